This design comes from an exercise in tuning for small area and a short achievable clock period on the open sky130 flow, not from production work. RTL that was checked went through simulation tests only; none was proved equivalent to the original. Runs are listed by start time; runs that overlapped did not see each other's results, and the first one shown may already differ from the original design. Not every run is shown, and edits may drop behaviour that the tests do not exercise. The RTL of runs 1 and 2 was laid out without a check of its function. Power is estimated from default activity; no workload was simulated.

`config.mk`:
```
export PLATFORM = sky130hd
export DESIGN_NAME = mips_core
export DESIGN_NICKNAME = mips_core
export VERILOG_FILES = /design/flow/design.v
export SDC_FILE = /design/flow/constraint.sdc
export NUM_CORES = 4
export LEC_CHECK = 0
export CAP_MARGIN = 20
export CORE_MARGIN = 2
export CORE_UTILIZATION = 30
export PLACE_DENSITY = 0.45
export SLEW_MARGIN = 20
```
`constraint.sdc`:
```
create_clock -name core_clock -period 8.0 [get_ports {clk}]
set_input_delay 1.6000 -clock core_clock [delete_from_list [all_inputs] [get_ports {clk}]]
set_output_delay 1.6000 -clock core_clock [all_outputs]
set_load 0.01 [all_outputs]
```
`design.v`:
```
module mux (a,b,out,select); 
  parameter n=32;
  input[n-1:0] a,b;
  output reg[n-1:0] out;
  input select;
	always@(a, b, select) out = (select==0) ? a : b;
endmodule
module ALU(
	input signed[31:0] val1, val2,
	input [3:0] exe_cmd,
	output reg [31:0] alu_res
);
	always@(*) begin
		case(exe_cmd)
			0: alu_res <= val1 + val2;
			2: alu_res <= val1 - val2;
			4: alu_res <= val1 & val2;
			5: alu_res <= val1 | val2;
			6: alu_res <= ~(val1 | val2);		 
			7: alu_res <= val1 ^ val2;			 
			8: alu_res <= val1 << val2;
			9: alu_res<=val1 >>> val2;
			10: alu_res <= val1 >> val2;
			default: alu_res <= 32'd0;
		endcase
	end
endmodule
module CU(input [5:0] opcode,
        output reg [3:0] execute_command,
        output  mem_read,
        output  mem_write,
        output  wb_enable,
        output is_immediate,
        output [1:0] branch_type
);
    wire is_i_type;
	assign is_i_type = (opcode == 32 || 
	                       opcode == 33 || 
	                         opcode == 36 || 
	                           opcode == 37 || 
	                             opcode == 40 || 
	                               opcode == 41 || 
	                                 opcode == 42 ) ? 1 : 0;
    assign is_immediate = is_i_type;
	assign branch_type = ((opcode == 40) ? 3 : (opcode == 41) ? 2 : (opcode == 42) ? 1 : 0);
	assign mem_read = ((opcode == 36) ? 1 : 0);    
	assign mem_write = ((opcode == 37) ? 1 : 0);   
	assign wb_enable = ((opcode == 32 || opcode == 33 || (!is_i_type == 1 && opcode!=0) || opcode==36) ? 1 : 0);
	always@(opcode) begin
        case(opcode) 
            1: execute_command = 0;
            3: execute_command = 2;
            5: execute_command = 4;
            6: execute_command = 5;
            7: execute_command = 6;
            8: execute_command = 7;
            9: execute_command = 8;     
            10: execute_command = 8;
            11: execute_command = 9;
            12: execute_command = 10;
            32: execute_command = 0;
            33: execute_command = 2;
            36: execute_command = 0;
            37: execute_command = 0;
            40: execute_command=0;
            41: execute_command=0;
            42: execute_command=0;
			0:execute_command=0;
			default:execute_command=0;
        endcase
    end
endmodule
module Condition_check(
    input [31:0] val1, src2_val,
    input [1:0] branch_type,
    output branch_taken
);
    assign branch_taken = ( (branch_type == 3 && val1 == 0) || 
                            (branch_type == 2 && val1 != src2_val) || 
                             branch_type == 1
                          ) ? 1 : 0; 
endmodule
module hazardDetector(input[4:0] src1,src2,exeDst,memDst,
	input isRegWriterAndImmediate,MEMwb_en,EXEwb_en,output hazard,input fwEn,IDRegMemReadEn);
    wire oneSource, twoSource;
  assign hazard =(fwEn==1)?(IDRegMemReadEn && (src1==exeDst || (src2==exeDst && !isRegWriterAndImmediate))):( oneSource | twoSource);
   assign oneSource = (isRegWriterAndImmediate && ((MEMwb_en && src1 == memDst) || (EXEwb_en && src1 == exeDst))) ? 1 : 0;
    assign twoSource = (!isRegWriterAndImmediate && ((MEMwb_en && (src1 == memDst || src2 == memDst)) || (EXEwb_en && (src1 == exeDst || src2 == exeDst)))) ? 1 : 0;
endmodule
module ForwardingUnit(input forwardEn,exeWbEn,memWbEn,input[4:0] exeRegDst,memRegDst,stAndBneSrc,src1,src2,
	output[1:0] val1Forward,val2Forward,src2_valForward);
	assign val1Forward=forwardEn?((exeRegDst==src1 && exeWbEn && exeRegDst!=0)?1:(memRegDst==src1 && memWbEn && memRegDst!=0)?2:0):0;
	assign val2Forward=forwardEn?((exeRegDst==src2 && exeWbEn && exeRegDst!=0)?1:(memRegDst==src2 && memWbEn && memRegDst!=0)?2:0):0;
	assign src2_valForward=forwardEn?((stAndBneSrc==exeRegDst && exeWbEn && exeRegDst!=0)?1:(stAndBneSrc==memRegDst && memWbEn && memRegDst!=0)?2:0):0;
endmodule
module Register_file(
	input clk,rst,wr_en,
	input[31:0] valueToWrite,
	input[4:0] readSrc1,readSrc2,writeDest,
	output[31:0] readVal1,readVal2
	);
	reg [31:0] rf[31:0];
	integer i;
	always@(posedge rst,negedge clk) begin
		if (rst) begin
			for(i = 0; i < 32; i = i + 1) begin
				rf[i] = i;
			end
		end
		else begin
			if(wr_en && writeDest != 0) rf[writeDest]<=valueToWrite;
		end
	end
	assign readVal1=rf[readSrc1];
	assign readVal2=rf[readSrc2];
endmodule
module IF_Stage(
	input clk,
	input rst, 
	input Br_taken,
	input [31:0] Br_addr,
	output [31:0] PCp4, instruction,
	input freeze,
	output [31:0] imem_addr,
	input [31:0] imem_rdata
);
	reg [31:0] pc;
	wire [31:0] next_offset, next_pc, Instruction;
	assign next_pc=(Br_taken==0)?(PCp4):(Br_addr);
	assign imem_addr = pc;
	assign Instruction = imem_rdata;
	always@(posedge clk,posedge rst) begin
		if (rst) pc <= 0;
		else begin
			pc <= (Br_taken) ? Br_addr : (freeze) ? pc : next_pc;
		end
	end
	assign PCp4 = pc+32'd4;
	assign instruction = Instruction;
endmodule
module IF_Stage_reg(
	input clk,
	input rst,
	input flush,
	input[31:0] PC_in, Instruction_in,
	output reg [31:0] PC, Instruction,
	input freeze
);
	always@(posedge clk,posedge rst)begin
		if(rst)
			{PC,Instruction}=64'd0;
		else if(flush)
			{PC,Instruction}=64'd0;
		else begin
			{Instruction, PC} <= (freeze) ? {Instruction, PC} : {Instruction_in, PC_in};
		end
	end
endmodule
module ID_Stage(
	input clk, rst,
	input [31:0] Instruction, reg1, reg2,	 
	output [4:0] src1, src2,hazardSrc2, dst,			 
	output [31:0] Reg2, Val2, Val1,
	output [1:0] finalBr_type,
	output [3:0] exe_cmd,
	output finalMem_r_en, finalMem_w_en, finalWb_en,
	input freeze,
	output isRegWriterAndImmediate
);
	wire [31:0] imm_sign_extended;
	wire i_type;
	wire[1:0]Br_type;
	wire wb_en,mem_w_en,mem_r_en;
	CU control_unit(
		.opcode(Instruction[31:26]),
		.execute_command(exe_cmd),
		.mem_read(mem_r_en),
		.mem_write(mem_w_en),
		.wb_enable(wb_en),
		.is_immediate(i_type),
		.branch_type(Br_type)
	);
	mux #(5) bubbleORnormalInsreuction_Selector ({mem_r_en,mem_w_en,wb_en,Br_type},5'b0,
	                   {finalMem_r_en,finalMem_w_en,finalWb_en,finalBr_type},freeze);
	assign isRegWriterAndImmediate= (i_type && Instruction[31:26] != 37 && Instruction[31:26] != 41) ? 1 : 0;
	assign src1 = Instruction[25:21]; 
	assign src2 = Instruction[20:16];
	assign hazardSrc2=(!i_type)?Instruction[20:16]:5'b00000;
	assign dst = (!i_type) ? Instruction[15:11] : (i_type) ? Instruction[20:16] : 0;
	assign Val1 = reg1;
	assign imm_sign_extended = (Instruction[15]) ? {16'b1111111111111111, Instruction[15:0]} : {16'b0, Instruction[15:0]};
	assign Val2 = (i_type) ? (Br_type!=0?imm_sign_extended<<2:imm_sign_extended) : reg2;
	assign Reg2 = reg2;
endmodule
module ID_Stage_reg(
	input clk, rst,flush,
	input [4:0] dst_in,
	input [31:0] reg2_in, val2_in, val1_in, PC_in,
	input [1:0] Br_type_in,
	input [3:0] exe_cmd_in,
	input mem_r_en_in, mem_w_en_in, wb_en_in,
	input[4:0] src1_in,src2_in,
	output reg [4:0] dst,
	output reg [31:0] reg2, val2, val1, PC_out,
	output reg [1:0] Br_type,
	output reg [3:0] exe_cmd,
	output reg mem_r_en, mem_w_en, wb_en,
	output reg[4:0] src1,src2
);
	always@(posedge clk,posedge rst)begin
		if(rst )
			{dst,reg2,val2,val1,PC_out,Br_type,exe_cmd,mem_r_en,mem_w_en,wb_en,src1,src2}=0;
		else if( flush)
			{dst,reg2,val2,val1,PC_out,Br_type,exe_cmd,mem_r_en,mem_w_en,wb_en,src1,src2}=0;
		else begin
			dst<=dst_in;
			reg2<=reg2_in;
			val2<=val2_in;
			val1<=val1_in;
			PC_out<=PC_in;
			Br_type<=Br_type_in;
			exe_cmd<=exe_cmd_in;
			mem_r_en<=mem_r_en_in;
			mem_w_en<=mem_w_en_in;
			wb_en<=wb_en_in;
			src1<=src1_in;
			src2<=src2_in;
		end
	end
endmodule
module EXE_Stage (
	input clk,
	input [3:0] exe_cmd,
	input [31:0] val1, val2, val_src2, PC,
	input [1:0] Br_type,
	output [31:0] alu_result, Br_addr,
	output Br_taken,
	output [31:0] st_val,
	input[31:0] exeStVal,memStVal,
	input[1:0] val1Forward,val2Forward,src2_valForward
);
	wire[31:0] finalVal2=(val2Forward==1)?exeStVal:(val2Forward==2)?memStVal:val2;
	wire[31:0] finalVal1=(val1Forward==1)?exeStVal:(val1Forward==2)?memStVal:val1;
	ALU arithmetic_and_logic_unit(
		.val1((Br_type!=0)?PC:finalVal1),
		.val2(finalVal2),
		.exe_cmd(exe_cmd),
		.alu_res(alu_result)
	);
	wire[31:0] finalVal_src2=(src2_valForward==1)?exeStVal:(src2_valForward==2)?memStVal:val_src2;
	Condition_check  conditionCheck(
		.val1(finalVal1),
		.src2_val(finalVal_src2),
		.branch_type(Br_type),
		.branch_taken(Br_taken)
	);
	assign st_val = finalVal_src2;
	assign Br_addr =    alu_result;
endmodule
module EXE_Stage_reg (
	input clk, rst,
	input wb_en_in, mem_r_en_in, mem_w_en_in,
	input[4:0] dst_in,
	input [31:0] PC_in, alu_result_in, st_val_in,
	output reg wb_en, mem_r_en, mem_w_en,
	output reg [31:0] PC, alu_result, st_val,
	output reg [4:0] dst
);
	always@(posedge clk,posedge rst)begin
		if(rst)
			{wb_en,mem_r_en,mem_w_en,PC,alu_result,st_val,dst}=104'd0;
		else begin
			wb_en<=wb_en_in;
			mem_r_en<=mem_r_en_in;
			mem_w_en<=mem_w_en_in;
			PC<=PC_in;
			alu_result<=alu_result_in;
			st_val<=st_val_in;
			dst<=dst_in;
		end
	end
endmodule
module MEM_Stage (
	input clk, rst,mem_r_en_in, mem_w_en_in,
	input [31:0] alu_result_in, st_val,
	output [31:0] mem_read_value,
	output [31:0] dmem_addr, dmem_wdata,
	output dmem_we, dmem_re,
	input [31:0] dmem_rdata
);
assign dmem_addr=alu_result_in;
assign dmem_wdata=st_val;
assign dmem_we=mem_w_en_in;
assign dmem_re=mem_r_en_in;
assign mem_read_value=dmem_rdata;
endmodule
module MEM_Stage_reg (
	input clk, rst, wb_en_in, mem_r_en_in,
	input [31:0] alu_result_in, mem_read_value_in,
	input [4:0] dst_in,
	output reg wb_en, mem_r_en,
	output reg [31:0] alu_result, mem_read_value,
	output reg [4:0] dst
);
	always@(posedge clk,posedge rst)begin
		if(rst)
			{wb_en,mem_r_en,alu_result,mem_read_value,dst}=71'd0;
		else begin
			wb_en<=wb_en_in;
			mem_r_en<=mem_r_en_in;
			alu_result<=alu_result_in;
			mem_read_value<=mem_read_value_in;
			dst<=dst_in;
		end
	end
endmodule
module WB_Stage (
	input clk, wb_en_in, mem_r_en,
	input [31:0] alu_result, mem_r_value,
	input [4:0] dst_in,
	output wb_en, 
	output [31:0] write_value,
	output [4:0] dst
);
mux #(32) wb_result (alu_result,mem_r_value,write_value,mem_r_en);
assign wb_en=wb_en_in;
assign dst=dst_in;
endmodule
module mips_core(
	input clk,
	input rst,
	input fwd_en,
	output [31:0] imem_addr,
	input  [31:0] imem_rdata,
	output [31:0] dmem_addr,
	output [31:0] dmem_wdata,
	output dmem_we,
	output dmem_re,
	input  [31:0] dmem_rdata,
	output wb_en,
	output [4:0] wb_dst,
	output [31:0] wb_data
);
wire myClock = clk;
		wire[31:0] PC_if_ifReg,inst_if_ifReg;
	 wire Br_taken_EXE_IFandIFReg;
	 wire[31:0] Br_addr_EXE_IF;
	 wire hazard_HD_IFandIFRegAndID; 
	IF_Stage if_stage (.clk(myClock),
								.rst(rst),
								.Br_taken(Br_taken_EXE_IFandIFReg),
								.Br_addr(Br_addr_EXE_IF),
								.PCp4(PC_if_ifReg),
								.instruction(inst_if_ifReg),
								.freeze(hazard_HD_IFandIFRegAndID),
								.imem_addr(imem_addr),
								.imem_rdata(imem_rdata)
	);
	wire[31:0] PC_IFReg_IDReg,inst_IFReg_ID;
	   wire flush_EXE_IFRegandIDReg;
	   assign flush_EXE_IFRegandIDReg=Br_taken_EXE_IFandIFReg;
	IF_Stage_reg IF_ID_stage_reg(.clk(myClock),
										.rst(rst),
										.flush(flush_EXE_IFRegandIDReg),
										.PC_in(PC_if_ifReg),
										.Instruction_in(inst_if_ifReg),
										.Instruction(inst_IFReg_ID),
										.PC(PC_IFReg_IDReg),
										.freeze(hazard_HD_IFandIFRegAndID)
										);
  wire [4:0] src1_ID_RF, src2_ID_RF, dst_ID_IDReg;
	wire [31:0] Reg2_ID_IDReg, Val2_ID_IDReg, Val1_ID_IDReg; 
	wire [1:0] Br_type_ID_IDReg;
	wire [3:0] exe_cmd_ID_IDReg;
	wire mem_r_en_ID_IDReg, mem_w_en_ID_IDReg, wb_en_ID_IDReg;
	wire isRegWriterAndImmediate_ID_HD;
	wire[4:0] hazardSrc2_ID_IDReg;
  wire[31:0] Reg1_RF_ID,Reg2_RF_ID;
	ID_Stage id_stage (.clk(myClock),
								.rst(rst),
								.Instruction(inst_IFReg_ID),
								.reg1(Reg1_RF_ID), 
								.reg2(Reg2_RF_ID),
	              .src1(src1_ID_RF),
	              .src2(src2_ID_RF),
				  .hazardSrc2(hazardSrc2_ID_IDReg),
	              .dst(dst_ID_IDReg),
                .Reg2(Reg2_ID_IDReg),
                .Val2(Val2_ID_IDReg),
                .Val1(Val1_ID_IDReg),
                .finalBr_type(Br_type_ID_IDReg),
                .exe_cmd(exe_cmd_ID_IDReg),
	              .finalMem_r_en(mem_r_en_ID_IDReg),
	              .finalMem_w_en(mem_w_en_ID_IDReg),
	              .finalWb_en(wb_en_ID_IDReg),
	              .freeze(hazard_HD_IFandIFRegAndID),
	              .isRegWriterAndImmediate(isRegWriterAndImmediate_ID_HD)
);
  wire wb_en_WB_RF;
  wire[31:0] valueToWrite_WB_RF;
  wire[4:0] writeDest_WB_RF;
Register_file r_f(.clk(myClock),
							.rst(rst),
							.wr_en(wb_en_WB_RF),
							.valueToWrite(valueToWrite_WB_RF),
							.readSrc1(src1_ID_RF),
							.readSrc2(src2_ID_RF),
							.writeDest(writeDest_WB_RF),
							.readVal1(Reg1_RF_ID),
							.readVal2(Reg2_RF_ID)
							);
	wire[4:0] dst_IDReg_EXEReg;
	wire[31:0] reg2_IDReg_EXEandEXEReg, val2_IDReg_EXE, val1_IDReg_EXE, PC_IDReg_EXEandEXEReg;
	wire[1:0] Br_type_IDReg_EXE;
	wire[3:0] exe_cmd_IDReg_EXE;
	wire mem_r_en_IDReg_EXEReg, mem_w_en_IDReg_EXEReg, wb_en_IDReg_EXEReg;
	wire[4:0] src1_IDReg_FU,src2_IDReg_FU;
  wire[4:0] src1_ID_RFandIDReg=src1_ID_RF;
ID_Stage_reg  ID_EXE_stage_reg(
   .clk(myClock),
   .rst(rst),
   .flush(flush_EXE_IFRegandIDReg),
	 .dst_in(dst_ID_IDReg),
	 .reg2_in(Reg2_ID_IDReg), 
	 .val2_in(Val2_ID_IDReg), 
	 .val1_in(Val1_ID_IDReg), 
	 .PC_in(PC_IFReg_IDReg),
	 .Br_type_in(Br_type_ID_IDReg),
	 .exe_cmd_in(exe_cmd_ID_IDReg),
	 .mem_r_en_in(mem_r_en_ID_IDReg), 
	 .mem_w_en_in(mem_w_en_ID_IDReg),
	 .wb_en_in(wb_en_ID_IDReg),
	 .src1_in(src1_ID_RFandIDReg),
	 .src2_in(hazardSrc2_ID_IDReg),
	 .dst(dst_IDReg_EXEReg),
	 .reg2(reg2_IDReg_EXEandEXEReg),
	 .val2(val2_IDReg_EXE),
	 .val1(val1_IDReg_EXE),
	 .PC_out(PC_IDReg_EXEandEXEReg),
	 .Br_type(Br_type_IDReg_EXE),
	 .exe_cmd(exe_cmd_IDReg_EXE),
	 .mem_r_en(mem_r_en_IDReg_EXEReg), 
	 .mem_w_en(mem_w_en_IDReg_EXEReg),
	 .wb_en(wb_en_IDReg_EXEReg),
	 .src1(src1_IDReg_FU),
	 .src2(src2_IDReg_FU)
);
  wire[31:0] alu_result_EXE_EXEReg;
  wire[31:0] st_val_EXE_EXEReg;
	wire[1:0] val1Forward_FU_EXE,val2Forward_FU_EXE,src2ValForward_FU_EXE;
	wire[31:0] alu_result_EXEReg_MEMandMEMReg; 
	wire[31:0] alu_result_EXEReg_MEMandMEMRegAndEXE=alu_result_EXEReg_MEMandMEMReg;
	wire[31:0] valueToWrite_WB_RFandEXE=valueToWrite_WB_RF;
EXE_Stage exe(
	.clk(myClock),
	.exe_cmd(exe_cmd_IDReg_EXE),
	.val1(val1_IDReg_EXE),
	.val2(val2_IDReg_EXE), 
	.val_src2(reg2_IDReg_EXEandEXEReg), 
	.PC(PC_IDReg_EXEandEXEReg),
	.Br_type(Br_type_IDReg_EXE),
	.alu_result(alu_result_EXE_EXEReg),
	.Br_addr(Br_addr_EXE_IF),
	.Br_taken(Br_taken_EXE_IFandIFReg),
	.st_val(st_val_EXE_EXEReg),
	.exeStVal(alu_result_EXEReg_MEMandMEMRegAndEXE),
	.memStVal(valueToWrite_WB_RFandEXE),
	.val1Forward(val1Forward_FU_EXE),
	.val2Forward(val2Forward_FU_EXE),
	.src2_valForward(src2ValForward_FU_EXE)
);
  wire[31:0] PC_EXEReg_WBReg,reg2_EXEReg_MEM;
  wire wb_en_EXEReg_MEMReg, mem_r_en_EXEReg_MEMandMEMReg, mem_w_en_EXEReg_MEM;
  wire[4:0] dst_EXEReg_MEMReg;
EXE_Stage_reg exe_reg(
	.clk(myClock),
	.rst(rst),
	.wb_en_in(wb_en_IDReg_EXEReg), 
	.mem_r_en_in(mem_r_en_IDReg_EXEReg), 
	.mem_w_en_in(mem_w_en_IDReg_EXEReg),
	.dst_in(dst_IDReg_EXEReg),
	.PC_in(PC_IDReg_EXEandEXEReg), 
	.alu_result_in(alu_result_EXE_EXEReg), 
	.st_val_in(st_val_EXE_EXEReg), 
	.wb_en(wb_en_EXEReg_MEMReg), 
	.mem_r_en(mem_r_en_EXEReg_MEMandMEMReg),
	.mem_w_en(mem_w_en_EXEReg_MEM),
	.PC(PC_EXEReg_WBReg), 
	.alu_result(alu_result_EXEReg_MEMandMEMReg), 
	.st_val(reg2_EXEReg_MEM),
	.dst(dst_EXEReg_MEMReg)
);
  wire[31:0] memReadVal_MEM_MEMReg;
MEM_Stage mem(
	.clk(myClock), 
	.rst(rst),
	.mem_r_en_in(mem_r_en_EXEReg_MEMandMEMReg), 
	.mem_w_en_in(mem_w_en_EXEReg_MEM),
	.alu_result_in(alu_result_EXEReg_MEMandMEMReg), 
	.st_val(reg2_EXEReg_MEM),
	.mem_read_value(memReadVal_MEM_MEMReg),
	.dmem_addr(dmem_addr),
	.dmem_wdata(dmem_wdata),
	.dmem_we(dmem_we),
	.dmem_re(dmem_re),
	.dmem_rdata(dmem_rdata)
);	
  wire wb_en_MEMReg_WB,mem_r_en_MEMReg_WB;
  wire[31:0] alu_result_MEMReg_WB,memReadValue_MEMReg_WB;
  wire[4:0] dst_MEMReg_WB; 
MEM_Stage_reg mem_reg(
	.clk(myClock), 
	.rst(rst), 
	.wb_en_in(wb_en_EXEReg_MEMReg), 
	.mem_r_en_in(mem_r_en_EXEReg_MEMandMEMReg),
	.alu_result_in(alu_result_EXEReg_MEMandMEMReg), 
	.mem_read_value_in(memReadVal_MEM_MEMReg),
	.dst_in(dst_EXEReg_MEMReg),
	.wb_en(wb_en_MEMReg_WB), 
	.mem_r_en(mem_r_en_MEMReg_WB),
	.alu_result(alu_result_MEMReg_WB), 
	.mem_read_value(memReadValue_MEMReg_WB),
	.dst(dst_MEMReg_WB)
);
  wire wb_en_IDReg_EXERegAndHD=wb_en_IDReg_EXEReg;
  wire wb_en_EXEReg_MEMRegAndHD=wb_en_EXEReg_MEMReg;
  wire[4:0] dst_IDReg_EXERegAndHD=dst_IDReg_EXEReg;
  wire[4:0] dst_EXEReg_MEMRegAndHD=dst_EXEReg_MEMReg;
  wire[4:0] src1_ID_RFandHD=src1_ID_RF;
  wire[4:0] src2_ID_RFandHD=src2_ID_RF;
  wire forwardingEn=fwd_en;
  wire mem_r_en_IDReg_EXERegAndHD=mem_r_en_IDReg_EXEReg;
  hazardDetector HD(.src1(src1_ID_RFandHD),
                    .src2(src2_ID_RFandHD),
                    .exeDst(dst_IDReg_EXERegAndHD),
                    .memDst(dst_EXEReg_MEMRegAndHD),
                    .isRegWriterAndImmediate(isRegWriterAndImmediate_ID_HD),
                    .MEMwb_en(wb_en_EXEReg_MEMRegAndHD),
                    .EXEwb_en(wb_en_IDReg_EXERegAndHD),
                    .hazard(hazard_HD_IFandIFRegAndID),
					.fwEn(forwardingEn),
					.IDRegMemReadEn(mem_r_en_IDReg_EXERegAndHD)
  );  
WB_Stage wb(
	.clk(myClock), 
	.wb_en_in(wb_en_MEMReg_WB), 
	.mem_r_en(mem_r_en_MEMReg_WB),
	.alu_result(alu_result_MEMReg_WB),
	.mem_r_value(memReadValue_MEMReg_WB),
	.dst_in(dst_MEMReg_WB),
	.wb_en(wb_en_WB_RF), 
	.write_value(valueToWrite_WB_RF),
	.dst(writeDest_WB_RF)
);
	wire wb_en_MEMReg_WBandFU=wb_en_MEMReg_WB;
	wire[4:0] dst_MEMReg_WBandFU=dst_MEMReg_WB;
	wire wb_en_EXEReg_MEMRegAndFU=wb_en_EXEReg_MEMReg;
	wire[4:0] dst_EXEReg_MEMRegAndFU=dst_EXEReg_MEMReg;
	wire[4:0] StAndBneSrc2_IDReg_FU=dst_IDReg_EXEReg;
	ForwardingUnit fu(
		.forwardEn(forwardingEn),
		.exeWbEn(wb_en_EXEReg_MEMRegAndFU),
		.memWbEn(wb_en_MEMReg_WBandFU),
		.exeRegDst(dst_EXEReg_MEMRegAndFU),
		.memRegDst(dst_MEMReg_WBandFU),
		.stAndBneSrc(StAndBneSrc2_IDReg_FU),
		.src1(src1_IDReg_FU),
		.src2(src2_IDReg_FU),
		.val1Forward(val1Forward_FU_EXE),
		.val2Forward(val2Forward_FU_EXE),
		.src2_valForward(src2ValForward_FU_EXE)
	);
assign wb_en = wb_en_WB_RF;
assign wb_dst = writeDest_WB_RF;
assign wb_data = valueToWrite_WB_RF;
endmodule
```
`run.sh`:
```
#!/bin/bash
# synth_recipe.tcl (not shown) runs the flow's synth.tcl, then flattens the netlist and writes it again
# the make line also repeats each setting of config.mk as NAME=value (left out here)
make -C /OpenROAD-flow-scripts/flow DESIGN_CONFIG=/design/flow/config.mk WORK_HOME=/design/flow/orfs CLKGATE_MAP_FILE= SYNTH_SCRIPT=/design/flow/synth_recipe.tcl finish
```
==> results of run 1 <==
-- sequential cells by signal, indices dropped and copies added (netlist names), 2 cells and up --
signal	flops
IF_ID_stage_reg.PC	32
ID_EXE_stage_reg.exe_cmd	4
ID_EXE_stage_reg.dst	5
ID_EXE_stage_reg.val2	32
IF_ID_stage_reg.Instruction	32
ID_EXE_stage_reg.val1	32
exe_reg.dst	5
ID_EXE_stage_reg.PC_out	32
ID_EXE_stage_reg.Br_type	2
exe_reg.st_val	32
exe_reg.alu_result	32
ID_EXE_stage_reg.src1	5
mem_reg.dst	5
mem_reg.alu_result	32
if_stage.pc	32
ID_EXE_stage_reg.src2	5
mem_reg.mem_read_value	32
ID_EXE_stage_reg.reg2	32
r_f.rf	1024
-- power by group --
| group | internal (uW) | switching [uW] |
|---|---|---|
| logic | 9430 | 18400 |
| registers | 10800 | 3860 |
| clock network | 4870 | 3550 |
-- kinds of logic after synthesis --
logic type / synth area share
compound gates: 0.252
buf+inv: 0.0476
flops: 0.474
xor+xnor: 0.0226
mux: 0.0525
fa+ha+maj: 0.0173
simple gates: 0.134
-- metal layers --
layer	GRT usage	up-vias
li1	-	30100
met1	0.453	37300
met2	0.540	5864
met3	0.102	1736
met4	0.240	34
met5	0.00206	-
-- worst max path at each step --
stage	from	to	slack, ns	depth (start not counted)
3_5_place_dp	fwd_en	if_stage.pc[27]	0.14	24
5_1_grt	fwd_en	if_stage.pc[27]	0.66	25
4_1_cts	mem_reg.dst[2]	r_f.rf[29][9]	0.98	5
6_report	fwd_en	if_stage.pc[27]	0.87	24
3_3_place_gp	fwd_en	if_stage.pc[27]	-0.05	23
2_1_floorplan	rst	r_f.rf[0][0]	-16.62	1
-- layout by cell type, fill, tap and decap left out, types with 102 or more instances in the layout --
cell type	count
a21oi_1	827
inv_1	232
clkdlybuf4s50_1	202
nand2_1	602
dfrtn_1	944
a22oi_1	336
mux2i_1	186
buf_4	494
dfrtp_1	388
a22o_1	321
nand4_1	161
o21ai_0	472
a221oi_1	373
nor2_1	922
xnor2_1	156
ha_1	102
nand3_1	121
clkbuf_16	172
-- per-stage QoR --
stage | utilization | total power, uW | instances | TNS [ns]
detailed placement | 0.340 | 41300 | 11400 | 0
global route | 0.365 | 52500 | 11700 | 0
floorplan | - | 26900 | 8021 | -
CTS | 0.365 | 49800 | 11700 | 0
finish | 0.366 | 50900 | 11800 | 0
global placement | 0.340 | 41200 | 11400 | -0.0591
-- cell usage after synthesis, types with 12 or more instances --
cell / count
a211oi_1: 86
a21o_1: 25
a21oi_1: 827
a221oi_1: 375
a22o_1: 321
a22oi_1: 336
a31oi_1: 41
a32oi_1: 12
and2_1: 54
and3_1: 22
buf_1: 46
buf_2: 51
clkbuf_1: 655
dfrtn_1: 944
dfrtp_1: 391
dfstp_2: 80
ha_1: 102
inv_1: 155
mux2_2: 43
mux2i_1: 219
mux4_2: 55
nand2_1: 613
nand2b_1: 21
nand3_1: 122
nand4_1: 161
nor2_1: 1002
nor2b_1: 83
nor3_1: 100
nor4_1: 19
o211ai_1: 40
o21ai_0: 472
o221ai_1: 17
o22ai_1: 21
o31ai_1: 30
o32a_1: 49
o32ai_1: 41
or3_1: 23
xnor2_1: 156
xor2_1: 37
-- final cells by class --
cell class	count	area [um^2]	share of cell area
diodes	20	50.0	0.000551
clock inverters	150	1270	0.0140
repair buffers	766	7120	0.0784
clock buffers	244	4940	0.0544
well taps	3330	4170	0.0459
flip-flops and latches	1415	35500	0.391
multi-input cells	5687	37200	0.409
inverters	155	586	0.00645
==> impl_metrics.ini, run 1 <==
[floorplanning]
die_h_um = 504
start_util = 0.302
row_count = 183
die_area_um2 = 254000
ios = 203
die_x_um = 504
coreArea_um2 = 248000

[timing]
max_slew_margin = 0.110
fmax_mhz = 140
finalHoldViolCount = 0
finalCritPeriodShare = 0.891
period_needed_ns = 7.13
finalClockSkew_ns = 0.116
fin_ws_ns = 0.874
whs_ns = 0.341
setup_violations = 0
rsz0062_at_grt = false
slew_viol_final = 0
worstMarginPinSlew_ns = 1.33

[place]
gp_congestion = 1.03
pre_cts_slack_ns = 0.140
dpl_cell_area_um2 = 84600
io_buffers = 202
hpwl_mm = 309

[worst_setup_path]
crit_required_ns = 8.74
worstRegToRegCells = 5
path_cells = clkdlybuf4s50_1, o211ai_2, buf_4, or4_1, buf_4, nor2_1, buf_4, a221oi_1, buf_4, a21boi_0, inv_1, ha_1, buf_4, inv_1, or3_1, o22ai_1, buf_4, nand4_1, a21oi_1, a41oi_1, xor2_1, o22ai_1, or4_1, mux2_2
crit_top_cell = buf_4
reg2reg_slack_ns = 0.98
crit_path_max_incr_delay_ns = 0.83
cpMaxStageDelayCell = or4_1
crit_buf_inv = 9
crit_family = buffers and inverters
critical_path.max_fanout = 17
timing.rr.end = r_f.rf[29][9]
arrival_ns = 7.86
end_kind = flop
r2r_start = mem_reg.dst[2]
cp-start-kind = primary input
crit_type = primary input to flop

[logic_synthesis]
synthesis.area_um2 = 74900
synth_cells = 8021
seq_area_frac_synth = 0.474
synth-main-ff-cell = dfrtn_1
synth_edf_count = 0
synth_area_leaders = dfrtn_1 (32%), dfrtp_1 (13%), a21oi_1 (5.5%), nor2_1 (5.0%), a221oi_1 (4.4%)
synth_top_area_share = 0.315
ys_warn_count = 11
synth.distinct_cells = 93
async_reset_ff_frac = 1.00
avgSynthCellArea_um2 = 9.34
synth_top_area_cell = dfrtn_1
synth-seq-cells = 1415

[worst_hold_path]
min_from = ID_EXE_stage_reg.mem_w_en
hp-class = flop to flop
whs_path_depth = 0
holdPathEnd = exe_reg.mem_w_en

[clocking]
cts_buffers = 169
ctsHoldBuffers = 0
cts-root-buf = clkbuf_16
ctsHtreeMaxLevel = 4
clockBufferDepth = 3
cts-resized-gates = 0
cts_tree = yes
path_clk_slew_ns = 0.06
clk_latency_ns = 0.87
cts_num_sinks = 1415
post_cts_buffers = 0

[finish]
fill_cells = 25000
area_delta_synth_final_pct = 21.2
post-route-cell-area_um2 = 90800
layout-drive-gt1-share = 0.145
nets = 8444

[route]
route.met3.wl_mm = 52.1
dr.pass1.iters = 8
avgViaCountPerCell = 6.37
drc_errors = 0
highest_layer = met5
drtAntennaViolNets = 0
drt_wl_total_mm = 473
wl_per_cell_um = 40.2
vias = 75000
wl_met2_mm = 203
wl_met1_mm = 180
dr.first_iter.drc_count = 12300

[power_and_ir_drop]
leakagePower_uw = 0.0382
powerDensity_nw_per_um2 = 560
vdd_drop_max_mv = 0.300

[global_routing]
overflow = 0
grt_pass1_vias = 71200
grt_max_degree = 94
antenna_found_initial = 60
grt_pass1_wl_mm = 637
grt.total_usage = 0.361

[run_status]
outcome = finished clean

[flow_run]
cap_violations = 0
==> run 2, diff against run 1 <==
==> design.v (replaced) <==
module mips_core(
	input clk,
	input rst,
	input fwd_en,
	output [31:0] imem_addr,
	input  [31:0] imem_rdata,
	output [31:0] dmem_addr,
	output [31:0] dmem_wdata,
	output dmem_we,
	output dmem_re,
	input  [31:0] dmem_rdata,
	output wb_en,
	output [4:0] wb_dst,
	output [31:0] wb_data
);
	reg  [31:2] pc;
	reg  [31:16] ir_hi;           
	reg  [15:0]  ir_lo;           
	reg         ex_wb, ex_mr, ex_mw, ex_bez, ex_bne, ex_jmp;
	reg         ex_usepc, ex_itype;
	reg  [3:0]  ex_cmd;
	reg  [18:0] ex_imm;
	reg  [4:0]  ex_dst;
	reg  [31:0] ex_a, ex_b;
	reg         ex_f1e, ex_f1m, ex_f2e, ex_f2m;
	reg         m_wb, m_mr, m_mw;
	reg  [31:0] m_res, m_st;
	reg  [4:0]  m_dst;
	reg         w_en;
	reg  [4:0]  w_dst;
	reg  [31:0] w_val;
	reg  [31:1] rf_vld;
	wire [31:0] rf_q [1:31];
	wire [5:0] op = ir_hi[31:26];
	wire [4:0] rs = ir_hi[25:21];
	wire [4:0] rt = ir_hi[20:16];
	wire [4:0] rd = ir_lo[15:11];
	wire [15:0] imm = ir_lo;
	wire d_bez   = (op == 6'd40);
	wire d_bne   = (op == 6'd41);
	wire d_jmp   = (op == 6'd42);
	wire d_br    = d_bez | d_bne | d_jmp;
	wire d_ld    = (op == 6'd36);
	wire d_st    = (op == 6'd37);
	wire d_itype = (op == 6'd32) | (op == 6'd33) | d_ld | d_st | d_br;
	wire d_wb    = (op == 6'd32) | (op == 6'd33) | d_ld | (!d_itype && op != 6'd0);
	wire d_rwi   = d_itype & !d_st & !d_bne;    
	wire [4:0] d_dst = d_itype ? rt : rd;
	reg [3:0] d_cmd;
	always @(*) begin
		case (op)
			6'd3, 6'd33: d_cmd = 4'd2;    
			6'd5:        d_cmd = 4'd4;    
			6'd6:        d_cmd = 4'd5;    
			6'd7:        d_cmd = 4'd6;    
			6'd8:        d_cmd = 4'd7;    
			6'd9, 6'd10: d_cmd = 4'd8;    
			6'd11:       d_cmd = 4'd9;    
			6'd12:       d_cmd = 4'd10;   
			default:     d_cmd = 4'd0;    
		endcase
	end
	wire [16:0] imm_sx  = {imm[15], imm};
	wire [16:0] imm_m1  = imm_sx - 17'd1;
	wire [18:0] d_imm   = d_br ? {imm_m1, 2'b00} : {{3{imm[15]}}, imm};
	wire rs_e = (rs == ex_dst), rt_e = (rt == ex_dst);
	wire rs_m = (rs == m_dst),  rt_m = (rt == m_dst);
	wire hz_fwd = ex_mr & (rs_e | (rt_e & !d_rwi));
	wire hz_nofwd = d_rwi ? ((m_wb & rs_m) | (ex_wb & rs_e))
	                      : ((m_wb & (rs_m | rt_m)) | (ex_wb & (rs_e | rt_e)));
	wire freeze = fwd_en ? hz_fwd : hz_nofwd;
	wire exd_nz = |ex_dst, md_nz = |m_dst;
	wire f1e = fwd_en & ex_wb & exd_nz & rs_e;
	wire f1m = fwd_en & m_wb & md_nz & rs_m;
	wire f2e = fwd_en & ex_wb & exd_nz & rt_e;
	wire f2m = fwd_en & m_wb & md_nz & rt_m;
	reg  [31:0] ra, rb;
	reg         ha, hb;
	integer k;
	always @(*) begin
		ra = 32'd0; rb = 32'd0; ha = 1'b0; hb = 1'b0;
		for (k = 1; k < 32; k = k + 1) begin
			ra = ra | ({32{rs == k && rf_vld[k]}} & rf_q[k]);
			rb = rb | ({32{rt == k && rf_vld[k]}} & rf_q[k]);
			ha = ha | (rs == k && rf_vld[k]);
			hb = hb | (rt == k && rf_vld[k]);
		end
		ra[4:0] = ra[4:0] | (rs & {5{!ha}});
		rb[4:0] = rb[4:0] | (rt & {5{!hb}});
	end
	wire [31:0] fa = ex_f1e ? m_res : ex_f1m ? w_val : ex_a;
	wire [31:0] fb = ex_f2e ? m_res : ex_f2m ? w_val : ex_b;
	wire [31:0] x  = ex_usepc ? {pc, 2'b00} : fa;
	wire [31:0] y  = ex_itype ? {{13{ex_imm[18]}}, ex_imm} : fb;
	wire        sub = (ex_cmd == 4'd2);
	wire [31:0] sum = x + (y ^ {32{sub}}) + {31'd0, sub};
	wire        sh_left  = (ex_cmd == 4'd8);
	wire        sh_fill  = (ex_cmd == 4'd9) & x[31];
	wire        sh_big   = |y[31:5];
	reg  [31:0] x_rev, r_rev;
	wire [31:0] sh_in = sh_left ? x_rev : x;
	wire [32:0] sh_ext = $signed({sh_fill, sh_in}) >>> y[4:0];
	wire [31:0] sh_r = sh_ext[31:0];
	always @(*) begin
		for (k = 0; k < 32; k = k + 1) begin
			x_rev[k] = x[31-k];
			r_rev[k] = sh_r[31-k];
		end
	end
	wire [31:0] sh_out = sh_big ? {32{sh_fill}} : (sh_left ? r_rev : sh_r);
	reg [31:0] res;
	always @(*) begin
		case (ex_cmd)
			4'd4:    res = x & y;
			4'd5:    res = x | y;
			4'd6:    res = ~(x | y);
			4'd7:    res = x ^ y;
			4'd8, 4'd9, 4'd10: res = sh_out;
			default: res = sum;
		endcase
	end
	wire br_taken = (ex_bez & (fa == 32'd0)) | (ex_bne & (fa != fb)) | ex_jmp;
	wire [31:0] m_val = m_mr ? dmem_rdata : m_res;
	wire        rf_we = m_wb & (|m_dst);
	always @(posedge clk or posedge rst) begin
		if (rst) pc <= 30'd0;
		else if (br_taken) pc <= sum[31:2];
		else if (!freeze) pc <= pc + 30'd1;
	end
	always @(posedge clk or posedge rst) begin
		if (rst) ir_hi <= 16'd0;
		else if (br_taken) ir_hi <= 16'd0;
		else if (!freeze) ir_hi <= imem_rdata[31:16];
	end
	always @(posedge clk) begin
		if (!freeze) ir_lo <= imem_rdata[15:0];
	end
	always @(posedge clk or posedge rst) begin
		if (rst) {ex_wb, ex_mr, ex_mw, ex_bez, ex_bne, ex_jmp} <= 6'd0;
		else if (br_taken | freeze) {ex_wb, ex_mr, ex_mw, ex_bez, ex_bne, ex_jmp} <= 6'd0;
		else {ex_wb, ex_mr, ex_mw, ex_bez, ex_bne, ex_jmp} <= {d_wb, d_ld, d_st, d_bez, d_bne, d_jmp};
	end
	always @(posedge clk) begin
		ex_usepc <= d_br;
		ex_itype <= d_itype;
		ex_cmd   <= d_cmd;
		ex_imm   <= d_imm;
		ex_dst   <= d_dst;
		ex_a     <= ra;
		ex_b     <= rb;
		ex_f1e   <= f1e;
		ex_f1m   <= f1m;
		ex_f2e   <= f2e;
		ex_f2m   <= f2m;
	end
	always @(posedge clk or posedge rst) begin
		if (rst) {m_wb, m_mr, m_mw} <= 3'd0;
		else {m_wb, m_mr, m_mw} <= {ex_wb, ex_mr, ex_mw};
	end
	always @(posedge clk) begin
		m_res <= res;
		m_st  <= fb;
		m_dst <= ex_dst;
	end
	always @(posedge clk or posedge rst) begin
		if (rst) w_en <= 1'b0;
		else w_en <= m_wb;
	end
	always @(posedge clk) begin
		w_dst <= m_dst;
		w_val <= m_val;
	end
	genvar gi;
	generate
		for (gi = 1; gi < 32; gi = gi + 1) begin : g_rf
			reg [31:0] r;
			always @(posedge clk) begin
				if (rf_we && m_dst == gi) r <= m_val;
			end
			assign rf_q[gi] = r;
			always @(posedge clk or posedge rst) begin
				if (rst) rf_vld[gi] <= 1'b0;
				else if (rf_we && m_dst == gi) rf_vld[gi] <= 1'b1;
			end
		end
	endgenerate
	assign imem_addr  = {pc, 2'b00};
	assign dmem_addr  = m_res;
	assign dmem_wdata = m_st;
	assign dmem_we    = m_mw;
	assign dmem_re    = m_mr;
	assign wb_en      = w_en;
	assign wb_dst     = w_dst;
	assign wb_data    = w_val;
endmodule
==> run 2 against run 1 <==
Still clean; sequential power decreased by 25%; sequential share of layout area grew 11 points; highest routed layer unchanged; register-to-register slack improved by 1.9 ns; largest cell class is now registers.
==> impl_metrics.ini, run 2 <==
[logic_synthesis]
synth_top_area_cell = edfxtp_1
synthesis.area_um2 = 61800
ys_warn_count = 1
synth_area_leaders = edfxtp_1 (49%), a22oi_1 (7.4%), dfxtp_1 (6.6%), dfrtp_1 (3.5%), a221oi_1 (2.5%)
async_reset_ff_frac = 0.0670
synth_common_cells = edfxtp_1 (1008), a22oi_1 (611), clkbuf_1 (297)
synth.distinct_cells = 111
synth-main-ff-cell = edfxtp_1
synth_cells = 4984
seq_area_frac_synth = 0.591
synth-seq-cells = 1299
avgSynthCellArea_um2 = 12.4
synth_top_area_share = 0.490
yosysMostFrequentCell = edfxtp_1
synth_edf_count = 1008

[timing]
period_needed_ns = 5.15
finalCritPeriodShare = 0.643
setup_tns_ns = 0
worstMarginPinSlew_ns = 1.24
finalHoldViolCount = 0
setup_violations = 0
finalClockSkew_ns = 0.0531
slew_viol_final = 0
fmax_mhz = 194
max_slew_margin = 0.173
rsz0062_at_grt = false

[clocking]
clockBufferDepth = 3
cts_tree = yes
cts-root-buf = clkbuf_16
clk_latency_ns = 0.83
cts-resized-gates = 0
path_clk_slew_ns = 0.06
ctsHtreeMaxLevel = 4
post_cts_buffers = 0
cts_num_sinks = 1299
cts_buffers = 150
ctsHoldBuffers = 0

[worst_setup_path]
critical_path.max_fanout = 18
crit_required_ns = 8.64
path_cells = buf_4, nor2b_1, a211o_1, a21boi_1, mux2i_1, xnor2_1, ha_1, nand2_1, or2_2, o211ai_1, a21oi_1, a41oi_1, xor2_1, a221oi_1, o21ai_1
crit_family = compound AO/OA/AOI/OAI gates
reg2reg_slack_ns = 2.85
crit_path_max_incr_delay_ns = 0.69
crit_type = flop to flop
end_kind = flop
cp-start-kind = flop
arrival_ns = 5.79
crit_buf_inv = 1
cpMaxStageDelayCell = dfxtp_2

[finish]
nets = 5283
largest_register_ffs = 992
layout_common_cells = edfxtp_1 (1008), a22oi_1 (611), nand3_1 (238)
area_delta_synth_final_pct = 17.2
regMostFlops = g_rf.r
final_common_cell = edfxtp_1
layout-drive-gt1-share = 0.140

[route]
drtAntennaViolNets = 0
dr.pass1.iters = 8
avgViaCountPerCell = 6.69
drc_errors = 0
wl_per_cell_um = 44.5
drt_wl_total_mm = 353
dr.first_iter.drc_count = 9544
vias = 53100

[floorplanning]
die_area_um2 = 210000
die_x_um = 458
die_h_um = 458
row_count = 166
start_util = 0.302
ios = 203
coreArea_um2 = 205000

[place]
gp_congestion = 0.977
io_buffers = 200
hpwl_mm = 216

[power_and_ir_drop]
total_power_uw = 33100
leakagePower_uw = 0.0251
vdd_drop_max_mv = 0.216
powerDensity_nw_per_um2 = 457

[global_routing]
grt.total_usage = 0.326
grt_max_degree = 62
grt_pass1_vias = 50400
overflow = 0
antenna_found_initial = 30
grt_pass1_wl_mm = 465

[worst_hold_path]
hp-class = flop to flop

[run_status]
outcome = finished clean

[flow_run]
cap_violations = 0
==> run 2: power breakdown <==
| part | total, uW | internal [uW] | switching (uW) |
|---|---|---|---|
| Clock | 7270 | 4200 | 3070 |
| Combinational | 14800 | 4570 | 10300 |
| Sequential | 11000 | 9340 | 1610 |
==> run 2: cell families (layout without fill, tap and decap cells) <==
family | Yosys count | in the layout | synth area share
mux | 271 | 271 | 0.0485
buf+inv | 521 | 778 | 0.0348
simple gates | 1063 | 1063 | 0.0889
flops | 1299 | 1299 | 0.591
xor+xnor | 153 | 153 | 0.0217
compound gates | 1579 | 1579 | 0.195
fa+ha+maj | 97 | 97 | 0.0198
other cells | 1 | 11 | 0.0000607
==> run 2: layout make-up <==
class	count	area (um^2)
Multi-Input combinational cell	3165	23500
Antenna cell	9	22.5
Clock buffer	192	4130
Timing Repair Buffer	387	3450
Tap cell	2688	3360
Fill cell	19900	132000
Inverter	116	438
Sequential cell	1299	36500
Clock inverter	83	988
==> run 2: per-layer routing <==
metal | share of wire | vias up | GRT usage | routed length, um
met2 | 0.44 | 4718 | 0.504 | 156000
met4 | 0.079 | 14 | 0.206 | 27800
met5 | 0.00029 | - | 0 | 104
met3 | 0.12 | 1265 | 0.0968 | 42900
li1 | - | 20300 | - | -
met1 | 0.36 | 26800 | 0.398 | 127000
==> run 2: stage by stage <==
step | util | instance area (um^2) | std cells | hold WS, ns | setup WS [ns]
floorplan | - | 61800 | 4985 | 0.329 | 3.60
global placement | 0.328 | 67200 | 7652 | 0.343 | 2.85
detailed placement | 0.329 | 67200 | 7654 | 0.347 | 2.88
CTS | 0.354 | 72300 | 7929 | 0.359 | 2.88
global route | 0.354 | 72400 | 7931 | 0.363 | 2.45
finish | 0.354 | 72400 | 7939 | 0.354 | 2.85
==> run 2: path summary, 6_finish.rpt <==
check,depth (start not counted),startpoint,endpoint
min in group asynchronous,2,rst,rf_vld[9]
max reg2reg,15,ex_f2m,m_res[30]
max,15,ex_f2m,m_res[30]
min reg2reg,0,ex_mw,m_mw
min,0,ex_mw,m_mw
max in group asynchronous,3,rst,pc[25]
==> run 3, diff against run 2 <==
--- a/design.v
+++ b/design.v
@@ -17,12 +17,14 @@
 	reg  [31:16] ir_hi;           
 	reg  [15:0]  ir_lo;           
 	reg         ex_wb, ex_mr, ex_mw, ex_bez, ex_bne, ex_jmp;
-	reg         ex_usepc, ex_itype;
+	reg         ex_sub;
 	reg  [3:0]  ex_cmd;
-	reg  [18:0] ex_imm;
+	reg  [16:0] ex_imm;               
 	reg  [4:0]  ex_dst;
 	reg  [31:0] ex_a, ex_b;
-	reg         ex_f1e, ex_f1m, ex_f2e, ex_f2m;
+	reg         ex_f1e, ex_f1m, ex_f1r;    
+	reg         ex_f2e, ex_f2m, ex_f2r;    
+	reg         ex_ye, ex_ym, ex_yr, ex_yi;  
 	reg         m_wb, m_mr, m_mw;
 	reg  [31:0] m_res, m_st;
 	reg  [4:0]  m_dst;
@@ -61,8 +63,7 @@
 		endcase
 	end
 	wire [16:0] imm_sx  = {imm[15], imm};
-	wire [16:0] imm_m1  = imm_sx - 17'd1;
-	wire [18:0] d_imm   = d_br ? {imm_m1, 2'b00} : {{3{imm[15]}}, imm};
+	wire [16:0] d_imm   = d_br ? imm_sx - 17'd1 : imm_sx;
 	wire rs_e = (rs == ex_dst), rt_e = (rt == ex_dst);
 	wire rs_m = (rs == m_dst),  rt_m = (rt == m_dst);
 	wire hz_fwd = ex_mr & (rs_e | (rt_e & !d_rwi));
@@ -88,18 +89,32 @@
 		ra[4:0] = ra[4:0] | (rs & {5{!ha}});
 		rb[4:0] = rb[4:0] | (rt & {5{!hb}});
 	end
-	wire [31:0] fa = ex_f1e ? m_res : ex_f1m ? w_val : ex_a;
-	wire [31:0] fb = ex_f2e ? m_res : ex_f2m ? w_val : ex_b;
-	wire [31:0] x  = ex_usepc ? {pc, 2'b00} : fa;
-	wire [31:0] y  = ex_itype ? {{13{ex_imm[18]}}, ex_imm} : fb;
-	wire        sub = (ex_cmd == 4'd2);
+	wire [31:0] fa = ({32{ex_f1e}} & m_res) | ({32{ex_f1m}} & w_val) | ({32{ex_f1r}} & ex_a);
+	wire [31:0] fb = ({32{ex_f2e}} & m_res) | ({32{ex_f2m}} & w_val) | ({32{ex_f2r}} & ex_b);
+	wire [31:0] x  = fa;
+	wire [31:0] y  = ({32{ex_ye}} & m_res) | ({32{ex_ym}} & w_val) | ({32{ex_yr}} & ex_b)
+	               | ({32{ex_yi}} & {{15{ex_imm[16]}}, ex_imm});
+	wire        sub = ex_sub;
 	wire [31:0] sum = x + (y ^ {32{sub}}) + {31'd0, sub};
+	wire [31:2] br_addr = pc + {{13{ex_imm[16]}}, ex_imm};
+	wire [31:2] pc_inc;
+	genvar gk;
+	generate
+		for (gk = 2; gk < 32; gk = gk + 1) begin : g_inc
+			if (gk == 2) begin : g0
+				assign pc_inc[gk] = !pc[gk];
+			end else begin : gn
+				assign pc_inc[gk] = pc[gk] ^ (&pc[gk-1:2]);
+			end
+		end
+	endgenerate
 	wire        sh_left  = (ex_cmd == 4'd8);
 	wire        sh_fill  = (ex_cmd == 4'd9) & x[31];
 	wire        sh_big   = |y[31:5];
 	reg  [31:0] x_rev, r_rev;
 	wire [31:0] sh_in = sh_left ? x_rev : x;
-	wire [32:0] sh_ext = $signed({sh_fill, sh_in}) >>> y[4:0];
+	wire signed [32:0] sh_sin = {sh_fill, sh_in};
+	wire signed [32:0] sh_ext = sh_sin >>> y[4:0];
 	wire [31:0] sh_r = sh_ext[31:0];
 	always @(*) begin
 		for (k = 0; k < 32; k = k + 1) begin
@@ -124,8 +139,8 @@
 	wire        rf_we = m_wb & (|m_dst);
 	always @(posedge clk or posedge rst) begin
 		if (rst) pc <= 30'd0;
-		else if (br_taken) pc <= sum[31:2];
-		else if (!freeze) pc <= pc + 30'd1;
+		else if (br_taken) pc <= br_addr;
+		else if (!freeze) pc <= pc_inc;
 	end
 	always @(posedge clk or posedge rst) begin
 		if (rst) ir_hi <= 16'd0;
@@ -141,17 +156,22 @@
 		else {ex_wb, ex_mr, ex_mw, ex_bez, ex_bne, ex_jmp} <= {d_wb, d_ld, d_st, d_bez, d_bne, d_jmp};
 	end
 	always @(posedge clk) begin
-		ex_usepc <= d_br;
-		ex_itype <= d_itype;
+		ex_sub   <= (d_cmd == 4'd2);
 		ex_cmd   <= d_cmd;
 		ex_imm   <= d_imm;
 		ex_dst   <= d_dst;
 		ex_a     <= ra;
 		ex_b     <= rb;
 		ex_f1e   <= f1e;
-		ex_f1m   <= f1m;
+		ex_f1m   <= f1m & !f1e;
+		ex_f1r   <= !f1m & !f1e;
 		ex_f2e   <= f2e;
-		ex_f2m   <= f2m;
+		ex_f2m   <= f2m & !f2e;
+		ex_f2r   <= !f2m & !f2e;
+		ex_ye    <= !d_itype & f2e;
+		ex_ym    <= !d_itype & f2m & !f2e;
+		ex_yr    <= !d_itype & !f2m & !f2e;
+		ex_yi    <= d_itype;
 	end
 	always @(posedge clk or posedge rst) begin
 		if (rst) {m_wb, m_mr, m_mw} <= 3'd0;
--- a/config.mk
+++ b/config.mk
@@ -9,4 +9,5 @@
 export CORE_MARGIN = 2
 export CORE_UTILIZATION = 30
 export PLACE_DENSITY = 0.45
+export SETUP_SLACK_MARGIN = 4.5
 export SLEW_MARGIN = 20
==> run 3 against run 2 <==
Still clean on timing, DRC and antenna; synthesized cell count is 1.0% lower; critical path depth decreased by 6; via count grew 0.96%; critical path type unchanged; highest routed layer unchanged.
==> impl_metrics.ini, run 3 <==
[flow_run]
cap_violations = 0

[power_and_ir_drop]
vdd_drop_max_mv = 0.183
leakagePower_uw = 0.0261
powerDensity_nw_per_um2 = 413

[logic_synthesis]
synth_common_cells = edfxtp_1 (1008), a22oi_1 (665), clkbuf_1 (325)
synth.distinct_cells = 83
ys_warn_count = 1
synth_top_area_cell = edfxtp_1
synth_edf_count = 1008
synth-main-ff-cell = edfxtp_1
synthesis.area_um2 = 61200
synth_cells = 4934
synth_top_area_share = 0.494
seq_area_frac_synth = 0.598
synth-seq-cells = 1302
yosysMostFrequentCell = edfxtp_1
async_reset_ff_frac = 0.0668
avgSynthCellArea_um2 = 12.4
synth_area_leaders = edfxtp_1 (49%), a22oi_1 (8.2%), dfxtp_1 (6.8%), dfrtp_1 (3.6%), ha_1 (2.6%)

[worst_setup_path]
arrival_ns = 4.37
critPathLaunch = ir_hi[22]
cp-start-kind = flop
end_kind = flop
r2r_start = ir_hi[22]
crit_type = flop to flop
critical_path.max_fanout = 17
crit_required_ns = 8.70

[floorplanning]
row_count = 165
die_h_um = 456
die_area_um2 = 208000
coreArea_um2 = 203000
ios = 203
start_util = 0.302
die_x_um = 456

[timing]
setup_tns_ns = 0
finalCritPeriodShare = 0.458
rsz0062_at_grt = true
fmax_mhz = 273
setup_violations = 0
slew_viol_final = 0
finalClockSkew_ns = 0.0374
max_slew_margin = 0.174
period_needed_ns = 3.67
worstMarginPinSlew_ns = 1.24
finalHoldViolCount = 0

[clocking]
ctsHoldBuffers = 0
cts-root-buf = clkbuf_16
clockBufferDepth = 3
cts_num_sinks = 1302
cts_tree = yes
ctsHtreeMaxLevel = 4
clk_latency_ns = 0.84
cts_buffers = 146
path_clk_slew_ns = 0.06

[route]
avgViaCountPerCell = 6.69
vias = 53600
dr.pass1.iters = 10
drc_errors = 0
wl_per_cell_um = 42.5
drtAntennaViolNets = 0
dr.first_iter.drc_count = 8889
drt_wl_total_mm = 340

[global_routing]
grt_pass1_wl_mm = 449
antenna_found_initial = 34
grt_pass1_vias = 50200
grt_max_degree = 73
grt.total_usage = 0.314
overflow = 0

[finish]
regMostFlops = g_rf.r
layout_common_cells = edfxtp_1 (1008), a22oi_1 (649), buf_4 (243)
area_delta_synth_final_pct = 21.6
final_common_cell = edfxtp_1
nets = 5400
layout-drive-gt1-share = 0.183
final_core_util = 0.368
largest_register_ffs = 992

[worst_hold_path]
min_from = ex_mw
hp-class = flop to flop

[place]
gp_congestion = 0.921
hpwl_mm = 199
io_buffers = 200

[run_status]
outcome = finished clean
-- run 3: cell count changes after synthesis, moves of 28 or more --
cell,change
a222oi_1,+34
ha_1,+33
nor2_1,-31
a21oi_1,-36
clkbuf_1,+28
mux2_2,-31
a22oi_1,+54
nor2b_1,+30
-- run 3: cells by family after synthesis --
logic type      synth area share
xor+xnor                  0.0240
fa+ha+maj                 0.0270
mux                       0.0367
flops                      0.598
compound gates             0.191
buf+inv                   0.0314
other cells            0.0000612
simple gates              0.0918
-- run 3: worst max-delay path, cell delays in order (launching register included) --
cell and delay (ns):
dfrtp_2 0.59, nor2b_1 0.47, nor2b_1 0.41, and3_2 0.23, buf_4 0.52, buf_4 0.57
a22o_1 0.21, a221oi_1 0.05, nand3_1 0.13, or4_1 0.32
-- run 3: final timing paths --
path | endpoint | slack, ns | cells after the start
min | m_mw | 0.35 | 0
min in group asynchronous | w_en | 1.32 | 3
max reg2reg | ex_a[22] | 4.33 | 9
min reg2reg | m_mw | 0.35 | 0
max | ex_a[22] | 4.33 | 9
max in group asynchronous | pc[27] | 5.59 | 4
-- run 3: layout make-up --
cell class	instances	area, um^2
clock inverters	69	783
inverters	98	439
repair buffers	511	5040
multi-input cells	3141	24000
repair inverters	2	17.5
clock buffers	197	4070
fillers	19400	128000
flip-flops and latches	1302	36700
well taps	2672	3340
diodes	12	30.0
-- run 3: where the power goes --
part | internal [uW] | switching, uW
Clock | 3910 | 3010
Combinational | 4710 | 8620
Sequential | 9280 | 1200
-- run 3: per-stage QoR --
step	cells	instance area, um^2	total power, uW	worst slack [ns]	hold WS [ns]
2_1_floorplan	4935	61400	16300	4.39	0.329
3_3_place_gp	7588	66800	21900	2.86	0.339
3_5_place_dp	7590	66800	21900	2.93	0.341
4_1_cts	7928	73300	29700	4.28	0.354
5_1_grt	7993	74400	31600	4.29	0.354
6_report	8004	74500	30700	4.33	0.353
-- run 3: repair_timing --
| action | 4_1_cts | 5_1_grt |
|---|---|---|
| setup endpoints to repair | 191 | 82 |
| pin swaps | 39 | 66 |
| resized for setup | 293 | 124 |
| buffers inserted | 56 | 60 |
| gates cloned | 16 | 4 |
-- run 3: metal layers --
| layer | vias to the layer above | global-route usage | routed length, um |
|---|---|---|---|
| met5 | - | 0.000689 | 289 |
| met4 | 26 | 0.177 | 24800 |
| met3 | 1238 | 0.106 | 44000 |
| met2 | 4722 | 0.478 | 147000 |
| met1 | 27100 | 0.388 | 124000 |
| li1 | 20500 | - | - |
==> run 4, diff against run 3 <==
--- a/design.v
+++ b/design.v
@@ -18,7 +18,8 @@
 	reg  [15:0]  ir_lo;           
 	reg         ex_wb, ex_mr, ex_mw, ex_bez, ex_bne, ex_jmp;
 	reg         ex_sub;
-	reg  [3:0]  ex_cmd;
+	reg         ex_r_add, ex_r_and, ex_r_or, ex_r_nor, ex_r_xor, ex_r_sh;   
+	reg         ex_sh_left, ex_sh_arith;
 	reg  [16:0] ex_imm;               
 	reg  [4:0]  ex_dst;
 	reg  [31:0] ex_a, ex_b;
@@ -31,6 +32,7 @@
 	reg         w_en;
 	reg  [4:0]  w_dst;
 	reg  [31:0] w_val;
+	reg         fwd_q;
 	reg  [31:1] rf_vld;
 	wire [31:0] rf_q [1:31];
 	wire [5:0] op = ir_hi[31:26];
@@ -69,12 +71,12 @@
 	wire hz_fwd = ex_mr & (rs_e | (rt_e & !d_rwi));
 	wire hz_nofwd = d_rwi ? ((m_wb & rs_m) | (ex_wb & rs_e))
 	                      : ((m_wb & (rs_m | rt_m)) | (ex_wb & (rs_e | rt_e)));
-	wire freeze = fwd_en ? hz_fwd : hz_nofwd;
+	wire freeze = fwd_q ? hz_fwd : hz_nofwd;
 	wire exd_nz = |ex_dst, md_nz = |m_dst;
-	wire f1e = fwd_en & ex_wb & exd_nz & rs_e;
-	wire f1m = fwd_en & m_wb & md_nz & rs_m;
-	wire f2e = fwd_en & ex_wb & exd_nz & rt_e;
-	wire f2m = fwd_en & m_wb & md_nz & rt_m;
+	wire f1e = fwd_q & ex_wb & exd_nz & rs_e;
+	wire f1m = fwd_q & m_wb & md_nz & rs_m;
+	wire f2e = fwd_q & ex_wb & exd_nz & rt_e;
+	wire f2m = fwd_q & m_wb & md_nz & rt_m;
 	reg  [31:0] ra, rb;
 	reg         ha, hb;
 	integer k;
@@ -108,8 +110,8 @@
 			end
 		end
 	endgenerate
-	wire        sh_left  = (ex_cmd == 4'd8);
-	wire        sh_fill  = (ex_cmd == 4'd9) & x[31];
+	wire        sh_left  = ex_sh_left;
+	wire        sh_fill  = ex_sh_arith & x[31];
 	wire        sh_big   = |y[31:5];
 	reg  [31:0] x_rev, r_rev;
 	wire [31:0] sh_in = sh_left ? x_rev : x;
@@ -123,17 +125,12 @@
 		end
 	end
 	wire [31:0] sh_out = sh_big ? {32{sh_fill}} : (sh_left ? r_rev : sh_r);
-	reg [31:0] res;
-	always @(*) begin
-		case (ex_cmd)
-			4'd4:    res = x & y;
-			4'd5:    res = x | y;
-			4'd6:    res = ~(x | y);
-			4'd7:    res = x ^ y;
-			4'd8, 4'd9, 4'd10: res = sh_out;
-			default: res = sum;
-		endcase
-	end
+	wire [31:0] res = ({32{ex_r_add}} & sum)
+	                | ({32{ex_r_and}} & (x & y))
+	                | ({32{ex_r_or}}  & (x | y))
+	                | ({32{ex_r_nor}} & ~(x | y))
+	                | ({32{ex_r_xor}} & (x ^ y))
+	                | ({32{ex_r_sh}}  & sh_out);
 	wire br_taken = (ex_bez & (fa == 32'd0)) | (ex_bne & (fa != fb)) | ex_jmp;
 	wire [31:0] m_val = m_mr ? dmem_rdata : m_res;
 	wire        rf_we = m_wb & (|m_dst);
@@ -157,7 +154,15 @@
 	end
 	always @(posedge clk) begin
 		ex_sub   <= (d_cmd == 4'd2);
-		ex_cmd   <= d_cmd;
+		ex_r_add <= (d_cmd == 4'd0) | (d_cmd == 4'd2);
+		ex_r_and <= (d_cmd == 4'd4);
+		ex_r_or  <= (d_cmd == 4'd5);
+		ex_r_nor <= (d_cmd == 4'd6);
+		ex_r_xor <= (d_cmd == 4'd7);
+		ex_r_sh  <= (d_cmd == 4'd8) | (d_cmd == 4'd9) | (d_cmd == 4'd10);
+		ex_sh_left  <= (d_cmd == 4'd8);
+		ex_sh_arith <= (d_cmd == 4'd9);
+		fwd_q    <= fwd_en;
 		ex_imm   <= d_imm;
 		ex_dst   <= d_dst;
 		ex_a     <= ra;
--- a/config.mk
+++ b/config.mk
@@ -7,7 +7,9 @@
 export LEC_CHECK = 0
 export CAP_MARGIN = 20
 export CORE_MARGIN = 2
-export CORE_UTILIZATION = 30
-export PLACE_DENSITY = 0.45
+export CORE_UTILIZATION = 40
+export CTS_CLUSTER_DIAMETER = 80
+export CTS_CLUSTER_SIZE = 30
+export PLACE_DENSITY = 0.55
 export SETUP_SLACK_MARGIN = 4.5
 export SLEW_MARGIN = 20
==> run 4 against run 3 <==
Still clean on timing, DRC and antenna; non-clock buffer count shrank 32; worst setup slack gained 0.0062 ns; largest cell class unchanged; cell area shrank 5.4%; first-iteration DRC count grew 5.7%.
==> impl_metrics.ini, run 4 <==
[timing]
max_slew_margin = 0.195
fmax_mhz = 273
worstMarginPinSlew_ns = 1.21
setup_tns_ns = 0
rsz0062_at_grt = true
slew_viol_final = 0
finalClockSkew_ns = 0.0602
setup_violations = 0
period_needed_ns = 3.66
finalCritPeriodShare = 0.457
finalHoldViolCount = 0

[power_and_ir_drop]
vdd_drop_max_mv = 0.208
leakagePower_uw = 0.0248
powerDensity_nw_per_um2 = 399

[global_routing]
grt_pass1_wl_mm = 412
overflow = 0
grt.total_usage = 0.380
grt_max_degree = 69
grt_pass1_vias = 48900
antenna_found_initial = 18

[logic_synthesis]
avgSynthCellArea_um2 = 12.6
async_reset_ff_frac = 0.0666
synth_top_area_cell = edfxtp_1
synth_edf_count = 1008
synthesis.area_um2 = 61000
seq_area_frac_synth = 0.602
synth-main-ff-cell = edfxtp_1
synth_common_cells = edfxtp_1 (1008), a22oi_1 (578), clkbuf_1 (342)
synth_area_leaders = edfxtp_1 (50%), a22oi_1 (7.1%), dfxtp_1 (7.0%), dfrtp_1 (3.6%), a221oi_1 (3.0%)
synth_cells = 4841
synth.distinct_cells = 82
synth_top_area_share = 0.496
ys_warn_count = 1
synth-seq-cells = 1307
yosysMostFrequentCell = edfxtp_1

[finish]
regMostFlops = g_rf.r
layout-drive-gt1-share = 0.158
final_common_cell = edfxtp_1
layout_common_cells = edfxtp_1 (1008), a22oi_1 (563), buf_4 (234)
area_delta_synth_final_pct = 15.5
nets = 5196
largest_register_ffs = 992
multiInputGateArea_um2 = 23500
fill_cells = 13700
seq_area_um2 = 36800
final_core_util = 0.464

[route]
wl_met2_mm = 130
avgViaCountPerCell = 7.35
dr.first_iter.drc_count = 9392
route.met3.wl_mm = 46.1
vias = 52200
drtAntennaViolNets = 0
wl_per_cell_um = 43.3
wl_met1_mm = 104
drc_errors = 0
dr.pass1.iters = 13
drt_wl_total_mm = 308
highest_layer = met5

[worst_setup_path]
reg2reg_slack_ns = 4.34
end_kind = flop
crit_required_ns = 8.42
crit_type = flop to flop
critical_path.max_fanout = 19
cp-start-kind = flop
arrival_ns = 4.08

[floorplanning]
die_h_um = 394
die_area_um2 = 156000
coreArea_um2 = 152000
die_x_um = 394
start_util = 0.402
row_count = 143
ios = 203

[clocking]
ctsHoldBuffers = 0
clk_latency_ns = 0.76
cts_buffers = 70
cts-root-buf = clkbuf_16
clockBufferDepth = 3
path_clk_slew_ns = 0.11
ctsHtreeMaxLevel = 3
cts_tree = yes
cts_num_sinks = 1307

[run_status]
outcome = finished clean

[flow_run]
cap_violations = 0

[place]
hpwl_mm = 176
io_buffers = 200
gp_congestion = 0.947

[worst_hold_path]
hp-class = flop to flop
==> run 4: cell count changes in the layout (fill, tap and decap cells not counted), moves of 29 or more <==
| cell | before | now |
|---|---|---|
| nor2b_1 | 44 | 15 |
| dlygate4sd2_1 | 32 | 2 |
| a22oi_1 | 649 | 563 |
| inv_1 | 90 | 120 |
| clkdlybuf4s50_1 | 166 | 198 |
| clkbuf_16 | 152 | 75 |
| or4_1 | 59 | 28 |
| nand3_1 | 241 | 205 |
| a22o_1 | 163 | 199 |
| a221oi_1 | 172 | 208 |
==> run 4: per-layer routing <==
metal / global-route usage / up-vias
li1: - / 19900
met1: 0.460 / 25700
met2: 0.568 / 5126
met3: 0.134 / 1506
met4: 0.260 / 16
met5: 0.00277 / -
==> run 4: final cells by class <==
type,count,area share
Timing Repair inverter,2,0.000249
Tap cell,2030,0.0361
Clock inverter,46,0.0110
Multi-Input combinational cell,3009,0.333
Timing Repair Buffer,479,0.0639
Inverter,129,0.00767
Sequential cell,1307,0.522
Antenna cell,13,0.000462
Clock buffer,81,0.0258
==> run 4: worst max-delay path: stages, from the launching register on <==
cell	delay, ns
dfrtp_2	0.65
nor3b_1	0.58
and3_4	0.63
buf_4	0.57
nor4_1	0.11
nand4_1	0.12
nor2_1	0.12
nand2_1	0.13
nand3_1	0.43
==> run 4: logic make-up after synthesis <==
family / after synthesis / share of synthesized area
flip-flops: 1307 / 0.602
XOR/XNOR: 171 / 0.0246
other: 1 / 0.0000615
buffers and inverters: 528 / 0.0333
multiplexers: 192 / 0.0370
AO/OA/AOI/OAI: 1494 / 0.191
adder cells (fa/ha/maj): 131 / 0.0271
AND/OR/NAND/NOR: 1017 / 0.0855
==> run 4: path summary, 6_finish.rpt <==
| check | start | to | depth (start not counted) |
|---|---|---|---|
| max | ir_hi[20] | ex_b[2] | 8 |
| min | ex_mw | m_mw | 0 |
| max reg2reg | ir_hi[20] | ex_b[2] | 8 |
| min reg2reg | ex_mw | m_mw | 0 |
| max in group asynchronous | rst | ir_hi[29] | 3 |
| min in group asynchronous | rst | ir_hi[25] | 2 |
==> run 4: stage by stage <==
stage / instance area, um^2 / total power (uW) / hold WS (ns) / std cells / worst slack, ns
finish: 70400 / 28100 / 0.361 / 7096 / 4.34
detailed placement: 65500 / 21500 / 0.337 / 6823 / 2.81
global placement: 65400 / 21500 / 0.339 / 6821 / 2.89
global route: 70400 / 28900 / 0.371 / 7083 / 4.31
floorplan: 61100 / 16300 / 0.329 / 4842 / 4.34
CTS: 69500 / 26800 / 0.362 / 7038 / 4.29
==> run 4: power breakdown <==
| group | internal (uW) | total, uW | switching (uW) |
|---|---|---|---|
| logic | 4720 | 13000 | 8320 |
| registers | 9250 | 10500 | 1240 |
| clock network | 1920 | 4560 | 2650 |
==> run 4: repair_timing <==
action / in CTS / in global routing
pin swaps: 57 / 68
cloned: 7 / 4
resized for setup: 185 / 113
setup endpoints to repair: 91 / 66
buffers inserted: 81 / 41
==> run 5, diff against run 4 <==
--- a/design.v
+++ b/design.v
@@ -16,7 +16,14 @@
 	reg  [31:2] pc;
 	reg  [31:16] ir_hi;           
 	reg  [15:0]  ir_lo;           
-	reg         ex_wb, ex_mr, ex_mw, ex_bez, ex_bne, ex_jmp;
+	reg         ex_wb_r, ex_mr_r, ex_mw_r, ex_bez_r, ex_bne_r, ex_jmp_r;
+	reg         ex_kill;
+	wire        ex_wb  = ex_wb_r  & !ex_kill;
+	wire        ex_mr  = ex_mr_r  & !ex_kill;
+	wire        ex_mw  = ex_mw_r  & !ex_kill;
+	wire        ex_bez = ex_bez_r & !ex_kill;
+	wire        ex_bne = ex_bne_r & !ex_kill;
+	wire        ex_jmp = ex_jmp_r & !ex_kill;
 	reg         ex_sub;
 	reg         ex_r_add, ex_r_and, ex_r_or, ex_r_nor, ex_r_xor, ex_r_sh;   
 	reg         ex_sh_left, ex_sh_arith;
@@ -112,11 +119,11 @@
 	endgenerate
 	wire        sh_left  = ex_sh_left;
 	wire        sh_fill  = ex_sh_arith & x[31];
-	wire        sh_big   = |y[31:5];
+	wire        sh_big   = |fb[31:5];
 	reg  [31:0] x_rev, r_rev;
 	wire [31:0] sh_in = sh_left ? x_rev : x;
 	wire signed [32:0] sh_sin = {sh_fill, sh_in};
-	wire signed [32:0] sh_ext = sh_sin >>> y[4:0];
+	wire signed [32:0] sh_ext = sh_sin >>> fb[4:0];
 	wire [31:0] sh_r = sh_ext[31:0];
 	always @(*) begin
 		for (k = 0; k < 32; k = k + 1) begin
@@ -148,9 +155,12 @@
 		if (!freeze) ir_lo <= imem_rdata[15:0];
 	end
 	always @(posedge clk or posedge rst) begin
-		if (rst) {ex_wb, ex_mr, ex_mw, ex_bez, ex_bne, ex_jmp} <= 6'd0;
-		else if (br_taken | freeze) {ex_wb, ex_mr, ex_mw, ex_bez, ex_bne, ex_jmp} <= 6'd0;
-		else {ex_wb, ex_mr, ex_mw, ex_bez, ex_bne, ex_jmp} <= {d_wb, d_ld, d_st, d_bez, d_bne, d_jmp};
+		if (rst) {ex_wb_r, ex_mr_r, ex_mw_r, ex_bez_r, ex_bne_r, ex_jmp_r, ex_kill} <= 7'd0;
+		else begin
+			if (freeze) {ex_wb_r, ex_mr_r, ex_mw_r, ex_bez_r, ex_bne_r, ex_jmp_r} <= 6'd0;
+			else {ex_wb_r, ex_mr_r, ex_mw_r, ex_bez_r, ex_bne_r, ex_jmp_r} <= {d_wb, d_ld, d_st, d_bez, d_bne, d_jmp};
+			ex_kill <= br_taken;
+		end
 	end
 	always @(posedge clk) begin
 		ex_sub   <= (d_cmd == 4'd2);
--- a/config.mk
+++ b/config.mk
@@ -7,9 +7,9 @@
 export LEC_CHECK = 0
 export CAP_MARGIN = 20
 export CORE_MARGIN = 2
-export CORE_UTILIZATION = 40
-export CTS_CLUSTER_DIAMETER = 80
-export CTS_CLUSTER_SIZE = 30
+export CORE_UTILIZATION = 38
+export CTS_CLUSTER_DIAMETER = 50
+export CTS_CLUSTER_SIZE = 25
 export PLACE_DENSITY = 0.55
 export SETUP_SLACK_MARGIN = 4.5
 export SLEW_MARGIN = 20
==> run 5 against run 4 <==
Still clean on timing, DRC and antenna; die area rose by 6.6%; non-clock buffer count rose by 31; routed wire length barely moved; synthesized cell count increased by 1.2%; cell count increased by 4.3%; maximum frequency grew 0.61%; count of clock-buffer cells in the layout grew 44; worst hold slack better by 0.054 ns; critical endpoint is now ex_a[21]; largest cell class unchanged.
==> impl_metrics.ini, run 5 <==
[timing]
finalCritPeriodShare = 0.455
period_needed_ns = 3.64
rsz0062_at_grt = true
max_slew_margin = 0.231
slew_viol_final = 0
worstMarginPinSlew_ns = 1.15
finalClockSkew_ns = 0.0589
setup_violations = 0
finalHoldViolCount = 0
whs_ns = 0.415
setup_tns_ns = 0
fmax_mhz = 275

[finish]
regMostFlops = g_rf.r
final_core_util = 0.456
post-route-cell-area_um2 = 73400
fill_cells = 14300
final_common_cell = edfxtp_1
area_delta_synth_final_pct = 18.8
layout-drive-gt1-share = 0.180
seq_area_um2 = 36800
multiInputGateArea_um2 = 24200
largest_register_ffs = 992
nets = 5313
layout_common_cells = edfxtp_1 (1008), a22oi_1 (636), buf_4 (264)

[worst_hold_path]
whs_path_depth = 0
min_from = ex_dst[4]
hp-class = flop to flop

[global_routing]
grt_pass1_vias = 49800
grt_max_degree = 67
overflow = 0
grt.total_usage = 0.354
antenna_found_initial = 26
grt_pass1_wl_mm = 413

[logic_synthesis]
avgSynthCellArea_um2 = 12.6
synth_common_cells = edfxtp_1 (1008), a22oi_1 (649), clkbuf_1 (306)
synth_cells = 4900
seq_area_frac_synth = 0.594
async_reset_ff_frac = 0.0673
synth-main-ff-cell = edfxtp_1
synth_top_area_share = 0.490
synth_edf_count = 1008
ys_warn_count = 1
synth-seq-cells = 1308
synthesis.area_um2 = 61800
synth.distinct_cells = 85
synth_top_area_cell = edfxtp_1
synth_area_leaders = edfxtp_1 (49%), a22oi_1 (7.9%), dfxtp_1 (6.9%), dfrtp_1 (3.6%), ha_1 (2.6%)
yosysMostFrequentCell = edfxtp_1

[route]
vias = 53500
dr.first_iter.drc_count = 11700
drt_wl_total_mm = 307
drtAntennaViolNets = 0
wl_per_cell_um = 41.5
dr.pass1.iters = 12
drc_errors = 0
avgViaCountPerCell = 7.23

[worst_setup_path]
cp-start-kind = flop
crit_type = flop to flop
arrival_ns = 4.26
end_kind = flop
critical_path.max_fanout = 19
r2r_start = ir_hi[21]
reg2reg_slack_ns = 4.36
crit_required_ns = 8.63
worstRegToRegCells = 7
critPathLaunch = ir_hi[21]

[floorplanning]
start_util = 0.384
row_count = 147
die_x_um = 407
die_area_um2 = 166000
ios = 203
die_h_um = 407
coreArea_um2 = 161000

[run_status]
outcome = finished clean

[flow_run]
cap_violations = 0

[place]
dpl_cell_area_um2 = 66400
io_buffers = 200
gp_congestion = 0.995
hpwl_mm = 175

[clocking]
cts-root-buf = clkbuf_16
clk_latency_ns = 0.78
ctsHoldBuffers = 0
path_clk_slew_ns = 0.07
cts_buffers = 118
cts_tree = yes
ctsHtreeMaxLevel = 3
cts_num_sinks = 1308
clockBufferDepth = 3

[power_and_ir_drop]
vdd_drop_max_mv = 0.219
powerDensity_nw_per_um2 = 367
leakagePower_uw = 0.0262
==> run 5: cell count changes in the layout (fill, tap and decap cells not counted), sizes merged, moves of 31 or more <==
cell / delta
clkbuf: +45
nand3: +40
a22o: -38
mux2i: +31
a22oi: +71
a221oi: -32
inv: +34
nand2: -40
buf: +32
==> run 5: worst max-delay path, cell delays in order, from the launching register on <==
cell and delay, ns:
dfrtp_2 0.62, nand2_1 0.10, nor2_1 0.61, and3_2 0.84, buf_4 0.63, a222oi_1 0.22, nand3_1 0.13, or4_1 0.32
==> run 5: what timing repair did <==
item                       CTS  global route
setup endpoints to repair  130            75
gates resized for setup    185           140
setup buffers               90            44
cloned                       4             6
pin swaps                   52            45
==> run 5: layer usage <==
metal	wire, um	GRT usage
met2	128000	0.522
met1	105000	0.432
met4	26900	0.229
met3	47400	0.135
met5	322	0.0115
==> run 5: final timing paths <==
check | endpoint
hold reg to reg | m_dst[4]
hold / removal | m_dst[4]
setup / recovery | ex_a[21]
max in group asynchronous | m_mr
setup reg to reg | ex_a[21]
min in group asynchronous | ir_hi[16]
==> run 5: logic make-up after synthesis <==
| kind of cell | after synthesis | share of synthesized area |
|---|---|---|
| buffers and inverters | 546 | 0.0353 |
| other | 1 | 0.0000607 |
| AO/OA/AOI/OAI | 1513 | 0.190 |
| AND/OR/NAND/NOR | 1005 | 0.0846 |
| flip-flops | 1308 | 0.594 |
| XOR/XNOR | 165 | 0.0234 |
| multiplexers | 231 | 0.0453 |
| adder cells (fa/ha/maj) | 131 | 0.0268 |
==> run 5: cell type report <==
cell class              count  share of cell area
clock inverters            99              0.0178
inverters                 129             0.00680
well taps                2160              0.0368
clock buffers             125              0.0412
diodes                     20            0.000682
multi-input cells        3048               0.330
repair buffers            510              0.0656
flip-flops and latches   1308               0.501
==> run 5: stage by stage <==
step / total power, uW / std cells / worst slack [ns]
finish: 26900 / 7399 / 4.36
global route: 27600 / 7380 / 4.34
CTS: 25900 / 7329 / 4.45
detailed placement: 18900 / 7011 / 3.39
global placement: 18900 / 7010 / 3.27
floorplan: 14800 / 4901 / 4.51
==> run 5: where the power goes <==
| part | internal (uW) | switching, uW | total [uW] |
|---|---|---|---|
| Combinational | 4060 | 6640 | 10700 |
| Clock | 3170 | 3150 | 6320 |
| Sequential | 8930 | 946 | 9870 |
==> run 6, diff against run 5 <==
==> flow/run.sh (new file) <==
#!/bin/bash
# The standard layout (standard.sh, standard synthesis included), with
# one change: the buffers that buffer_ports puts on every input and output
# port are sky130_fd_sc_hd__buf_1 cells instead of the default delay-buffer
# cell; repair_design/repair_timing still resize them as timing needs.
# make's full output goes to standard.log; each ORFS step keeps its own log
# under orfs/logs/.
set -euo pipefail
export BUFFER_PORTS_ARGS="-buffer_cell sky130_fd_sc_hd__buf_1"
bash standard.sh > standard.log 2>&1
==> standard.sh (new file) <==
#!/bin/bash
# synth_recipe.tcl (not shown) runs the flow's synth.tcl, then flattens the netlist and writes it again
# the make line also repeats each setting of config.mk as NAME=value (left out here)
make -C /OpenROAD-flow-scripts/flow DESIGN_CONFIG=/design/flow/config.mk WORK_HOME=/design/flow/orfs CLKGATE_MAP_FILE= SYNTH_SCRIPT=/design/flow/synth_recipe.tcl "${@:-finish}"
removed: run.sh
==> run 6 against run 5 <==
Die area did not move; worst hold slack improved by 0.011 ns; combinational power barely moved; worst setup slack got worse by 0.093 ns; still clean on timing, DRC and antenna; largest power group unchanged; maximum frequency fell by 2.5%; via count rose by 1.2%.
==> impl_metrics.ini, run 6 <==
[run_status]
outcome = finished clean

[worst_hold_path]
hp-class = flop to flop
whs_path_depth = 0

[route]
vias = 54100
drt_wl_total_mm = 311
dr.pass1.iters = 12
avgViaCountPerCell = 7.32
drtAntennaViolNets = 0
drc_errors = 0
wl_per_cell_um = 42.0
dr.first_iter.drc_count = 11100

[timing]
finalHoldViolCount = 0
max_slew_margin = 0.207
finalCritPeriodShare = 0.466
period_needed_ns = 3.73
rsz0062_at_grt = true
slew_viol_final = 0
finalClockSkew_ns = 0.0559
fmax_mhz = 268
worstMarginPinSlew_ns = 1.19
setup_violations = 0
setup_tns_ns = 0

[logic_synthesis]
synth_area_leaders = edfxtp_1 (49%), a22oi_1 (7.9%), dfxtp_1 (6.9%), dfrtp_1 (3.6%), ha_1 (2.6%)
synth-seq-cells = 1308
avgSynthCellArea_um2 = 12.6
synthesis.area_um2 = 61800
synth-main-ff-cell = edfxtp_1
synth_top_area_share = 0.490
ys_warn_count = 1
synth_cells = 4900
async_reset_ff_frac = 0.0673
synth.distinct_cells = 85
seq_area_frac_synth = 0.594
synth_common_cells = edfxtp_1 (1008), a22oi_1 (649), clkbuf_1 (306)
synth_edf_count = 1008
yosysMostFrequentCell = edfxtp_1
synth_top_area_cell = edfxtp_1

[finish]
area_delta_synth_final_pct = 16.8
fill_cells = 14500
final_common_cell = edfxtp_1
layout-drive-gt1-share = 0.178
post-route-cell-area_um2 = 72200
regMostFlops = g_rf.r
layout_common_cells = edfxtp_1 (1008), a22oi_1 (638), buf_4 (261)
nets = 5312
largest_register_ffs = 992

[worst_setup_path]
critical_path.max_fanout = 7
end_kind = flop
crit_required_ns = 8.68
cpMaxStageDelayCell = a222oi_1
path_cells = buf_12, a222oi_1, buf_4, buf_12, buf_4, mux2i_1, mux4_2, mux2i_4, a21oi_1, nor2_2, a21oi_1, a221o_1
worstRegToRegCells = 12
crit_path_max_incr_delay_ns = 0.61
cp-start-kind = flop
crit_type = flop to flop
arrival_ns = 4.41

[power_and_ir_drop]
powerDensity_nw_per_um2 = 368
vdd_drop_max_mv = 0.241
leakagePower_uw = 0.0256

[global_routing]
antenna_found_initial = 22
grt_pass1_vias = 49400
grt_max_degree = 68
overflow = 0
grt_pass1_wl_mm = 414
grt.total_usage = 0.356

[floorplanning]
die_h_um = 407
die_x_um = 407
start_util = 0.384
row_count = 147
ios = 203
die_area_um2 = 166000
coreArea_um2 = 161000

[clocking]
path_clk_slew_ns = 0.09
cts_num_sinks = 1308
ctsHtreeMaxLevel = 3
clockBufferDepth = 3
cts-root-buf = clkbuf_16
cts_buffers = 116
clk_latency_ns = 0.80
cts_tree = yes

[place]
hpwl_mm = 173
gp_congestion = 1.00
io_buffers = 200
dpl_cell_area_um2 = 65100

[flow_run]
cap_violations = 0
-- run 6: changes by cell type in the layout (fill, tap and decap cells not counted), moves of 6 or more --
cell | before | now
buf_1 | 0 | 200
dlygate4sd2_1 | 6 | 0
clkdlybuf4s50_1 | 193 | 0
and3_2 | 38 | 46
and3_4 | 25 | 18
dfxtp_2 | 26 | 2
dfxtp_1 | 184 | 204
-- run 6: worst paths after layout --
path	startpoint	to	slack (ns)
worst max-delay path	ex_f2m	m_res[22]	4.27
worst min-delay path	ex_dst[4]	m_dst[4]	0.43
worst max register to register	ex_f2m	m_res[22]	4.27
worst min register to register	ex_dst[4]	m_dst[4]	0.43
max in group asynchronous	rst	m_mr	5.74
min in group asynchronous	rst	rf_vld[19]	0.84
-- run 6: final cells by class --
cell class | instances | area [um^2] | share of cell area
Clock inverter | 99 | 1350 | 0.0188
Tap cell | 2160 | 2700 | 0.0375
Timing Repair Buffer | 510 | 3550 | 0.0492
Timing Repair inverter | 1 | 5.00 | 0.0000694
Clock buffer | 122 | 2970 | 0.0411
Multi-Input combinational cell | 3048 | 24300 | 0.336
Antenna cell | 18 | 45.0 | 0.000624
Sequential cell | 1308 | 36800 | 0.509
Inverter | 129 | 515 | 0.00714
-- run 6: logic make-up (layout without fill, tap and decap cells) --
logic type,Yosys count,after routing,synth area share
AOI/OAI and AO/OA,1513,1514,0.190
xor gates and xnor gates,165,165,0.0234
adders and majority gates,131,131,0.0268
buffers and inverters,546,861,0.0353
DFF,1308,1308,0.594
muxes,231,231,0.0453
other,1,20,0.0000607
and+or+nand+nor,1005,1005,0.0846
-- run 6: metrics by stage --
step                      worst slack (ns)   util  hold WS [ns]  std cells  power [uW]
after floorplan                       4.51      -         0.329       4901       14800
after global placement                3.10  0.405         0.414       7008       18500
after detailed placement              3.43  0.405         0.417       7009       18500
after CTS                             4.43  0.438         0.427       7298       25200
after global routing                  4.17  0.448         0.437       7379       27200
final                                 4.27  0.448         0.426       7395       26500
-- run 6: repair_timing --
| action | CTS | global route |
|---|---|---|
| setup buffers | 64 | 69 |
| hold buffers | 0 | 0 |
| gates cloned | 4 | 10 |
| endpoints found under the setup margin | 106 | 87 |
| pin swaps | 27 | 63 |
| resized for setup | 112 | 204 |
-- run 6: critical path, delay by kind of cell, from the launching register on --
kind                   cells  cell delay, ns
AO/OA/AOI/OAI              4            1.27
AND/OR/NAND/NOR            1            0.30
flip-flops                 1            0.37
buffers and inverters      4            0.73
multiplexers               3            0.94
-- run 6: layer usage --
| layer | global-route usage | share of wire | vias to the layer above |
|---|---|---|---|
| li1 | - | - | 20300 |
| met1 | 0.433 | 0.34 | 26500 |
| met2 | 0.522 | 0.41 | 5594 |
| met3 | 0.140 | 0.16 | 1705 |
| met4 | 0.232 | 0.090 | 15 |
| met5 | 0.00489 | 0.00073 | - |
-- run 6: power by group --
part / total (uW) / switching, uW / leakage, uW / internal, uW
Clock: 6290 / 3150 / 0.00207 / 3130
Combinational: 10400 / 6750 / 0.0116 / 3640
Sequential: 9870 / 960 / 0.0120 / 8910
==> run 7, diff against run 6 <==
==> run.sh (new file) <==
#!/bin/bash
# synth_recipe.tcl (not shown) runs the flow's synth.tcl, then flattens the netlist and writes it again
# the make line also repeats each setting of config.mk as NAME=value (left out here)
make -C /OpenROAD-flow-scripts/flow DESIGN_CONFIG=/design/flow/config.mk WORK_HOME=/design/flow/orfs CLKGATE_MAP_FILE= SYNTH_SCRIPT=/design/flow/synth_recipe.tcl finish
--- a/config.mk
+++ b/config.mk
@@ -7,9 +7,9 @@
 export LEC_CHECK = 0
 export CAP_MARGIN = 20
 export CORE_MARGIN = 2
-export CORE_UTILIZATION = 38
-export CTS_CLUSTER_DIAMETER = 50
-export CTS_CLUSTER_SIZE = 25
+export CORE_UTILIZATION = 40
+export CTS_CLUSTER_DIAMETER = 65
+export CTS_CLUSTER_SIZE = 30
 export PLACE_DENSITY = 0.55
-export SETUP_SLACK_MARGIN = 4.5
+export SETUP_SLACK_MARGIN = 4.8
 export SLEW_MARGIN = 20
removed: flow/run.sh
removed: standard.sh
==> run 7 against run 6 <==
Sequential cell count unchanged; count of clock-buffer cells in the layout shrank 20; sequential share of layout area fell by 1.7 points; clock skew is 0.0089 ns lower; cell count is 0.74% lower; global-route usage rose by 2.8 points; first-iteration DRC count is 4.5% lower; power up 2.5%.
==> impl_metrics.ini, run 7 <==
[run_status]
outcome = finished clean

[clocking]
clockBufferDepth = 3
ctsHtreeMaxLevel = 3
cts_num_sinks = 1308
cts-root-buf = clkbuf_16
clk_latency_ns = 0.77
cts_tree = yes
path_clk_slew_ns = 0.10
cts_buffers = 99
ctsHoldBuffers = 0

[logic_synthesis]
seq_area_frac_synth = 0.594
synth_common_cells = edfxtp_1 (1008), a22oi_1 (649), clkbuf_1 (306)
synthAdderAreaFrac = 0.0268
synth_top_family_by_area = compound AO/OA/AOI/OAI gates
synth.distinct_cells = 85
synth_edf_count = 1008
yosys.area_share.simple = 0.0846
synth-main-ff-cell = edfxtp_1
synth_top_area_share = 0.490
ys_warn_count = 1
synth-seq-cells = 1308
synthMuxAreaShare = 0.0453
synth_cells = 4900
synth_area_leaders = edfxtp_1 (49%), a22oi_1 (7.9%), dfxtp_1 (6.9%), dfrtp_1 (3.6%), ha_1 (2.6%)
avgSynthCellArea_um2 = 12.6
async_reset_ff_frac = 0.0673
synth_xor_area_frac = 0.0234
synth_top_area_cell = edfxtp_1
synthesis.area_um2 = 61800
yosysMostFrequentCell = edfxtp_1
synth_compound_area_frac = 0.190

[power_and_ir_drop]
power_frac_comb = 0.427
vdd_drop_max_mv = 0.217
clockPowerShare = 0.210
intPower_uw = 16000
powerDensity_nw_per_um2 = 363
leakagePower_uw = 0.0270
netSwitchingFraction = 0.411
power_switching_uw = 11200
seqPwrFrac = 0.363

[timing]
setup_tns_ns = 0
worstMarginPinSlew_ns = 1.16
rsz0062_at_grt = true
setup_violations = 0
fmax_mhz = 270
max_slew_margin = 0.225
period_needed_ns = 3.70
finalHoldViolCount = 0
slew_viol_final = 0
whs_ns = 0.418
finalCritPeriodShare = 0.463
finalClockSkew_ns = 0.0470

[route]
drtAntennaViolNets = 0
avgViaCountPerCell = 7.37
wl_per_cell_um = 42.7
dr.pass1.iters = 13
drc_errors = 0
drt_wl_total_mm = 314
vias = 54100
dr.first_iter.drc_count = 10600

[place]
gp_congestion = 0.981
io_buffers = 200
hpwl_mm = 177

[global_routing]
antenna_found_initial = 21
overflow = 0
grt_pass1_wl_mm = 420
grt_pass1_vias = 50300
grt_max_degree = 65
grt.total_usage = 0.384

[finish]
fill_cells = 13400
layout-drive-gt1-share = 0.225
nets = 5396
layout_common_cells = edfxtp_1 (1008), a22oi_1 (642), buf_4 (288)
regMostFlops = g_rf.r
final_core_util = 0.487
final_common_cell = edfxtp_1
area_delta_synth_final_pct = 21.2
largest_register_ffs = 992
seq_area_um2 = 36900
multiInputGateArea_um2 = 25200

[worst_setup_path]
critPathLaunch = ex_f1m
crit_type = flop to flop
r2r_start = ex_f1m
cp-start-kind = flop
end_kind = flop
critical_path.max_fanout = 4
arrival_ns = 4.27
crit_required_ns = 8.57

[floorplanning]
ios = 203
die_h_um = 397
start_util = 0.402
coreArea_um2 = 154000
die_x_um = 397
die_area_um2 = 158000
row_count = 144

[worst_hold_path]
hp-class = flop to flop
min_from = ex_dst[4]

[flow_run]
cap_violations = 0
-- run 7: cell counts after synthesis --
Identical to the previous run, type by type.
-- run 7: final cells by class --
type | count | share of cell area
sequential | 1308 | 0.493
timing repair inverter | 1 | 0.0000668
antenna | 12 | 0.000401
inverter | 129 | 0.00697
clock inverter | 85 | 0.0161
tap | 2044 | 0.0342
clock buffer | 102 | 0.0338
timing repair buffer | 612 | 0.0791
multi-input combinational | 3047 | 0.337
-- run 7: path summary, 6_finish.rpt --
check	to	slack, ns	depth (start not counted)
worst max-delay path	m_res[12]	4.30	15
worst min-delay path	m_dst[4]	0.42	0
worst max register to register	m_res[12]	4.30	15
worst min register to register	m_dst[4]	0.42	0
max in group asynchronous	ir_hi[16]	5.40	3
min in group asynchronous	rf_vld[31]	1.27	2
-- run 7: critical path, cell delays in order (launching register included) --
cell and delay, ns:
dfxtp_4 0.39, buf_12 0.14, buf_12 0.12, buf_12 0.12, buf_6 0.11, buf_12 0.11
a222oi_1 0.34, buf_4 0.28, mux2i_4 0.10, mux4_2 0.52, mux2i_4 0.27, nand2_1 0.08
a311oi_1 0.27, a21oi_1 0.08, a211oi_2 0.41, o221ai_1 0.17
-- run 7: timing repair --
| item | in CTS | in global routing |
|---|---|---|
| buffers inserted | 177 | 54 |
| pin swaps | 129 | 119 |
| gates resized for setup | 627 | 229 |
| cloned | 15 | 4 |
| endpoints found under the setup margin | 276 | 170 |
-- run 7: cell families (layout without fill, tap and decap cells) --
family / Yosys count / in the layout
AOI/OAI and AO/OA: 1513 / 1513
xor gates and xnor gates: 165 / 165
adders and majority gates: 131 / 131
buffers and inverters: 546 / 929
DFF: 1308 / 1308
muxes: 231 / 231
other: 1 / 14
and+or+nand+nor: 1005 / 1005
-- run 7: through the flow --
stage	power [uW]	std cells	instance area, um^2	setup slack (ns)
floorplan	14900	4901	61800	4.80
global placement	18900	6889	66200	3.51
detailed placement	18900	6891	66200	3.58
CTS	26000	7270	73400	4.47
global route	27900	7328	74900	4.26
finish	27200	7340	74900	4.30
-- run 7: layer usage --
layer | vias to the layer above | GRT usage | wire, um
met5 | - | 0.00212 | 240
met4 | 20 | 0.245 | 26900
met3 | 1562 | 0.158 | 50800
met2 | 5652 | 0.558 | 130000
met1 | 26400 | 0.471 | 106000
li1 | 20500 | - | -
-- run 7: power groups by stage --
| stage | clock (uW) | sequential, uW | combinational, uW |
|---|---|---|---|
| floorplan | 0 | 9600 | 5250 |
| global placement | 0 | 9960 | 8950 |
| detailed placement | 0 | 9950 | 8950 |
| CTS | 5700 | 9810 | 10500 |
| global route | 5940 | 9910 | 12000 |
| finish | 5700 | 9880 | 11600 |
==> run 8, diff against run 7 <==
--- a/config.mk
+++ b/config.mk
@@ -11,5 +11,5 @@
 export CTS_CLUSTER_DIAMETER = 65
 export CTS_CLUSTER_SIZE = 30
 export PLACE_DENSITY = 0.55
-export SETUP_SLACK_MARGIN = 4.8
+export SETUP_SLACK_MARGIN = 5.0
 export SLEW_MARGIN = 20
==> run 8 against run 7 <==
Still clean on timing, DRC and antenna; area after synthesis is the same; critical path type unchanged; critical path depth shrank 1; die area is the same; clock skew grew 0.020 ns; non-clock buffer count grew 165; power grew 4.3%; count of clock-buffer cells in the layout grew 1; via count grew 2.2%; largest cell class unchanged.
==> impl_metrics.ini, run 8 <==
[worst_setup_path]
arrival_ns = 4.23
cpMaxStageDelayCell = mux4_2
critical_path.max_fanout = 8
end_kind = flop
path_cells = buf_12, buf_4, a222oi_1, buf_4, buf_6, buf_8, mux2i_4, mux4_2, mux2i_4, nand2_1, a311oi_1, a21oi_1, a211oi_2, o221ai_1
crit_type = flop to flop
crit_path_max_incr_delay_ns = 0.53
cp-start-kind = flop
crit_required_ns = 8.62

[place]
gp_congestion = 0.967
pre_cts_slack_ns = 2.84
hpwl_mm = 180
dpl_cell_area_um2 = 66400
io_buffers = 200

[logic_synthesis]
avgSynthCellArea_um2 = 12.6
synthesis.area_um2 = 61800
synth_edf_count = 1008
synth_cells = 4900
synth_common_cells = edfxtp_1 (1008), a22oi_1 (649), clkbuf_1 (306)
async_reset_ff_frac = 0.0673
ys_warn_count = 1
synth_top_area_cell = edfxtp_1
yosysMostFrequentCell = edfxtp_1
seq_area_frac_synth = 0.594
synth-main-ff-cell = edfxtp_1
synth_area_leaders = edfxtp_1 (49%), a22oi_1 (7.9%), dfxtp_1 (6.9%), dfrtp_1 (3.6%), ha_1 (2.6%)
synth.distinct_cells = 85
synth_top_area_share = 0.490
synth-seq-cells = 1308

[timing]
max_slew_margin = 0.217
rsz0062_at_grt = true
period_needed_ns = 3.61
worstMarginPinSlew_ns = 1.17
setup_tns_ns = 0
fin_ws_ns = 4.39
finalHoldViolCount = 0
fmax_mhz = 277
finalClockSkew_ns = 0.0666
setup_violations = 0
slew_viol_final = 0
finalCritPeriodShare = 0.451

[floorplanning]
die_x_um = 397
row_count = 144
start_util = 0.402
die_h_um = 397
ios = 203
die_area_um2 = 158000
coreArea_um2 = 154000

[flow_run]
cap_violations = 0

[power_and_ir_drop]
leakagePower_uw = 0.0279
vdd_drop_max_mv = 0.213
total_power_uw = 28400
powerDensity_nw_per_um2 = 369

[clocking]
ctsHoldBuffers = 0
cts_num_sinks = 1308
path_clk_slew_ns = 0.11
cts_buffers = 99
cts-root-buf = clkbuf_16
cts_tree = yes
clockBufferDepth = 3
ctsHtreeMaxLevel = 3
clk_latency_ns = 0.81

[run_status]
outcome = finished clean

[finish]
regMostFlops = g_rf.r
nets = 5568
final_common_cell = edfxtp_1
multiInputGateArea_um2 = 25400
largest_register_ffs = 992
fill_cells = 13200
layout_common_cells = edfxtp_1 (1008), a22oi_1 (641), buf_4 (400)
area_delta_synth_final_pct = 24.5
post-route-cell-area_um2 = 76900
seq_area_um2 = 37000
layout-drive-gt1-share = 0.281

[route]
wl_per_cell_um = 42.6
route.met3.wl_mm = 50.8
drc_errors = 0
drtAntennaViolNets = 0
drt_wl_total_mm = 321
dr.pass1.iters = 11
dr.first_iter.drc_count = 10400
wl_met2_mm = 132
highest_layer = met5
vias = 55300
wl_met1_mm = 107
avgViaCountPerCell = 7.35

[global_routing]
grt_pass1_wl_mm = 430
overflow = 0
grt_max_degree = 57
antenna_found_initial = 21
grt_pass1_vias = 51800
grt.total_usage = 0.394

[worst_hold_path]
hp-class = flop to flop
run 8: cell counts after synthesis:
No cell type changed its count.
run 8: what timing repair did:
item,in CTS,in global routing
setup endpoints to repair,310,198
setup buffers,285,107
gates cloned,26,1
gates resized for setup,1090,273
pin swaps,131,113
run 8: cell families (layout without fill, tap and decap cells):
family,count (synthesis),after routing,synth area share
other,1,28,0.0000607
muxes,231,231,0.0453
DFF,1308,1308,0.594
and+or+nand+nor,1005,1011,0.0846
xor gates and xnor gates,165,165,0.0234
buffers and inverters,546,1095,0.0353
AOI/OAI and AO/OA,1513,1514,0.190
adders and majority gates,131,131,0.0268
run 8: through the flow:
stage | std cells | hold WS [ns] | utilization
4_1_cts | 7393 | 0.423 | 0.488
3_3_place_gp | 6892 | 0.414 | 0.432
3_5_place_dp | 6894 | 0.405 | 0.432
6_report | 7527 | 0.423 | 0.501
5_1_grt | 7505 | 0.439 | 0.500
2_1_floorplan | 4901 | 0.329 | -
run 8: final timing paths:
check / slack, ns / endpoint / from / cells past startpoint
max: 4.39 / m_res[12] / ex_f1m / 14
min: 0.42 / m_dst[1] / ex_dst[1] / 0
max reg2reg: 4.39 / m_res[12] / ex_f1m / 14
min reg2reg: 0.42 / m_dst[1] / ex_dst[1] / 0
max in group asynchronous: 5.34 / m_mr / rst / 3
min in group asynchronous: 1.37 / ir_hi[23] / rst / 2
run 8: layer usage:
layer / track usage / vias to the layer above
li1: - / 20900
met1: 0.479 / 26900
met2: 0.570 / 5801
met3: 0.155 / 1687
met4: 0.273 / 18
met5: 0.0169 / -
run 8: layout make-up:
| type | instances | share of cell area |
|---|---|---|
| repair inverters | 1 | 0.0000651 |
| well taps | 2044 | 0.0332 |
| clock inverters | 85 | 0.0183 |
| flip-flops and latches | 1308 | 0.481 |
| diodes | 26 | 0.000846 |
| inverters | 129 | 0.00680 |
| multi-input cells | 3054 | 0.331 |
| clock buffers | 103 | 0.0327 |
| repair buffers | 777 | 0.0969 |
run 8: critical path: cells and delay by family, from the launching register on:
kind / cells / cell delay (ns)
buffers and inverters: 5 / 0.75
and+or+nand+nor: 1 / 0.08
DFF: 1 / 0.41
AOI/OAI and AO/OA: 5 / 1.39
muxes: 3 / 0.83
run 8: power by group:
group          switching, uW  leakage (uW)  internal (uW)
Clock                   3200       0.00187           2660
Combinational           7640        0.0141           5030
Sequential               838        0.0120           9000
Total                  11700        0.0279          16700
==> run 9, diff against run 8 <==
--- a/config.mk
+++ b/config.mk
@@ -8,8 +8,8 @@
 export CAP_MARGIN = 20
 export CORE_MARGIN = 2
 export CORE_UTILIZATION = 40
-export CTS_CLUSTER_DIAMETER = 65
+export CTS_CLUSTER_DIAMETER = 70
 export CTS_CLUSTER_SIZE = 30
 export PLACE_DENSITY = 0.55
-export SETUP_SLACK_MARGIN = 5.0
+export SETUP_SLACK_MARGIN = 4.5
 export SLEW_MARGIN = 20
==> run 9 against run 8 <==
Sequential cell count did not move; first-iteration DRC count is 1.3% higher; worst hold slack lost 0.0087 ns; sequential power rose by 0.4%; power fell by 9.1%; non-clock buffer count is 297 lower; register-to-register slack lost 0.10 ns; global-route usage fell by 1.8 points; sequential share of layout area rose by 3.2 points; worst setup slack lost 0.10 ns.
==> impl_metrics.ini, run 9 <==
[route]
dr.pass1.iters = 14
drtAntennaViolNets = 0
dr.first_iter.drc_count = 10500
wl_per_cell_um = 42.9
vias = 53500
drt_wl_total_mm = 308
avgViaCountPerCell = 7.44
drc_errors = 0

[floorplanning]
row_count = 144
ios = 203
die_h_um = 397
die_x_um = 397
coreArea_um2 = 154000
start_util = 0.402
die_area_um2 = 158000

[logic_synthesis]
synth-main-ff-cell = edfxtp_1
yosysMostFrequentCell = edfxtp_1
synth_top_area_share = 0.490
avgSynthCellArea_um2 = 12.6
synth_area_leaders = edfxtp_1 (49%), a22oi_1 (7.9%), dfxtp_1 (6.9%), dfrtp_1 (3.6%), ha_1 (2.6%)
synth_cells = 4900
synth-seq-cells = 1308
synthesis.area_um2 = 61800
synth_edf_count = 1008
async_reset_ff_frac = 0.0673
seq_area_frac_synth = 0.594
ys_warn_count = 1
synth_common_cells = edfxtp_1 (1008), a22oi_1 (649), clkbuf_1 (306)
synth_top_area_cell = edfxtp_1
synth.distinct_cells = 85

[timing]
fmax_mhz = 269
setup_tns_ns = 0
setup_violations = 0
max_slew_margin = 0.168
rsz0062_at_grt = true
worstMarginPinSlew_ns = 1.25
finalCritPeriodShare = 0.464
slew_viol_final = 0
finalClockSkew_ns = 0.0762
period_needed_ns = 3.71
finalHoldViolCount = 0

[clocking]
cts_num_sinks = 1308
cts_tree = yes
clk_latency_ns = 0.78
path_clk_slew_ns = 0.11
cts_buffers = 84
cts-root-buf = clkbuf_16
ctsHtreeMaxLevel = 3
clockBufferDepth = 3

[power_and_ir_drop]
power_frac_comb = 0.413
vdd_drop_max_mv = 0.216
total_power_uw = 25800
netSwitchingFraction = 0.410
power_switching_uw = 10600
powerDensity_nw_per_um2 = 359
clockPowerShare = 0.204
intPower_uw = 15200
seqPwrFrac = 0.383
leakagePower_uw = 0.0255

[global_routing]
antenna_found_initial = 22
grt.total_usage = 0.376
grt_pass1_wl_mm = 412
grt_max_degree = 67
grt_pass1_vias = 49400
overflow = 0

[place]
io_buffers = 200
gp_congestion = 0.978
hpwl_mm = 174

[finish]
final_common_cell = edfxtp_1
largest_register_ffs = 992
layout-drive-gt1-share = 0.161
area_delta_synth_final_pct = 16.1
nets = 5250
layout_common_cells = edfxtp_1 (1008), a22oi_1 (643), nand3_1 (251)
regMostFlops = g_rf.r
fill_cells = 13700
final_core_util = 0.467

[worst_setup_path]
arrival_ns = 4.41
crit_type = flop to flop
crit_path_max_incr_delay_ns = 0.42
cp-start-kind = flop
end_kind = flop
critical_path.max_fanout = 8
path_cells = buf_12, a222oi_1, buf_4, inv_2, ha_4, and3_4, a32o_2, a311oi_4, a21oi_4, a21oi_4, o31ai_2, buf_4, a211o_1, mux2_4, nand3_2
cpMaxStageDelayCell = dfxtp_4
crit_required_ns = 8.69

[run_status]
outcome = finished clean

[worst_hold_path]
hp-class = flop to flop

[flow_run]
cap_violations = 0
run 9: cell count changes in the layout (fill, tap and decap cells not counted), sizes merged, moves of 6 or more:
| cell | previous run | this run |
|---|---|---|
| buf | 661 | 273 |
| clkdlybuf4s50 | 66 | 192 |
| clkbuf | 114 | 93 |
| clkdlybuf4s15 | 21 | 0 |
| inv | 168 | 158 |
| clkinv | 41 | 32 |
| dlygate4sd2 | 14 | 6 |
| nand3 | 259 | 253 |
run 9: logic make-up (layout without fill, tap and decap cells):
logic type / count (synthesis) / in the layout / share of synthesized area
other: 1 / 23 / 0.0000607
adder cells (fa/ha/maj): 131 / 131 / 0.0268
flip-flops: 1308 / 1308 / 0.594
AND/OR/NAND/NOR: 1005 / 1005 / 0.0846
multiplexers: 231 / 231 / 0.0453
XOR/XNOR: 165 / 165 / 0.0234
AO/OA/AOI/OAI: 1513 / 1514 / 0.190
buffers and inverters: 546 / 768 / 0.0353
run 9: timing repair:
| item | in CTS | in global routing |
|---|---|---|
| pin swaps | 39 | 56 |
| endpoints found under the setup margin | 130 | 82 |
| hold buffers | 0 | 0 |
| buffers inserted | 63 | 42 |
| gates cloned | 3 | 8 |
| gates resized for setup | 143 | 149 |
run 9: metal layers:
layer / routed length [um] / part of all wire / GRT usage / vias to the layer above
met5: 383 / 0.0012 / 0.00151 / -
met4: 26700 / 0.087 / 0.244 / 25
met3: 48000 / 0.16 / 0.154 / 1566
met2: 129000 / 0.42 / 0.552 / 5473
met1: 104000 / 0.34 / 0.456 / 26200
li1: - / - / - / 20200
run 9: area by class of cell:
type                       count  area [um^2]  area share
sequential                  1308        36800       0.512
multi-input combinational   3048        24100       0.336
timing repair buffer         480         4470      0.0623
tap                         2044         2560      0.0356
clock buffer                  88         2150      0.0299
clock inverter                70         1120      0.0156
inverter                     129          517     0.00720
antenna                       21         52.6    0.000732
timing repair inverter         1         5.00   0.0000698
run 9: power by group through the flow:
stage	Clock (uW)	Sequential [uW]	Combinational (uW)
2_1_floorplan	0	9600	5230
3_3_place_gp	0	9940	8970
3_5_place_dp	0	9940	8980
4_1_cts	5250	9820	9520
5_1_grt	5500	9920	11000
6_report	5250	9880	10600
run 9: per-stage QoR:
step	setup slack, ns	std cells	hold WS [ns]	area (um^2)
finish	4.29	7189	0.414	71700
CTS	4.49	7118	0.414	70600
floorplan	4.51	4901	0.329	61800
detailed placement	3.36	6894	0.404	66200
global route	4.21	7169	0.425	71700
global placement	3.35	6893	0.405	66200
run 9: critical path: cells and delay by family, from the launching register on:
family,cells,cell delay [ns]
buffers and inverters,4,0.57
flip-flops,1,0.42
adder cells (fa/ha/maj),1,0.26
AO/OA/AOI/OAI,7,1.82
multiplexers,1,0.32
AND/OR/NAND/NOR,2,0.22
run 9: final timing paths:
kind / start / endpoint / slack [ns] / cells after the start
setup / recovery: ex_f1m / m_res[27] / 4.29 / 15
hold / removal: ex_dst[3] / m_dst[3] / 0.41 / 0
setup reg to reg: ex_f1m / m_res[27] / 4.29 / 15
hold reg to reg: ex_dst[3] / m_dst[3] / 0.41 / 0
max in group asynchronous: rst / m_mr / 5.52 / 4
min in group asynchronous: rst / ir_hi[28] / 1.39 / 3
==> run 10, diff against run 9 <==
--- a/design.v
+++ b/design.v
@@ -16,14 +16,7 @@
 	reg  [31:2] pc;
 	reg  [31:16] ir_hi;           
 	reg  [15:0]  ir_lo;           
-	reg         ex_wb_r, ex_mr_r, ex_mw_r, ex_bez_r, ex_bne_r, ex_jmp_r;
-	reg         ex_kill;
-	wire        ex_wb  = ex_wb_r  & !ex_kill;
-	wire        ex_mr  = ex_mr_r  & !ex_kill;
-	wire        ex_mw  = ex_mw_r  & !ex_kill;
-	wire        ex_bez = ex_bez_r & !ex_kill;
-	wire        ex_bne = ex_bne_r & !ex_kill;
-	wire        ex_jmp = ex_jmp_r & !ex_kill;
+	reg         ex_wb, ex_mr, ex_mw, ex_bez, ex_bne, ex_jmp;
 	reg         ex_sub;
 	reg         ex_r_add, ex_r_and, ex_r_or, ex_r_nor, ex_r_xor, ex_r_sh;   
 	reg         ex_sh_left, ex_sh_arith;
@@ -119,11 +112,11 @@
 	endgenerate
 	wire        sh_left  = ex_sh_left;
 	wire        sh_fill  = ex_sh_arith & x[31];
-	wire        sh_big   = |fb[31:5];
+	wire        sh_big   = |y[31:5];
 	reg  [31:0] x_rev, r_rev;
 	wire [31:0] sh_in = sh_left ? x_rev : x;
 	wire signed [32:0] sh_sin = {sh_fill, sh_in};
-	wire signed [32:0] sh_ext = sh_sin >>> fb[4:0];
+	wire signed [32:0] sh_ext = sh_sin >>> y[4:0];
 	wire [31:0] sh_r = sh_ext[31:0];
 	always @(*) begin
 		for (k = 0; k < 32; k = k + 1) begin
@@ -155,12 +148,9 @@
 		if (!freeze) ir_lo <= imem_rdata[15:0];
 	end
 	always @(posedge clk or posedge rst) begin
-		if (rst) {ex_wb_r, ex_mr_r, ex_mw_r, ex_bez_r, ex_bne_r, ex_jmp_r, ex_kill} <= 7'd0;
-		else begin
-			if (freeze) {ex_wb_r, ex_mr_r, ex_mw_r, ex_bez_r, ex_bne_r, ex_jmp_r} <= 6'd0;
-			else {ex_wb_r, ex_mr_r, ex_mw_r, ex_bez_r, ex_bne_r, ex_jmp_r} <= {d_wb, d_ld, d_st, d_bez, d_bne, d_jmp};
-			ex_kill <= br_taken;
-		end
+		if (rst) {ex_wb, ex_mr, ex_mw, ex_bez, ex_bne, ex_jmp} <= 6'd0;
+		else if (br_taken | freeze) {ex_wb, ex_mr, ex_mw, ex_bez, ex_bne, ex_jmp} <= 6'd0;
+		else {ex_wb, ex_mr, ex_mw, ex_bez, ex_bne, ex_jmp} <= {d_wb, d_ld, d_st, d_bez, d_bne, d_jmp};
 	end
 	always @(posedge clk) begin
 		ex_sub   <= (d_cmd == 4'd2);
==> run 10 against run 9 <==
Power is 12% higher; routed wire length is 0.11% lower; first-iteration DRC count is 11% lower; cell count is 0.72% lower; critical endpoint is now ex_b[4]; largest power group unchanged.
==> impl_metrics.ini, run 10 <==
[route]
drtAntennaViolNets = 0
vias = 52700
avgViaCountPerCell = 7.38
drt_wl_total_mm = 308
dr.pass1.iters = 11
dr.first_iter.drc_count = 9395
wl_per_cell_um = 43.1
drc_errors = 0

[power_and_ir_drop]
netSwitchingFraction = 0.434
seqPwrFrac = 0.362
intPower_uw = 16400
leakagePower_uw = 0.0253
total_power_uw = 29000
power_switching_uw = 12600
power_frac_comb = 0.449
clockPowerShare = 0.189
vdd_drop_max_mv = 0.214
powerDensity_nw_per_um2 = 406

[logic_synthesis]
synth_xor_area_frac = 0.0246
synth_cells = 4841
seq_area_frac_synth = 0.602
synth_top_area_cell = edfxtp_1
synth_compound_area_frac = 0.191
synth-seq-cells = 1307
synth_edf_count = 1008
synth-main-ff-cell = edfxtp_1
async_reset_ff_frac = 0.0666
avgSynthCellArea_um2 = 12.6
synth_common_cells = edfxtp_1 (1008), a22oi_1 (578), clkbuf_1 (342)
ys_warn_count = 1
synth_area_leaders = edfxtp_1 (50%), a22oi_1 (7.1%), dfxtp_1 (7.0%), dfrtp_1 (3.6%), a221oi_1 (3.0%)
synth_top_area_share = 0.496
synthMuxAreaShare = 0.0370
yosysMostFrequentCell = edfxtp_1
synthesis.area_um2 = 61000
synth_top_family_by_area = compound AO/OA/AOI/OAI gates
yosys.area_share.simple = 0.0855
synth.distinct_cells = 82
synthAdderAreaFrac = 0.0271

[worst_setup_path]
worstRegToRegCells = 9
cp-start-kind = flop
critical_path.max_fanout = 16
crit_path_max_incr_delay_ns = 0.63
crit_required_ns = 8.44
crit_family = simple AND/OR/NAND/NOR gates
arrival_ns = 4.16
worst-path-stages = 9
crit_top_cell = buf_4
cp-endpoint = ex_b[4]
path_cells = nor3b_2, and4b_2, buf_4, buf_4, nor4_1, nand4_1, nor2_1, nand2_1, nand3_1
reg2reg_slack_ns = 4.27
end_kind = flop
crit_type = flop to flop
cpMaxStageDelayCell = dfrtp_2
crit_buf_inv = 2
r2r_start = ir_hi[16]
critPathLaunch = ir_hi[16]
timing.rr.end = ex_b[4]

[timing]
fin_ws_ns = 4.27
setup_violations = 0
finalHoldViolCount = 0
finalCritPeriodShare = 0.466
rsz0062_at_grt = true
max_slew_margin = 0.182
slew_viol_final = 0
setup_tns_ns = 0
fmax_mhz = 268
period_needed_ns = 3.73
finalClockSkew_ns = 0.0572
worstMarginPinSlew_ns = 1.23

[finish]
layout_common_cells = edfxtp_1 (1008), a22oi_1 (563), buf_4 (232)
layout-drive-gt1-share = 0.167
largest_register_ffs = 992
final_common_cell = edfxtp_1
post-route-cell-area_um2 = 71300
area_delta_synth_final_pct = 16.9
regMostFlops = g_rf.r
nets = 5214
final_cells = 7137

[place]
hpwl_mm = 176
place_inst = 6823
dpl_cell_area_um2 = 65500
pre_cts_slack_ns = 2.81
io_buffers = 200
gp_congestion = 0.947

[clocking]
ctsHoldBuffers = 0
ctsHtreeMaxLevel = 3
clockBufferDepth = 3
cts_tree = yes
cts-root-buf = clkbuf_16
cts_buffers = 90
cts_num_sinks = 1307
clk_latency_ns = 0.77
path_clk_slew_ns = 0.11

[floorplanning]
row_count = 143
die_x_um = 394
die_area_um2 = 156000
coreArea_um2 = 152000
die_h_um = 394
start_util = 0.402
ios = 203

[flow_run]
cap_violations = 0

[global_routing]
grt_pass1_vias = 49200
grt.total_usage = 0.380
overflow = 0
grt_pass1_wl_mm = 413
grt_max_degree = 69
antenna_found_initial = 25

[worst_hold_path]
hp-class = flop to flop
min_from = ex_mw

[run_status]
outcome = finished clean
## run 10: logic make-up after synthesis
family                     count (synthesis)
AOI/OAI and AO/OA                       1494
DFF                                     1307
and+or+nand+nor                         1017
buffers and inverters                    528
muxes                                    192
xor gates and xnor gates                 171
adders and majority gates                131
other                                      1
## run 10: per-stage QoR
step,utilization,hold WS [ns]
after floorplan,-,0.329
after global placement,0.431,0.339
after detailed placement,0.431,0.337
after CTS,0.464,0.358
after global routing,0.470,0.368
final,0.470,0.360
## run 10: how the worst min path moves through the flow
stage | slack, ns | endpoint | depth (start not counted)
after global placement | 0.34 | m_mw | 0
final | 0.36 | m_mw | 0
after detailed placement | 0.34 | m_mw | 0
after CTS | 0.36 | m_mw | 0
after floorplan | 0.33 | w_dst[0] | 0
after global routing | 0.37 | m_mw | 0
## run 10: repair_timing
item / in CTS / in global routing
gates resized for setup: 196 / 108
setup endpoints to repair: 95 / 69
hold endpoints to repair: 0 / 0
cloned: 7 / 3
pin swaps: 65 / 63
buffers inserted: 78 / 42
## run 10: worst reg2reg max path: cells and delay by family, from the launching register on
family | cells | cell delay, ns
and+or+nand+nor | 7 | 1.84
buffers and inverters | 2 | 0.96
DFF | 1 | 0.63
## run 10: per-layer routing
metal  vias to the layer above  wire length, um  global-route usage
met3                      1631            45100               0.137
li1                      19900                -                   -
met4                        16            28300               0.263
met5                         -              188             0.00277
met2                      5184           130000               0.567
met1                     25900           105000               0.459
## run 10: final cells by class
cell class                 instances  area, um^2
fill                           13700       80400
sequential                      1307       36800
multi-input combinational       3009       23500
timing repair buffer             477        4480
tap                             2030        2540
clock buffer                      96        2310
clock inverter                    74        1170
inverter                         129         538
antenna                           13        32.5
timing repair inverter             2        17.5
## run 10: power groups by stage
stage | clock network (uW) | registers (uW) | logic, uW
final | 5480 | 10500 | 13000
after global routing | 5730 | 10500 | 13400
after CTS | 5480 | 10400 | 11900
after detailed placement | 0 | 10500 | 10900
after global placement | 0 | 10500 | 11000
after floorplan | 0 | 10000 | 6280

==> separate check: timing with driven ports <==
No port has a modelled driver above. Below, the same layouts with a new extraction and two added sets of constraints. Step 1 sets driving cells, clkbuf_16 on the clock port and buf_2 on the other inputs (assumed; they add their load-dependent delay and slew). Step 2 moves the port delays by t, midway between the first and last clock arrival at a register: inputs arrive t later, outputs are due t later. That takes back most of the time a late clock gives input paths. Three values: ideal, step 1, step 2; two values: the first two.
run	t (ns)	setup slack, ns	worst setup path at the end
run 2	0.897	2.852 / 2.852 / 2.852	register to register
run 3	0.908	4.335 / 4.335 / 3.787	input to register
run 4	0.822	4.341 / 4.341 / 4.341	register to register
run 5	0.841	4.363 / 4.363 / 4.363	register to register
run 6	0.854	4.271 / 4.271 / 4.271	register to register
run 7	0.837	4.299 / 4.299 / 4.299	register to register
run 8	0.867	4.390 / 4.390 / 4.390	register to register
run 9	0.835	4.286 / 4.286 / 4.286	register to register
run 10	0.823	4.270 / 4.270 / 4.270	register to register
After both steps setup and hold are still met in every run listed. For run 3, which loses most, drivers alone change the setup slack by 0.000 ns; drivers and shift together by -0.548 ns.
